Context: an optimization exercise on an open-source flow, tuned for small area. The choices shown serve that exercise and are no tape-out recipe. In this exercise RTL edits were held to simulation tests only and were not proved equivalent to the original. Order is by start time. A run may have started before the one above it ended, and the first run may already hold edits. Not every run is shown, and edits may drop behaviour that the tests do not exercise. The flow treats the clock pin as an ideal source, which a real chip does not have. Power figures rest on the tool's default switching activity, not on a simulated workload.

`flow/design.v`:
```
`timescale 1ns / 1ps
module Decoder(input Clk,
					 input rst,
					 input High,
					 input Low,
					 output reg [31:0] Out,
					 output reg valid,
					input speed
    );
reg [1:0] High_reg;
reg [1:0] Low_reg;
reg decode_h;
reg decode_l;
reg [8:0] high_cnt;
reg [8:0] low_cnt;
reg [4:0] tmp_high;
reg [4:0] tmp_low;
reg [3:0] flg_h;
reg [3:0] flg_l;
reg [31:0] out_r;
reg dis_reg;
reg [5:0] cnt_v;
reg busy_l;
reg busy_h;
 reg flg;
reg [3:0] cnt_v_h;
reg [3:0] cnt_v_l;
	always@(posedge Clk) 
	begin
	 High_reg[0] <= High;
	 High_reg[1] <= High_reg[0];
	end
	always@(posedge Clk)  
	begin
	 Low_reg[0] <= Low;
	 Low_reg[1] <= Low_reg[0];
	end
	always@(posedge Clk )
	if(rst)
	begin
		valid <= 0;
		decode_h <= 0;
		decode_l <= 0;
		high_cnt <= 0;
		low_cnt <= 0;
		flg_h <= 0;
		flg_l <= 0;
		dis_reg <= 0;
		cnt_v <= 0;
		busy_l <= 0;
		busy_h <= 0;
		flg <= 0;
		cnt_v_h <= 0;
		cnt_v_l <= 0;
	end
	else
	begin
			valid <= 0 ;
		 if(dis_reg == 0)
		 begin
		 if(High_reg == 2'b01) 
		 decode_h <= 1;
		if( Low_reg == 2'b01) 
		 decode_l <= 1;
		 end
			if(speed == 1) 
			begin
				 if(decode_h == 1) 
			begin
			busy_h <= 1;
			dis_reg <= 1;
			high_cnt <= high_cnt + 1;
			if(flg_h == 0)
			begin
				if(high_cnt == 37)
				begin
				tmp_high <= {tmp_high[3:0],High};
				high_cnt <= 0;
				flg_h <= flg_h + 1;
				end
			end
			else
			begin
				if(high_cnt == 38)
				begin
					if(flg_h == 2)
					begin
					flg_h <= flg_h + 1;
					high_cnt <= 0;
					end
					else
					begin
					tmp_high <= {tmp_high[3:0],High};
					high_cnt <= 0;
					flg_h <= flg_h + 1;
					end
				end
			end
			if(flg_h == 6)
				begin
				flg_h <= 0;	
				dis_reg <= 0;
				decode_h <= 0;
				if(tmp_high == 5'b11000)
					begin
					out_r <= {1'b1,out_r[31:1]};
					cnt_v <= cnt_v + 1;
					end
				end
			end
		else busy_h <= 0;
				if(cnt_v == 32)
					begin
					busy_h <=1;
					high_cnt <= high_cnt + 1;
					if(high_cnt == 37)
					begin
					if(flg_h == 2)
						begin
						flg_h <= flg_h + 1;
						end
					else
						begin
						tmp_high <= {tmp_high[3:0],High};
						high_cnt <= 0;
						flg_h <= flg_h + 1;
						end
					end
					if(flg_h == 6)
						begin
						flg_h <= 0;
						decode_h <= 0;
						if(tmp_high == 5'b00000)
						cnt_v_h <= cnt_v_h + 1;
					end
			end	
			end
			if(speed == 1) 
		 begin
			 if(decode_l == 1) 
			begin
			busy_l <= 1;
			dis_reg <= 1;
			low_cnt <= low_cnt + 1;
			if(flg_l == 0)
			begin
				if(low_cnt == 37)
				begin
				tmp_low <= {tmp_low[3:0],Low};
				low_cnt <= 0;
				flg_l <= flg_l + 1;
				end
			end
			else
			begin
				if(low_cnt == 38)
				begin
					if(flg_l == 2)
					begin
					flg_l <= flg_l + 1;
					low_cnt <= 0;
					end
					else
					begin
					tmp_low <= {tmp_low[3:0],Low};
					low_cnt <= 0;
					flg_l <= flg_l + 1;
					end
				end
			end
			if(flg_l == 6)
				begin
				flg_l <= 0;	
				dis_reg <= 0;
				decode_l <= 0;
				if(tmp_low == 5'b11000)
					begin
					out_r <= {1'b0,out_r[31:1]};
					cnt_v <= cnt_v + 1;
					end
				end
			end
		 busy_l <= 0;
				if(cnt_v == 32)
					begin
					busy_l <= 1;
					low_cnt <= low_cnt + 1;
					if(low_cnt == 37)
					begin
					if(flg_l == 2)
						begin
						flg_l <= flg_l + 1;
						end
					else
						begin
						tmp_low <= {tmp_low[3:0],Low};
						low_cnt <= 0;
						flg_l <= flg_l + 1;
						end
					end
					if(flg_l == 6)
						begin
						flg_l <= 0;
						decode_l <= 0;
						if(tmp_low == 5'b00000)
						cnt_v_l <= cnt_v_l + 1;
					end
			end	
	end	
		if(speed == 0) 
			begin
			if(decode_h == 1) 
			begin
			busy_h <= 1;
			dis_reg <= 1;
			high_cnt <= high_cnt + 1;
			if(flg_h == 0)
			begin
				if(high_cnt == 317)
				begin
				tmp_high <= {tmp_high[3:0],High};
				high_cnt <= 0;
				flg_h <= flg_h + 1;
				end
			end
			else
			begin
				if(high_cnt == 317)
				begin
					if(flg_h == 2)
					begin
					flg_h <= flg_h + 1;
					high_cnt <= 0;
					end
					else
					begin
					tmp_high <= {tmp_high[3:0],High};
					high_cnt <= 0;
					flg_h <= flg_h + 1;
					end
				end
			end
			if(flg_h == 6)
				begin
				flg_h <= 0;	
				dis_reg <= 0;
				decode_h <= 0;
				if(tmp_high == 5'b11000)
					begin
					out_r <= {1'b1,out_r[31:1]};
					cnt_v <= cnt_v + 1;
					end
				end
			end
		else busy_h <= 0;
				if(cnt_v == 32)
					begin
					busy_h <=1;
					high_cnt <= high_cnt + 1;
					if(high_cnt == 317)
					begin
					if(flg_h == 2)
						begin
						flg_h <= flg_h + 1;
						end
					else
						begin
						tmp_high <= {tmp_high[3:0],High};
						high_cnt <= 0;
						flg_h <= flg_h + 1;
						end
					end
					if(flg_h == 6)
						begin
						flg_h <= 0;
						decode_h <= 0;
						if(tmp_high == 5'b00000)
						cnt_v_h <= cnt_v_h + 1;
					end
			end	
			end
			if(speed == 0) 
		 begin
			 if(decode_l == 1) 
			begin
			busy_l <= 1;
			dis_reg <= 1;
			low_cnt <= low_cnt + 1;
			if(flg_l == 0)
			begin
				if(low_cnt == 317)
				begin
				tmp_low <= {tmp_low[3:0],Low};
				low_cnt <= 0;
				flg_l <= flg_l + 1;
				end
			end
			else
			begin
				if(low_cnt == 317)
				begin
					if(flg_l == 2)
					begin
					flg_l <= flg_l + 1;
					low_cnt <= 0;
					end
					else
					begin
					tmp_low <= {tmp_low[3:0],Low};
					low_cnt <= 0;
					flg_l <= flg_l + 1;
					end
				end
			end
			if(flg_l == 6)
				begin
				flg_l <= 0;	
				dis_reg <= 0;
				decode_l <= 0;
				if(tmp_low == 5'b11000)
					begin
					out_r <= {1'b0,out_r[31:1]};
					cnt_v <= cnt_v + 1;
					end
				end
			end
		 busy_l <= 0;
				if(cnt_v == 32)
					begin
					busy_l <= 1;
					low_cnt <= low_cnt + 1;
					if(low_cnt == 317)
					begin
					if(flg_l == 2)
						begin
						flg_l <= flg_l + 1;
						end
					else
						begin
						tmp_low <= {tmp_low[3:0],Low};
						low_cnt <= 0;
						flg_l <= flg_l + 1;
						end
					end
					if(flg_l == 6)
						begin
						flg_l <= 0;
						decode_l <= 0;
						if(tmp_low == 5'b00000)
						cnt_v_l <= cnt_v_l + 1;
					end
			end	
	end	
	if(cnt_v_h == 4  && cnt_v_l == 4)
		begin
		flg <= 1;
		cnt_v_l <= 0;
		cnt_v_h <= 0;
		cnt_v <= 0;
		end
		if(flg)
		valid <= 1;
		if(valid)
			begin
			Out <= out_r;
			busy_l <= 0;
			busy_l <= 0;
			flg <= 0;
			end
end
endmodule
```
`flow/run.sh`:
```
#!/bin/bash
# synth_recipe.tcl (not shown) runs the flow's synth.tcl, then flattens the netlist and writes it again
# the make line also repeats each setting of config.mk as NAME=value (left out here)
make -C /OpenROAD-flow-scripts/flow DESIGN_CONFIG=/design/flow/config.mk WORK_HOME=/design/flow/orfs CLKGATE_MAP_FILE= SYNTH_SCRIPT=/design/flow/synth_recipe.tcl finish
```
`flow/constraint.sdc`:
```
create_clock -name core_clock -period 10.0 [get_ports {Clk}]
set_input_delay 2.0000 -clock core_clock [delete_from_list [all_inputs] [get_ports {Clk}]]
set_output_delay 2.0000 -clock core_clock [all_outputs]
set_load 0.01 [all_outputs]
```
`flow/config.mk`:
```
export PLATFORM = sky130hd
export DESIGN_NAME = Decoder
export DESIGN_NICKNAME = Decoder
export VERILOG_FILES = /design/flow/design.v
export SDC_FILE = /design/flow/constraint.sdc
export NUM_CORES = 4
export LEC_CHECK = 0
export CAP_MARGIN = 20
export CORE_MARGIN = 2
export CORE_UTILIZATION = 40
export SLEW_MARGIN = 20
```
==> results.toml, run 1 <==
[job]
cap_viol_max_count = 0

[worst_setup_path]
cp-startpoint = "speed"
critPathKind = "primary input to flop"
critical_path_peak_fanout = 31
cpPeakStageDelay_ns = 0.45
crit_slowest_cell = "clkdlybuf4s50_1"
crit_buf_inv = 2
crit_family = "buffers and inverters"
cp.depth = 5
cp.required_ns = 10.16
regToRegStartpoint = "cnt_v[0]"
regToRegSetupSlack_ns = 7.17
crit_chain = "clkdlybuf4s50_1 -> buf_4 -> and3b_1 -> o21ai_1 -> mux2_2"
reg2regPathDepth = 8
crit_path_end_kind = "flop"
cp-start-kind = "primary input"
cp.arrival_ns = 3.71
critPathCapture = "tmp_low[2]"
rr_endpoint = "cnt_v_l[3]"

[drt]
drc_errors = 0
routedWlPerCell_um = 15.4
ant_nets = 0
vias_per_cell = 5.52
dr.pass1.iters = 6
drtIter0Drc = 443
num_vias = 4783
routed_wl_um = 13400

[final_layout]
fin_cells = 866
area_delta_synth_final_pct = 17.3
n_fill_cell = 1456
antenna_cells = 0
final_util_pct = 47.6
drive_gt1_share_pct = 14.9
top_regs = "Out: 32 flops, out_r: 32 flops"
nets = 661

[synthesis]
netlist_area_sq_um = 6390
synth_ff_type = "edfxtp_1"
synth_top_family_by_area = "simple AND/OR/NAND/NOR gates"
synthAdderAreaFrac_pct = 3.52
ys_seq_area_share_pct = 50.1
ys_async_sr_fraction_pct = 0
syn_area_per_cell_sq_um = 10.5
synth_compound_area_share_pct = 15.0
ys_types = 76
synth_nets = 631
synthTopCellsByArea = "edfxtp_1, dfxtp_1, mux2_2"
syn_inst = 608
synth_top_area_share_pct = 34.7
yosys.area_share.simple_pct = 17.5
synth_area_leader_cell = "edfxtp_1"
synth-seq-cells = 123
synth_xor_xnor_area_share_pct = 1.78
yosysWarnings = 1
synth.area.mux_share_pct = 8.12
synth_edf_count = 74

[cts]
clock_latency_ns = 0.42
cts_tree = "yes"
cts.path.max_buffers = 2
clk_pin_slew_ns = 0.05
cts_hold_buffers = 0
cts_resized = 0
ctsHtreeMaxLevel = 4
root_buffer = "clkbuf_16"
cts_inserted_buffers = 17
cts_setup_buffers = 0
cts.sinks = 123

[place]
io_buffer_count = 37
post-place-cells = 835
place.gp.congestion = 0.857
hpwl_um = 8880

[floorplanning]
ios = 38
die_x_um = 130
core-area_sq_um = 15800
dieArea_sq_um = 17000
start_util_pct = 40.6
placementRows = 46
die_h_um = 130

[global_routing]
grt_max_degree = 49
antenna_found_initial = 0
grt_pass1_wl_um = 21600
grt_use_total_pct = 16.2
gr-total-overflow = 0
grt_pass1_vias = 4389

[run_status]
outcome = "finished clean"

[timing]
fin_skew_ns = 0.0101
finalSetupViolCount = 0
tns_ns = 0
rsz0062_at_grt = "false"
whs_ns = 0.356
period_share_pct = 35.5
fin_crit_ns = 3.55
relSlewSlack_pct = 30.5
hold_viol = 0
slew_viol_final = 0
fmax_mhz = 282
worst_pin_slew_ns = 1.03

[pwr]
pwr_density_cell_nw_per_um2 = 163
peakVddDrop_uv = 115
leakagePower_nw = 2.61

[worst_hold_path]
hold_path_class = "flop to flop"
-- cells in the mapped netlist, types with 4 or more instances --
| cell | count |
|---|---|
| edfxtp_1 | 74 |
| dfxtp_1 | 49 |
| nand2_1 | 48 |
| a21oi_1 | 45 |
| nor2_1 | 45 |
| mux2_2 | 39 |
| o21ai_0 | 33 |
| inv_1 | 23 |
| clkbuf_1 | 20 |
| nand3_1 | 20 |
| ha_1 | 18 |
| nor3_1 | 18 |
| nand4_1 | 12 |
| xor2_1 | 9 |
| a31oi_1 | 8 |
| and2_1 | 8 |
| mux2i_1 | 8 |
| a211oi_1 | 7 |
| and3_1 | 7 |
| buf_2 | 5 |
| buf_6 | 5 |
| nor4_1 | 5 |
| o31ai_1 | 5 |
| a22o_1 | 4 |
| nor2b_1 | 4 |
| o22ai_1 | 4 |
| o32ai_1 | 4 |
| or2_2 | 4 |
| or3_1 | 4 |
| xnor2_1 | 4 |
-- stage by stage --
| step | power, mW | instance area, sq um | setup slack (ns) |
|---|---|---|---|
| finish | 1.22 | 7500 | 6.45 |
| global placement | 0.627 | 6920 | 6.09 |
| global route | 1.26 | 7500 | 6.33 |
| CTS | 1.23 | 7500 | 6.48 |
| floorplan | 0.612 | 6390 | 5.81 |
| detailed placement | 0.628 | 6920 | 6.05 |
-- power breakdown --
group	switching, mW	internal [mW]	leakage (nW)	total (mW)
clock network	0.219	0.387	0.275	0.606
registers	0.0138	0.552	1.09	0.566
logic	0.0312	0.0206	1.24	0.0518
total	0.264	0.960	2.61	1.22
-- worst min path at each step --
| stage | cells after the start | slack, ns | endpoint | startpoint |
|---|---|---|---|---|
| final | 0 | 0.36 | High_reg[1] | High_reg[0] |
| after global routing | 0 | 0.37 | High_reg[1] | High_reg[0] |
| after global placement | 0 | 0.33 | High_reg[1] | High_reg[0] |
| after CTS | 0 | 0.36 | High_reg[1] | High_reg[0] |
| after detailed placement | 0 | 0.35 | High_reg[1] | High_reg[0] |
| after floorplan | 0 | 0.33 | High_reg[1] | High_reg[0] |
-- worst reg2reg max path: stages (launching register included) --
cell and delay, ns:
dfxtp_1 0.32, inv_1 0.10, ha_1 0.18, nor4b_4 0.31
nand2_1 0.41, nor4_1 0.96, nand4_1 0.21, xor2_1 0.18
nor2_1 0.05
-- metal layers --
layer	GRT usage (%)	vias to the layer above	part of all wire (%)
met4	6.26	0	2.1
li1	-	2335	-
met1	20.4	2293	47
met3	3.75	30	4.2
met5	0	-	0
met2	27.0	125	47
-- placed cells by master (no fill, tap or decap), types with 4 or more instances in the layout --
cell type	count
edfxtp_1	74
dfxtp_1	49
nand2_1	48
nor2_1	45
a21oi_1	45
mux2_2	39
clkdlybuf4s50_1	37
o21ai_0	33
inv_1	23
nand3_1	20
nor3_1	18
ha_1	18
clkbuf_16	17
nand4_1	12
xor2_1	9
and2_1	8
a31oi_1	8
mux2i_1	8
a211oi_1	7
and3_1	7
buf_4	6
nor4_1	5
o31ai_1	5
a22o_1	4
o22ai_1	4
or2_2	4
o32ai_1	4
xnor2_1	4
or3_1	4
clkinv_2	4
clkinvlp_4	4
-- logic make-up (layout without fill, tap and decap cells) --
kind of cell    count (synthesis)  in the layout
fa+ha+maj                      18             18
xor+xnor                       13             13
flops                         123            123
compound gates                144            144
simple gates                  207            207
mux                            47             47
buf+inv                        56             98
-- area by class of cell --
cell class	count	area [sq um]	share of cell area [%]
Clock inverter	13	153	2.04
Sequential cell	123	3200	42.7
Multi-Input combinational cell	429	2940	39.2
Inverter	24	90.1	1.20
Tap cell	216	270	3.60
Timing Repair Buffer	43	415	5.54
Clock buffer	18	429	5.72
==> run 2, diff against run 1 <==
==> flow/design.v (replaced) <==
`timescale 1ns / 1ps
module Decoder(input Clk,
               input rst,
               input High,
               input Low,
               output reg [31:0] Out,
               output reg valid,
               input speed
    );
reg [1:0] High_reg;
reg [1:0] Low_reg;
reg decode_h, decode_l;
reg [8:0] high_cnt, low_cnt;
reg [2:0] flg_h, flg_l;
reg m1_h, m0_h, m1_l, m0_l;
reg [31:0] out_r;
reg dis_reg;
reg [5:0] cnt_v;
reg flg;
reg [3:0] cnt_v_h, cnt_v_l;
always @(posedge Clk) begin
  High_reg <= {High_reg[0], High};
  Low_reg  <= {Low_reg[0], Low};
end
wire cv32 = (cnt_v == 6'd32);
wire h_e37 = (high_cnt == 9'd37), h_e38 = (high_cnt == 9'd38), h_e317 = (high_cnt == 9'd317);
wire l_e37 = (low_cnt == 9'd37),  l_e38 = (low_cnt == 9'd38),  l_e317 = (low_cnt == 9'd317);
wire h_f0 = (flg_h == 3'd0), h_f2 = (flg_h == 3'd2), h_f6 = (flg_h == 3'd6);
wire l_f0 = (flg_l == 3'd0), l_f2 = (flg_l == 3'd2), l_f6 = (flg_l == 3'd6);
wire h_hitG = speed ? h_e37 : h_e317;
wire l_hitG = speed ? l_e37 : l_e317;
wire h_hitD = speed ? (h_f0 ? h_e37 : h_e38) : h_e317;
wire l_hitD = speed ? (l_f0 ? l_e37 : l_e38) : l_e317;
wire h_act = decode_h | cv32;
wire l_act = decode_l | cv32;
wire h_inc = (decode_h & h_hitD) | (cv32 & h_hitG);
wire l_inc = (decode_l & l_hitD) | (cv32 & l_hitG);
wire h_clr = cv32 ? (h_hitG & ~h_f2) : (decode_h & h_hitD);
wire l_clr = cv32 ? (l_hitG & ~l_f2) : (decode_l & l_hitD);
wire h_shift = h_inc & ~h_f2;
wire l_shift = l_inc & ~l_f2;
wire h_end = h_act & h_f6;
wire l_end = l_act & l_f6;
wire acc_h = decode_h & h_f6 & m1_h;
wire acc_l = decode_l & l_f6 & m1_l;
wire gap_h = cv32 & h_f6 & m0_h;
wire gap_l = cv32 & l_f6 & m0_l;
wire acc = acc_h | acc_l;
wire both4 = (cnt_v_h == 4'd4) & (cnt_v_l == 4'd4);
always @(posedge Clk) begin
  if (h_shift) begin
    m1_h <= (flg_h[2] | flg_h[1]) ? (m1_h & ~High) : (h_f0 ? High : (m1_h & High));
    m0_h <= ~High & (h_f0 | m0_h);
  end
  if (l_shift) begin
    m1_l <= (flg_l[2] | flg_l[1]) ? (m1_l & ~Low) : (l_f0 ? Low : (m1_l & Low));
    m0_l <= ~Low & (l_f0 | m0_l);
  end
  if (acc & ~rst)
    out_r <= {~acc_l, out_r[31:1]};
  if (valid & ~rst)
    Out <= out_r;
end
always @(posedge Clk) begin
  if (rst) begin
    valid <= 1'b0;
    decode_h <= 1'b0;
    decode_l <= 1'b0;
    high_cnt <= 9'd0;
    low_cnt <= 9'd0;
    flg_h <= 3'd0;
    flg_l <= 3'd0;
    dis_reg <= 1'b0;
    cnt_v <= 6'd0;
    flg <= 1'b0;
    cnt_v_h <= 4'd0;
    cnt_v_l <= 4'd0;
  end else begin
    valid <= flg;
    flg <= ~valid & (flg | both4);
    if (h_end) decode_h <= 1'b0;
    else if (~dis_reg & ~High_reg[1] & High_reg[0]) decode_h <= 1'b1;
    if (l_end) decode_l <= 1'b0;
    else if (~dis_reg & ~Low_reg[1] & Low_reg[0]) decode_l <= 1'b1;
    if (decode_l) dis_reg <= ~l_f6;
    else if (decode_h) dis_reg <= ~h_f6;
    if (h_clr) high_cnt <= 9'd0;
    else if (h_act) high_cnt <= high_cnt + 9'd1;
    if (l_clr) low_cnt <= 9'd0;
    else if (l_act) low_cnt <= low_cnt + 9'd1;
    if (h_end) flg_h <= 3'd0;
    else if (h_inc) flg_h <= flg_h + 3'd1;
    if (l_end) flg_l <= 3'd0;
    else if (l_inc) flg_l <= flg_l + 3'd1;
    if (both4) begin
      cnt_v <= 6'd0;
      cnt_v_h <= 4'd0;
      cnt_v_l <= 4'd0;
    end else begin
      if (acc) cnt_v <= cnt_v + 6'd1;
      if (gap_h) cnt_v_h <= cnt_v_h + 4'd1;
      if (gap_l) cnt_v_l <= cnt_v_l + 4'd1;
    end
  end
end
endmodule
==> run 2 against run 1 <==
Net effect:
- clock power up 1%
- total power down 6.7%
- synthesized cell count down 42%
- clock skew down 0.0034 ns
- core utilization up 4.1 points
- sequential cell count down 8
- first-iteration DRC count down 78%
- sequential share of layout area up 9.9 points
- still clean on timing, DRC and antenna
- combinational power down 53%
- sequential power down 11%
- design area down 24%
==> results.toml, run 2 <==
[worst_setup_path]
cp.arrival_ns = 3.58
critical_path_peak_fanout = 32
crit_chain = "clkdlybuf4s50_1 -> a21oi_4"
crit_slowest_cell = "a21oi_4"
critPathKind = "primary input to flop"
crit_path_end_kind = "flop"
cp-start-kind = "primary input"
cpPeakStageDelay_ns = 0.90
cp.required_ns = 10.03
crit_family = "compound AO/OA/AOI/OAI gates"
crit_buf_inv = 1

[timing]
fin_skew_ns = 0.00671
rsz0062_at_grt = "false"
tns_ns = 0
fin_crit_ns = 3.55
period_share_pct = 35.5
worst_pin_slew_ns = 1.01
fmax_mhz = 282
slew_viol_final = 0
hold_viol = 0
finalSetupViolCount = 0
relSlewSlack_pct = 32.3

[global_routing]
grt_pass1_vias = 2701
grt_use_total_pct = 13.0
gr-total-overflow = 0
antenna_found_initial = 0
grt_max_degree = 33
grt_pass1_wl_um = 12800

[synthesis]
synth_ff_type = "edfxtp_1"
ys_seq_area_share_pct = 65.5
synth_top_area_share_pct = 44.8
synth_commonest_cells = "edfxtp_1, dfxtp_1, nor2_1"
ys_async_sr_fraction_pct = 0
netlist_area_sq_um = 4550
synth-seq-cells = 115
synth_area_leader_cell = "edfxtp_1"
syn_area_per_cell_sq_um = 12.9
syn_inst = 353
synth_edf_count = 68
yosysMostFrequentCell = "edfxtp_1"
yosysWarnings = 1
ys_types = 43
synthTopCellsByArea = "edfxtp_1, dfxtp_1, ha_1"
synth_nets = 376

[cts]
ctsHtreeMaxLevel = 4
cts_inserted_buffers = 17
cts.sinks = 115
cts.path.max_buffers = 2
cts_setup_buffers = 0
clock_latency_ns = 0.41
clk_pin_slew_ns = 0.06
cts_hold_buffers = 0
cts_tree = "yes"
root_buffer = "clkbuf_16"
cts_resized = 0

[place]
dpl_cell_area_sq_um = 5070
place.gp.congestion = 0.762
post-place-cells = 522
hpwl_um = 4930
io_buffer_count = 37

[floorplanning]
placementRows = 38
die_h_um = 111
die_x_um = 111
core-area_sq_um = 11000
ios = 38
start_util_pct = 41.5
dieArea_sq_um = 12300

[drt]
routedWlPerCell_um = 13.5
routed_wl_um = 7490
ant_nets = 0
num_vias = 2700
drtIter0Drc = 99
dr.pass1.iters = 4
drc_errors = 0
vias_per_cell = 4.87

[pwr]
pwr_density_cell_nw_per_um2 = 201
leakagePower_nw = 2.02
peakVddDrop_uv = 81.0

[final_layout]
drive_gt1_share_pct = 10.9
multiInputGateArea_sq_um = 1470
fin_area_sq_um = 5670
mostFrequentLayoutCells = "edfxtp_1, dfxtp_1, nor2_1, clkdlybuf4s50_1, nand2_1"
area_delta_synth_final_pct = 24.6
final_common_cell = "edfxtp_1"
nets = 424
fin_cells = 554
ff_latch_area_sq_um = 2980
n_fill_cell = 989
top_regs = "Out: 32 flops, out_r: 32 flops"
antenna_cells = 0

[run_status]
outcome = "finished clean"

[job]
cap_viol_max_count = 0

[worst_hold_path]
hold_path_class = "flop to flop"
-- run 2: cell types whose count changed after synthesis, moves of 13 or more --
cell and delta:
a21oi_1 -35, nor3_1 -16, xor2_1 +13, nand2_1 -23, mux2_2 -39, o21ai_0 -29
nand3_1 -15, clkbuf_1 -17
-- run 2: cell type report --
class | instances | area share (%)
flip-flops and latches | 115 | 52.6
multi-input cells | 211 | 25.8
inverters | 18 | 1.19
well taps | 140 | 3.09
repair buffers | 38 | 6.66
clock buffers | 17 | 7.50
clock inverters | 15 | 3.18
-- run 2: power by group --
group          total (mW)  switching, mW  internal [mW]  leakage, nW
Sequential          0.506        0.00555          0.500        0.992
Clock               0.612          0.234          0.378        0.296
Combinational      0.0242         0.0142         0.0100        0.729
Total                1.14          0.254          0.888         2.02
-- run 2: per-layer routing --
| metal | routed length (um) | track usage, % | vias up |
|---|---|---|---|
| met5 | 0 | 0 | - |
| met4 | 131 | 6.08 | 0 |
| met3 | 318 | 4.26 | 15 |
| met2 | 3330 | 19.6 | 54 |
| met1 | 3710 | 17.2 | 1268 |
| li1 | - | - | 1363 |
-- run 2: cells by family after synthesis --
kind of cell    Yosys count  synth area share [%]
buf+inv                  27                  2.64
simple gates            124                  14.3
fa+ha+maj                18                  4.95
mux                       9                  1.98
flops                   115                  65.5
xor+xnor                 27                  5.19
compound gates           33                  5.41
-- run 2: through the flow --
step           total power, mW  worst slack [ns]  hold WS, ns  util [%]
6_report                  1.14              6.45        0.360      51.7
5_1_grt                   1.18              6.33        0.369      51.7
4_1_cts                   1.15              6.43        0.359      51.7
2_1_floorplan            0.534              5.78        0.331         -
3_3_place_gp             0.539              6.02        0.338      46.1
3_5_place_dp             0.540              5.98        0.354      46.1
-- run 2: final timing paths --
| check | start | to | slack [ns] | depth (start not counted) |
|---|---|---|---|---|
| setup / recovery | rst | out_r[24] | 6.45 | 2 |
| hold / removal | Low_reg[0] | Low_reg[1] | 0.36 | 0 |
| setup reg to reg | cnt_v[0] | flg_h[0] | 7.67 | 7 |
| hold reg to reg | Low_reg[0] | Low_reg[1] | 0.36 | 0 |
==> run 3, diff against run 2 <==
--- a/flow/design.v
+++ b/flow/design.v
@@ -19,13 +19,28 @@
 reg flg;
 reg [3:0] cnt_v_h, cnt_v_l;
+function [8:0] nx9(input [8:0] s);
+  nx9 = {s[7:0], s[8] ^ s[4] ^ (s[7:0] == 8'd0)};
+endfunction
+function [5:0] nx6(input [5:0] s);
+  nx6 = {s[4:0], s[5] ^ s[4] ^ (s[4:0] == 5'd0)};
+endfunction
+function [3:0] nx4(input [3:0] s);
+  nx4 = {s[2:0], s[3] ^ s[2] ^ (s[2:0] == 3'd0)};
+endfunction
+function [2:0] nx3(input [2:0] s);
+  nx3 = {s[1:0], s[2] ^ s[1] ^ (s[1:0] == 2'd0)};
+endfunction
+localparam [8:0] C37 = 9'b011000011, C38 = 9'b110000110, C317 = 9'b101110101;
+localparam [5:0] C32 = 6'b100100;
+localparam [3:0] C4 = 4'b1001;
 always @(posedge Clk) begin
   High_reg <= {High_reg[0], High};
   Low_reg  <= {Low_reg[0], Low};
 end
-wire cv32 = (cnt_v == 6'd32);
-wire h_e37 = (high_cnt == 9'd37), h_e38 = (high_cnt == 9'd38), h_e317 = (high_cnt == 9'd317);
-wire l_e37 = (low_cnt == 9'd37),  l_e38 = (low_cnt == 9'd38),  l_e317 = (low_cnt == 9'd317);
-wire h_f0 = (flg_h == 3'd0), h_f2 = (flg_h == 3'd2), h_f6 = (flg_h == 3'd6);
-wire l_f0 = (flg_l == 3'd0), l_f2 = (flg_l == 3'd2), l_f6 = (flg_l == 3'd6);
+wire cv32 = (cnt_v == C32);
+wire h_e37 = (high_cnt == C37), h_e38 = (high_cnt == C38), h_e317 = (high_cnt == C317);
+wire l_e37 = (low_cnt == C37),  l_e38 = (low_cnt == C38),  l_e317 = (low_cnt == C317);
+wire h_f0 = (flg_h == 3'b000), h_f2 = (flg_h == 3'b010), h_f6 = (flg_h == 3'b110);
+wire l_f0 = (flg_l == 3'b000), l_f2 = (flg_l == 3'b010), l_f6 = (flg_l == 3'b110);
 wire h_hitG = speed ? h_e37 : h_e317;
 wire l_hitG = speed ? l_e37 : l_e317;
@@ -47,5 +62,5 @@
 wire gap_l = cv32 & l_f6 & m0_l;
 wire acc = acc_h | acc_l;
-wire both4 = (cnt_v_h == 4'd4) & (cnt_v_l == 4'd4);
+wire both4 = (cnt_v_h == C4) & (cnt_v_l == C4);
 always @(posedge Clk) begin
   if (h_shift) begin
@@ -86,11 +101,11 @@
     else if (decode_h) dis_reg <= ~h_f6;
     if (h_clr) high_cnt <= 9'd0;
-    else if (h_act) high_cnt <= high_cnt + 9'd1;
+    else if (h_act) high_cnt <= nx9(high_cnt);
     if (l_clr) low_cnt <= 9'd0;
-    else if (l_act) low_cnt <= low_cnt + 9'd1;
+    else if (l_act) low_cnt <= nx9(low_cnt);
     if (h_end) flg_h <= 3'd0;
-    else if (h_inc) flg_h <= flg_h + 3'd1;
+    else if (h_inc) flg_h <= nx3(flg_h);
     if (l_end) flg_l <= 3'd0;
-    else if (l_inc) flg_l <= flg_l + 3'd1;
+    else if (l_inc) flg_l <= nx3(flg_l);
     if (both4) begin
       cnt_v <= 6'd0;
@@ -98,7 +113,7 @@
       cnt_v_l <= 4'd0;
     end else begin
-      if (acc) cnt_v <= cnt_v + 6'd1;
-      if (gap_h) cnt_v_h <= cnt_v_h + 4'd1;
-      if (gap_l) cnt_v_l <= cnt_v_l + 4'd1;
+      if (acc) cnt_v <= nx6(cnt_v);
+      if (gap_h) cnt_v_h <= nx4(cnt_v_h);
+      if (gap_l) cnt_v_l <= nx4(cnt_v_l);
     end
   end
==> flow/flow/run.sh (new file) <==
#!/bin/bash
# Standard ORFS layout (standard.sh, standard synthesis) with two changes:
# port buffers use the smallest buffer cell, and CTS inserts no dummy loads.
set -euo pipefail
CTS="-sink_clustering_enable -repair_clock_nets -dont_use_dummy_load -buf_list sky130_fd_sc_hd__clkbuf_8 -sink_clustering_size 30 -sink_clustering_max_diameter 80"
bash standard.sh "BUFFER_PORTS_ARGS=-buffer_cell sky130_fd_sc_hd__buf_1" "CTS_ARGS=$CTS" finish > flow.log 2>&1
==> flow/standard.sh (new file) <==
#!/bin/bash
# synth_recipe.tcl (not shown) runs the flow's synth.tcl, then flattens the netlist and writes it again
# the make line also repeats each setting of config.mk as NAME=value (left out here)
make -C /OpenROAD-flow-scripts/flow DESIGN_CONFIG=/design/flow/config.mk WORK_HOME=/design/flow/orfs CLKGATE_MAP_FILE= SYNTH_SCRIPT=/design/flow/synth_recipe.tcl "${@:-finish}"
--- a/flow/config.mk
+++ b/flow/config.mk
@@ -8,4 +8,4 @@
 export CAP_MARGIN = 20
 export CORE_MARGIN = 2
-export CORE_UTILIZATION = 40
+export CORE_UTILIZATION = 65
 export SLEW_MARGIN = 20
removed: flow/run.sh
==> run 3 against run 2 <==
Net effect:
- still clean
- clock power down 52%
- register-to-register slack better by 0.39 ns
- worst hold slack worse by 0.025 ns
- routed wire length down 6.6%
- clock skew up 0.021 ns
- via count up 2.1%
- design area down 13%
- combinational power down 28%
- critical endpoint is now m1_h
- highest routed layer unchanged
==> results.toml, run 3 <==
[global_routing]
grt_pass1_wl_um = 11600
grt_use_total_pct = 19.7
gr-total-overflow = 0
grt_pass1_vias = 2538
grt_max_degree = 33
antenna_found_initial = 0

[timing]
hold_viol = 0
tns_ns = 0
rsz0062_at_grt = "false"
fin_skew_ns = 0.0275
whs_ns = 0.334
fin_ws_ns = 6.70
worst_pin_slew_ns = 0.557
fmax_mhz = 303
finalSetupViolCount = 0
slew_viol_final = 0
relSlewSlack_pct = 62.8
period_share_pct = 33.0
fin_crit_ns = 3.30

[place]
dpl_cell_area_sq_um = 4690
io_buffer_count = 37
place.gp.congestion = 0.852
hpwl_um = 4670
post-place-cells = 452
preCtsSetupSlack_ns = 6.31

[final_layout]
area_delta_synth_final_pct = 9.73
final_util_pct = 72.9
drive_gt1_share_pct = 11.8
top_regs = "Out: 32 flops, out_r: 32 flops"
antenna_cells = 0
fin_cells = 469
final_common_cell = "edfxtp_1"
mostFrequentLayoutCells = "edfxtp_1, dfxtp_1, nor2_1, buf_1, mux2i_1"
nets = 401
fin_area_sq_um = 4930
n_fill_cell = 470

[drt]
num_vias = 2758
ant_nets = 0
drtIter0Drc = 160
routed_wl_um = 7000
drc_errors = 0
routedWlPerCell_um = 14.9
dr.pass1.iters = 4
vias_per_cell = 5.88

[pwr]
seq_power_share_pct = 62.0
p_sw_uw = 158
pwr-share-clk_pct = 35.9
power_frac_comb_pct = 2.1
peakVddDrop_uv = 106
internal_power_uw = 655
switching_share_pct = 19.4
total_power_uw = 813
leakagePower_nw = 1.61
pwr_density_cell_nw_per_um2 = 165

[floorplanning]
ios = 38
dieArea_sq_um = 7590
start_util_pct = 66.4
die_x_um = 87.1
die_h_um = 87.1
core-area_sq_um = 6760
placementRows = 30

[worst_setup_path]
crit_top_cell = "nor2_1"
cpPeakStageDelay_ns = 0.46
crit_buf_inv = 1
cp.required_ns = 10.08
critPathKind = "primary input to flop"
cp.arrival_ns = 3.38
crit_slowest_cell = "nor4b_1"
crit_chain = "buf_1 -> nand4b_1 -> nor4b_1 -> o31a_1 -> nor2_1 -> nor2_1"
crit_path_end_kind = "flop"
cp-start-kind = "primary input"
critical_path_peak_fanout = 6
crit_family = "simple AND/OR/NAND/NOR gates"

[cts]
cts_setup_buffers = 0
cts_hold_buffers = 0
cts_inserted_buffers = 17
ctsHtreeMaxLevel = 4
cts.path.max_buffers = 2
cts_tree = "yes"
clk_pin_slew_ns = 0.05
cts.sinks = 115
cts_resized = 0
root_buffer = "clkbuf_8"
clock_latency_ns = 0.41

[synthesis]
synth_nets = 352
synth_edf_count = 68
yosysWarnings = 1
synth-seq-cells = 115
synth_commonest_cells = "edfxtp_1, dfxtp_1, nor2_1"
syn_inst = 342
synth_ff_type = "edfxtp_1"
synth_area_leader_cell = "edfxtp_1"
ys_async_sr_fraction_pct = 0
netlist_area_sq_um = 4490
synthTopCellsByArea = "edfxtp_1, dfxtp_1, mux2i_1"
synth_top_area_share_pct = 45.5
ys_types = 54
ys_seq_area_share_pct = 66.4
syn_area_per_cell_sq_um = 13.1
yosysMostFrequentCell = "edfxtp_1"

[run_status]
outcome = "finished clean"

[worst_hold_path]
hold_path_class = "flop to flop"

[job]
cap_viol_max_count = 0
run 3: area by class of cell:
class / count / area, sq um / share of cell area (%)
Clock buffer: 17 / 234 / 4.75
Multi-Input combinational cell: 207 / 1410 / 28.7
Timing Repair Buffer: 39 / 154 / 3.12
Sequential cell: 115 / 2980 / 60.6
Inverter: 11 / 41.3 / 0.838
Tap cell: 80 / 100 / 2.03
run 3: cell families after synthesis:
family,Yosys count,share of synthesized area [%]
compound gates,58,9.42
xor+xnor,3,0.585
fa+ha+maj,5,1.39
buf+inv,20,2.20
flops,115,66.4
mux,21,4.68
simple gates,120,15.3
run 3: per-layer routing:
metal | share of wire (%) | up-vias | track usage [%]
li1 | - | 1350 | -
met1 | 48 | 1329 | 27.1
met2 | 47 | 74 | 30.1
met3 | 4.2 | 5 | 6.73
met4 | 0.66 | 0 | 6.01
met5 | 0 | - | 0
run 3: final timing paths:
path         cells past startpoint     endpoint        from  slack, ns
max                              6         m1_h       speed       6.70
min                              0   Low_reg[1]  Low_reg[0]       0.33
max reg2reg                      7  high_cnt[2]    cnt_v[4]       8.06
min reg2reg                      0   Low_reg[1]  Low_reg[0]       0.33
run 3: power groups by stage:
stage	Combinational (mW)	Sequential (mW)	Clock (mW)
after floorplan	0.0147	0.511	0
after global placement	0.0171	0.513	0
after detailed placement	0.0174	0.513	0
after CTS	0.0174	0.503	0.300
after global routing	0.0195	0.504	0.317
final	0.0174	0.504	0.292
==> run 4, diff against run 3 <==
==> flow/flow/run.sh (replaced) <==
#!/bin/bash
# Standard ORFS layout (standard.sh, standard synthesis) with two changes:
# port buffers use the smallest buffer cell, and CTS inserts no dummy loads.
set -euo pipefail
CTS="-sink_clustering_enable -repair_clock_nets -dont_use_dummy_load -buf_list sky130_fd_sc_hd__clkbuf_4 -sink_clustering_size 20 -sink_clustering_max_diameter 60"
bash standard.sh "BUFFER_PORTS_ARGS=-buffer_cell sky130_fd_sc_hd__buf_1" "CTS_ARGS=$CTS" finish > flow.log 2>&1
==> run 4 against run 3 <==
Net effect:
- critical endpoint unchanged
- routed wire length is 1.9% lower
- highest routed layer unchanged
- design area is 2.2% lower
- first-iteration DRC count is 3.1% lower
- synthesized cell count stayed put
- largest power group unchanged
- largest cell class unchanged
- sequential share of layout area is 1.3 points higher
- global-route usage is 0.23 points higher
- clock skew is 0.017 ns higher
- die area stayed put
==> results.toml, run 4 <==
[timing]
slew_viol_final = 0
rsz0062_at_grt = "false"
tns_ns = 0
period_share_pct = 32.4
fmax_mhz = 308
finalSetupViolCount = 0
fin_skew_ns = 0.0444
worst_pin_slew_ns = 0.564
fin_crit_ns = 3.24
relSlewSlack_pct = 62.3
whs_ns = 0.332
hold_viol = 0

[cts]
cts_resized = 0
root_buffer = "clkbuf_4"
ctsHtreeMaxLevel = 4
clk_pin_slew_ns = 0.07
cts_inserted_buffers = 17
cts.sinks = 115
cts_setup_buffers = 0
cts_hold_buffers = 0
clock_latency_ns = 0.49
cts_tree = "yes"
cts.path.max_buffers = 2

[floorplanning]
dieArea_sq_um = 7590
ios = 38
die_x_um = 87.1
core-area_sq_um = 6760
start_util_pct = 66.4
placementRows = 30
die_h_um = 87.1

[synthesis]
yosys.area_share.simple_pct = 15.3
synth_commonest_cells = "edfxtp_1, dfxtp_1, nor2_1"
synth_area_leader_cell = "edfxtp_1"
synthAdderAreaFrac_pct = 1.39
synth-seq-cells = 115
synth_compound_area_share_pct = 9.42
synth_ff_type = "edfxtp_1"
yosysWarnings = 1
synth_top_area_share_pct = 45.5
ys_types = 54
syn_area_per_cell_sq_um = 13.1
netlist_area_sq_um = 4490
ys_async_sr_fraction_pct = 0
ys_seq_area_share_pct = 66.4
synthTopCellsByArea = "edfxtp_1, dfxtp_1, mux2i_1"
synth_top_family_by_area = "simple AND/OR/NAND/NOR gates"
synth_nets = 352
syn_inst = 342
synth_xor_xnor_area_share_pct = 0.585
synth.area.mux_share_pct = 4.68
yosysMostFrequentCell = "edfxtp_1"
synth_edf_count = 68

[final_layout]
area_delta_synth_final_pct = 7.36
drive_gt1_share_pct = 11.8
n_fill_cell = 481
final_common_cell = "edfxtp_1"
antenna_cells = 0
fin_cells = 469
top_regs = "Out: 32 flops, out_r: 32 flops"
nets = 401
mostFrequentLayoutCells = "edfxtp_1, dfxtp_1, nor2_1, buf_1, mux2i_1"

[drt]
num_vias = 2733
drc_errors = 0
vias_per_cell = 5.83
drtIter0Drc = 155
routed_wl_um = 6870
routedWlPerCell_um = 14.6
dr.pass1.iters = 4
ant_nets = 0

[place]
io_buffer_count = 37
place.gp.congestion = 0.852
hpwl_um = 4670
post-place-cells = 452

[worst_setup_path]
cp-start-kind = "primary input"
critPathKind = "primary input to flop"
crit_path_end_kind = "flop"
cp.arrival_ns = 3.39
critical_path_peak_fanout = 6
cp.required_ns = 10.15

[global_routing]
grt_pass1_wl_um = 11500
antenna_found_initial = 0
gr-total-overflow = 0
grt_use_total_pct = 20.0
grt_max_degree = 33
grt_pass1_vias = 2514

[pwr]
peakVddDrop_uv = 57.3
pwr_density_cell_nw_per_um2 = 151
leakagePower_nw = 1.57

[run_status]
outcome = "finished clean"

[job]
cap_viol_max_count = 0

[worst_hold_path]
hold_path_class = "flop to flop"
-- run 4: worst max-delay path, cell delays in order --
cell      delay, ns
buf_1          0.22
nand4b_1       0.20
nor4b_1        0.46
o31a_1         0.23
nor2_1         0.09
nor2_1         0.19
-- run 4: path summary, 6_finish.rpt --
check	start	end	slack [ns]	cells past startpoint
setup / recovery	speed	m1_h	6.76	6
hold / removal	Low_reg[0]	Low_reg[1]	0.33	0
setup reg to reg	cnt_v[4]	high_cnt[2]	8.07	7
hold reg to reg	Low_reg[0]	Low_reg[1]	0.33	0
-- run 4: final cells by class --
class | count | area, sq um | area share, %
flip-flops and latches | 115 | 2980 | 61.9
multi-input cells | 207 | 1410 | 29.3
repair buffers | 39 | 154 | 3.19
clock buffers | 17 | 128 | 2.65
well taps | 80 | 100 | 2.08
inverters | 11 | 41.3 | 0.857
-- run 4: cell families (layout without fill, tap and decap cells) --
group | after synthesis | after routing
and+or+nand+nor | 120 | 120
DFF | 115 | 115
AOI/OAI and AO/OA | 58 | 58
muxes | 21 | 21
buffers and inverters | 20 | 67
adders and majority gates | 5 | 5
xor gates and xnor gates | 3 | 3
-- run 4: stage by stage --
step / util, % / instance area, sq um / worst slack [ns] / power, mW
after floorplan: - / 4490 / 5.86 / 0.526
after global placement: 69.4 / 4690 / 6.42 / 0.530
after detailed placement: 69.4 / 4690 / 6.31 / 0.531
after CTS: 71.3 / 4820 / 6.81 / 0.737
after global routing: 71.3 / 4820 / 6.61 / 0.758
final: 71.3 / 4820 / 6.76 / 0.729
-- run 4: power by group --
group	internal [mW]	switching, mW
registers	0.498	0.00395
clock network	0.0776	0.131
logic	0.00677	0.0106
total	0.583	0.146
-- run 4: metal layers --
metal | track usage [%] | part of all wire [%]
met2 | 29.2 | 46
met5 | 0 | 0
met4 | 8.53 | 0.93
met1 | 27.1 | 49
met3 | 7.30 | 4.0
==> run 5, diff against run 4 <==
==> flow/flow/run.sh (replaced) <==
#!/bin/bash
# Standard ORFS layout (standard.sh, standard synthesis) with two changes:
# port buffers use the smallest buffer cell, and CTS inserts no dummy loads.
set -euo pipefail
CTS="-sink_clustering_enable -repair_clock_nets -dont_use_dummy_load -buf_list sky130_fd_sc_hd__clkbuf_4 -sink_clustering_size 20 -sink_clustering_max_diameter 60"
bash standard.sh "BUFFER_PORTS_ARGS=-buffer_cell sky130_fd_sc_hd__buf_1" "CTS_ARGS=$CTS" RECOVER_POWER=100 finish > flow.log 2>&1
--- a/flow/config.mk
+++ b/flow/config.mk
@@ -8,4 +8,4 @@
 export CAP_MARGIN = 20
 export CORE_MARGIN = 2
-export CORE_UTILIZATION = 65
+export CORE_UTILIZATION = 75
 export SLEW_MARGIN = 20
==> run 5 against run 4 <==
Net effect:
- the layout now fails its checks (max-capacitance violations, max-slew violations)
- critical path depth is the same
- non-clock buffer count is the same
- critical endpoint is now low_cnt[3]
- register-to-register slack lost 0.98 ns
- largest cell class unchanged
==> results.toml, run 5 <==
[synthesis]
yosysMostFrequentCell = "edfxtp_1"
ys_async_sr_fraction_pct = 0
synth_commonest_cells = "edfxtp_1, dfxtp_1, nor2_1"
syn_inst = 342
ys_types = 54
synth-seq-cells = 115
synth_edf_count = 68
synth_area_leader_cell = "edfxtp_1"
ys_seq_area_share_pct = 66.4
synth_ff_type = "edfxtp_1"
yosysWarnings = 1
synth_top_area_share_pct = 45.5
netlist_area_sq_um = 4490
synth_nets = 352
synthTopCellsByArea = "edfxtp_1, dfxtp_1, mux2i_1"
syn_area_per_cell_sq_um = 13.1

[run_status]
outcome = "finished with violations"
so.violations = "max-capacitance violations, max-slew violations"

[final_layout]
final_util_pct = 81.4
nets = 401
area_delta_synth_final_pct = 6.13
mostFrequentLayoutCells = "edfxtp_1, dfxtp_1, nor2_1, buf_1, mux2i_1"
antenna_cells = 0
top_regs = "Out: 32 flops, out_r: 32 flops"
fin_area_sq_um = 4760
final_common_cell = "edfxtp_1"
drive_gt1_share_pct = 10.3

[pwr]
peakVddDrop_uv = 92.3
total_power_uw = 740
leakagePower_nw = 1.55
internal_power_uw = 582
p_sw_uw = 158
power_frac_comb_pct = 2.5
pwr-share-clk_pct = 29.5
seq_power_share_pct = 67.9
pwr_density_cell_nw_per_um2 = 155
switching_share_pct = 21.3

[place]
hpwl_um = 6140
place.gp.congestion = 0.863
io_buffer_count = 37
preCtsSetupSlack_ns = 6.23
dpl_cell_area_sq_um = 4690

[drt]
vias_per_cell = 6.54
routed_wl_um = 9490
drtIter0Drc = 469
num_vias = 3036
drc_errors = 0
wl_met1_um = 3670
ant_nets = 0
wl_met2_um = 4620
dr_wl_met3_um = 927
topRoutingLayerUsed = "met4"
dr.pass1.iters = 5
routedWlPerCell_um = 20.4

[timing]
period_share_pct = 37.5
worst_pin_slew_ns = 1.77
hold_viol = 0
finalSetupViolCount = 0
rsz0062_at_grt = "false"
fin_skew_ns = 0.0364
tns_ns = 0
slew_viol_final = 66
fin_ws_ns = 6.25
relSlewSlack_pct = -17.8
fmax_mhz = 267
fin_crit_ns = 3.75

[worst_setup_path]
cp.required_ns = 10.41
cp-start-kind = "primary input"
critical_path_peak_fanout = 9
critPathKind = "primary input to flop"
cp.arrival_ns = 4.15
crit_path_end_kind = "flop"

[global_routing]
grt_use_total_pct = 31.4
grt_pass1_vias = 2927
gr-total-overflow = 0
grt_pass1_wl_um = 14900
grt_max_degree = 33
antenna_found_initial = 0

[cts]
clock_latency_ns = 0.51
cts_setup_buffers = 0
ctsHtreeMaxLevel = 4
cts_resized = 0
cts_inserted_buffers = 17
root_buffer = "clkbuf_4"
cts_hold_buffers = 0
clk_pin_slew_ns = 0.07
cts_tree = "yes"
cts.path.max_buffers = 2
cts.sinks = 115

[floorplanning]
die_x_um = 81.4
core-area_sq_um = 5850
start_util_pct = 76.7
die_h_um = 81.4
dieArea_sq_um = 6620
ios = 38
placementRows = 28

[worst_hold_path]
hold_path_class = "flop to flop"

[job]
cap_viol_max_count = 2
[run 5: cell types whose count changed in the layout (fill, tap and decap cells not counted), sizes merged]
| cell | delta |
|---|---|
| buf | -4 |
| clkbuf | +4 |
[run 5: metrics by stage]
stage          hold WS (ns)  instances
3_5_place_dp          0.355        447
6_report              0.367        464
5_1_grt               0.379        464
3_3_place_gp          0.335        447
2_1_floorplan         0.331        342
4_1_cts               0.366        464
[run 5: layout make-up]
class	count	area [sq um]
sequential	115	2980
fill	296	1090
multi-input combinational	207	1370
inverter	11	41.3
clock buffer	17	128
tap	75	93.8
timing repair buffer	39	146
[run 5: layer usage]
layer  track usage (%)  up-vias
li1                  -     1347
met1              40.2     1432
met2              49.8      224
met3              10.2       33
met4              12.5        0
met5                 0        -
[run 5: power groups by stage]
| stage | clock network, mW | registers (mW) | logic, mW |
|---|---|---|---|
| floorplan | 0 | 0.511 | 0.0147 |
| global placement | 0 | 0.513 | 0.0170 |
| detailed placement | 0 | 0.513 | 0.0184 |
| CTS | 0.220 | 0.502 | 0.0190 |
| global route | 0.240 | 0.503 | 0.0203 |
| finish | 0.219 | 0.503 | 0.0187 |
[run 5: final timing paths]
kind / from / end / slack, ns / cells past startpoint
min reg2reg: High_reg[0] / High_reg[1] / 0.37 / 0
max reg2reg: decode_l / out_r[3] / 7.09 / 3
max: speed / low_cnt[3] / 6.25 / 6
min: High_reg[0] / High_reg[1] / 0.37 / 0
[run 5: cell families (layout without fill, tap and decap cells)]
family	after synthesis	count (layout)	share of synthesized area, %
and+or+nand+nor	120	120	15.3
buffers and inverters	20	67	2.20
muxes	21	21	4.68
DFF	115	115	66.4
xor gates and xnor gates	3	3	0.585
AOI/OAI and AO/OA	58	58	9.42
adders and majority gates	5	5	1.39
[run 5: critical path, stage by stage]
cell and delay [ns]:
clkbuf_1 0.16, and2_0 0.21, and4bb_2 0.23, a221oi_1 0.68, o221ai_1 0.59, a21oi_1 0.28
==> run 6, diff against run 5 <==
--- a/flow/config.mk
+++ b/flow/config.mk
@@ -8,4 +8,4 @@
 export CAP_MARGIN = 20
 export CORE_MARGIN = 2
-export CORE_UTILIZATION = 75
+export CORE_UTILIZATION = 65
 export SLEW_MARGIN = 20
==> run 6 against run 5 <==
Net effect:
- the layout still fails its checks (max-capacitance violations, max-slew violations)
- sequential cell count is the same
- synthesized cell count is the same
- fmax grew 4.5%
- via count shrank 10%
- design area grew 0.13%
- final cell count grew 1.1%
- combinational power shrank 9%
- worst hold slack lost 0.036 ns
- largest cell class unchanged
- largest power group unchanged
==> results.toml, run 6 <==
[run_status]
outcome = "finished with violations"
so.violations = "max-capacitance violations, max-slew violations"

[cts]
cts_tree = "yes"
cts_setup_buffers = 0
cts_hold_buffers = 0
cts_resized = 0
cts.sinks = 115
cts_inserted_buffers = 17
clock_latency_ns = 0.49
cts.path.max_buffers = 2
ctsHtreeMaxLevel = 4
clk_pin_slew_ns = 0.08
root_buffer = "clkbuf_4"

[timing]
period_share_pct = 35.8
slew_viol_final = 66
tns_ns = 0
relSlewSlack_pct = -9.68
fmax_mhz = 279
worst_pin_slew_ns = 1.65
finalSetupViolCount = 0
fin_skew_ns = 0.0429
rsz0062_at_grt = "false"
hold_viol = 0
fin_crit_ns = 3.58

[place]
io_buffer_count = 37
place.gp.congestion = 0.852
hpwl_um = 4670
dpl_cell_area_sq_um = 4690

[floorplanning]
die_x_um = 87.1
start_util_pct = 66.4
core-area_sq_um = 6760
die_h_um = 87.1
ios = 38
dieArea_sq_um = 7590
placementRows = 30

[global_routing]
grt_pass1_vias = 2514
antenna_found_initial = 0
gr-total-overflow = 0
grt_use_total_pct = 20.0
grt_pass1_wl_um = 11500
grt_max_degree = 33

[drt]
vias_per_cell = 5.83
num_vias = 2732
drtIter0Drc = 145
ant_nets = 0
dr.pass1.iters = 4
routed_wl_um = 6910
drc_errors = 0
routedWlPerCell_um = 14.7

[worst_setup_path]
regToRegSetupSlack_ns = 7.25
crit_slowest_cell = "a221oi_1"
cpPeakStageDelay_ns = 0.61
cp.arrival_ns = 3.97
crit_buf_inv = 1
critPathKind = "primary input to flop"
critical_path_peak_fanout = 9
cp-start-kind = "primary input"
crit_path_end_kind = "flop"
crit_chain = "clkbuf_1 -> and2_0 -> and2_2 -> a221oi_1 -> o221ai_1 -> a21oi_1"
cp.required_ns = 10.39
crit_family = "compound AO/OA/AOI/OAI gates"

[pwr]
power_frac_comb_pct = 2.3
p_sw_uw = 146
internal_power_uw = 582
pwr_density_cell_nw_per_um2 = 153
pwr-share-clk_pct = 28.7
leakagePower_nw = 1.55
peakVddDrop_uv = 57.3
switching_share_pct = 20.1
seq_power_share_pct = 68.9

[synthesis]
synth_nets = 352
synth-seq-cells = 115
syn_inst = 342
yosysMostFrequentCell = "edfxtp_1"
ys_types = 54
synth_edf_count = 68
yosysWarnings = 1
ys_async_sr_fraction_pct = 0
synth_ff_type = "edfxtp_1"
ys_seq_area_share_pct = 66.4
syn_area_per_cell_sq_um = 13.1
synth_top_area_share_pct = 45.5
synth_area_leader_cell = "edfxtp_1"
synth_commonest_cells = "edfxtp_1, dfxtp_1, nor2_1"
synthTopCellsByArea = "edfxtp_1, dfxtp_1, mux2i_1"
netlist_area_sq_um = 4490

[final_layout]
antenna_cells = 0
area_delta_synth_final_pct = 6.27
fin_area_sq_um = 4770
n_fill_cell = 488
nets = 401
top_regs = "Out: 32 flops, out_r: 32 flops"
mostFrequentLayoutCells = "edfxtp_1, dfxtp_1, nor2_1, buf_1, mux2i_1"
drive_gt1_share_pct = 10.3
final_common_cell = "edfxtp_1"

[job]
cap_viol_max_count = 2

[worst_hold_path]
hold_path_class = "flop to flop"
-- run 6: cell counts after synthesis --
No cell type changed its count.
-- run 6: layer usage --
metal  share of wire [%]  global-route usage, %
met1                  48                   27.1
met2                  46                   29.2
met5                   0                      0
met4                 1.0                   8.53
met3                 4.5                   7.30
-- run 6: per-stage QoR --
stage	worst slack (ns)	power [mW]	std cells	hold slack, ns	util (%)
floorplan	5.86	0.526	342	0.331	-
global placement	6.42	0.530	452	0.336	69.4
detailed placement	6.31	0.531	452	0.341	69.4
CTS	6.81	0.737	469	0.334	71.3
global route	6.26	0.758	469	0.342	70.6
finish	6.42	0.729	469	0.330	70.6
-- run 6: cell type report --
cell class	instances	area (sq um)	area share, %
sequential	115	2980	62.5
clock buffer	17	128	2.68
timing repair buffer	39	146	3.07
multi-input combinational	207	1370	28.8
inverter	11	41.3	0.865
tap	80	100	2.10
-- run 6: final timing paths --
check	depth (start not counted)	to	startpoint
hold reg to reg	0	Low_reg[1]	Low_reg[0]
setup / recovery	6	low_cnt[5]	speed
setup reg to reg	3	out_r[7]	decode_l
hold / removal	0	Low_reg[1]	Low_reg[0]
-- run 6: cell families after synthesis --
kind of cell / count (synthesis) / synth area share, %
AND/OR/NAND/NOR: 120 / 15.3
buffers and inverters: 20 / 2.20
adder cells (fa/ha/maj): 5 / 1.39
multiplexers: 21 / 4.68
flip-flops: 115 / 66.4
AO/OA/AOI/OAI: 58 / 9.42
XOR/XNOR: 3 / 0.585
-- run 6: power by group through the flow --
| stage | logic, mW | registers, mW | clock network, mW |
|---|---|---|---|
| after floorplan | 0.0147 | 0.511 | 0 |
| after CTS | 0.0175 | 0.502 | 0.217 |
| after global placement | 0.0171 | 0.513 | 0 |
| final | 0.0170 | 0.502 | 0.209 |
| after global routing | 0.0190 | 0.503 | 0.236 |
| after detailed placement | 0.0174 | 0.513 | 0 |
-- run 6: worst reg2reg max path, delay by kind of cell (launching register included) --
kind | cells | cell delay [ns]
AOI/OAI and AO/OA | 1 | 0.18
buffers and inverters | 1 | 1.20
DFF | 1 | 0.69
and+or+nand+nor | 1 | 0.27
==> run 7, diff against run 6 <==
==> flow/flow/run.sh (replaced) <==
#!/bin/bash
# Layout flow: standard.sh (standard synthesis, standard ORFS steps) with these changes:
#  - after the standard synthesis, the combinational logic is re-mapped for area with ABC
#    (flip-flop instances, their names and cell types are kept exactly as synthesised);
#  - port buffers use the smallest buffer cell;
#  - CTS inserts no dummy loads and uses clkbuf_4 buffers.
# Each tool's output goes to a log file in the work folder.
set -euo pipefail
W=$(pwd)
CTS="-sink_clustering_enable -repair_clock_nets -dont_use_dummy_load -buf_list sky130_fd_sc_hd__clkbuf_4 -sink_clustering_size 20 -sink_clustering_max_diameter 60"
ARGS=("BUFFER_PORTS_ARGS=-buffer_cell sky130_fd_sc_hd__buf_1" "CTS_ARGS=$CTS")
bash standard.sh "${ARGS[@]}" synth > synth.log 2>&1
R=$W/orfs/results/${FLOW_PLATFORM}/Decoder/base
cp $R/1_2_yosys.v $W/standard_netlist.v
REMAP_LIB=$FLOW_HOME/platforms/sky130hd/lib/sky130_fd_sc_hd__tt_025C_1v80.lib \
REMAP_IN=$W/standard_netlist.v REMAP_OUT=$W/remapped.v REMAP_SCRIPT=$W/flow/area.abc \
REMAP_TOP=$FLOW_TOP REMAP_DONT_USE="sky130_fd_sc_hd__lpflow_* sky130_fd_sc_hd__probe*" \
REMAP_STAT=$W/remap_stat.txt yosys -c $W/flow/remap.tcl > remap.log 2>&1
cp $W/remapped.v $R/1_2_yosys.v
rm -f $R/1_synth.odb
bash standard.sh "${ARGS[@]}" finish > flow.log 2>&1
==> flow/flow/area.abc (new file) <==
strash
dch -f
amap
topo
==> flow/flow/remap.tcl (new file) <==
# Re-map the combinational logic of the standard synthesis netlist for area.
# Registers (flip-flop cell instances) are kept as they are, with their names.
yosys -import
set lib $::env(REMAP_LIB)
set in $::env(REMAP_IN)
set out $::env(REMAP_OUT)
set script $::env(REMAP_SCRIPT)
read_liberty -ignore_miss_func $lib
read_verilog $in
hierarchy -top $::env(REMAP_TOP)
set ffs {}
foreach m [split [string trim [exec grep -o {sky130_fd_sc_hd__[a-z0-9_]*} $in | sort -u]] "\n"] {
  if {[regexp {__(e?df|sdf|dl|sedf|dfb|dfr|dfs)} $m]} { lappend ffs $m }
}
puts "keeping: $ffs"
foreach m $ffs { setattr -mod -set keep_hierarchy 1 $m }
flatten
opt_clean -purge
set du {}
foreach c $::env(REMAP_DONT_USE) { lappend du -dont_use $c }
abc -liberty $lib -script $script {*}$du
opt_clean -purge
setundef -zero
splitnets
opt_clean -purge
hilomap -singleton -hicell sky130_fd_sc_hd__conb_1 HI -locell sky130_fd_sc_hd__conb_1 LO
insbuf -buf sky130_fd_sc_hd__buf_4 A X
foreach m $ffs { blackbox $m }
tee -o $::env(REMAP_STAT) stat -liberty $lib
write_verilog -noattr -nohex -nodec -selected $out
==> run 7 against run 6 <==
Net effect:
- now clean on timing, DRC and antenna
- synthesized area is 8.3% lower
- clock-buffer cell count stayed put
- design area is 5.6% lower
- final cell count is 1.3% lower
- sequential share of layout area is 3.7 points higher
- first-iteration DRC count is 19% higher
- worst setup slack better by 0.24 ns
- via count is 2.2% lower
- critical path type unchanged
- largest power group unchanged
==> results.toml, run 7 <==
[worst_setup_path]
crit_family = "simple AND/OR/NAND/NOR gates"
cp.depth = 10
critical_path_peak_fanout = 18
critPathKind = "primary input to flop"
regToRegStartpoint = "flg_h[1]"
critPathCapture = "low_cnt[5]"
crit_chain = "buf_1 -> clkinv_1 -> nor3_1 -> nand3_1 -> nor4_1 -> nand2_1 -> a31oi_1 -> a211oi_1 -> buf_4 -> a32o_1"
crit_path_end_kind = "flop"
cp-startpoint = "speed"
reg2regPathDepth = 8
crit_buf_inv = 3
cpPeakStageDelay_ns = 0.33
rr_endpoint = "out_r[16]"
crit_slowest_cell = "nor4_1"
cp-start-kind = "primary input"
regToRegSetupSlack_ns = 7.17
cp.required_ns = 10.35
cp.arrival_ns = 3.69

[timing]
fin_skew_ns = 0.0540
relSlewSlack_pct = 32.9
tns_ns = 0
whs_ns = 0.354
fin_crit_ns = 3.35
slew_viol_final = 0
worst_pin_slew_ns = 1.00
rsz0062_at_grt = "false"
hold_viol = 0
finalSetupViolCount = 0
period_share_pct = 33.5
fmax_mhz = 299

[cts]
cts_tree = "yes"
cts.sinks = 115
cts_resized = 0
cts_inserted_buffers = 17
cts_setup_buffers = 0
ctsHtreeMaxLevel = 4
cts.path.max_buffers = 2
root_buffer = "clkbuf_4"
cts_hold_buffers = 0
clock_latency_ns = 0.50
clk_pin_slew_ns = 0.06

[run_status]
outcome = "finished clean"

[place]
place.gp.congestion = 0.876
hpwl_um = 4480
io_buffer_count = 37

[drt]
ant_nets = 0
drtIter0Drc = 173
routedWlPerCell_um = 14.1
drc_errors = 0
num_vias = 2673
dr.pass1.iters = 5
vias_per_cell = 5.77
routed_wl_um = 6520

[synthesis]
yosysWarnings = 1
synth_nets = 336
syn_area_per_cell_sq_um = 12.4
netlist_area_sq_um = 4120
syn_inst = 331

[floorplanning]
ios = 38
die_h_um = 83.6
die_x_um = 83.6
placementRows = 28
core-area_sq_um = 6030
start_util_pct = 68.3
dieArea_sq_um = 6990

[final_layout]
antenna_cells = 0
drive_gt1_share_pct = 5.67
top_regs = "Out: 32 flops, out_r: 32 flops"
nets = 395
area_delta_synth_final_pct = 9.42
n_fill_cell = 396
mostFrequentLayoutCells = "edfxtp_1, nor2_1, dfxtp_1, buf_1, clkinv_1"
final_common_cell = "edfxtp_1"

[global_routing]
grt_use_total_pct = 19.5
grt_max_degree = 33
grt_pass1_vias = 2403
antenna_found_initial = 0
gr-total-overflow = 0
grt_pass1_wl_um = 10700

[pwr]
pwr_density_cell_nw_per_um2 = 163
leakagePower_nw = 1.44
peakVddDrop_uv = 94.8

[worst_hold_path]
hold_path_class = "flop to flop"

[job]
cap_viol_max_count = 0
## run 7: cell count changes in the layout (fill, tap and decap cells not counted), sizes merged, moves of 9 or more
cell	delta
clkinv	+31
mux2i	-21
nor2	+21
o221a	+12
inv	-11
a21oi	-9
a32o	+9
## run 7: cell type report
class,count,area [sq um],share of cell area [%]
clock buffer,17,128,2.83
inverter,31,116,2.58
timing repair buffer,40,161,3.58
sequential,115,2980,66.2
tap,75,93.8,2.08
multi-input combinational,185,1020,22.7
## run 7: per-stage QoR
stage / util (%) / power (mW) / instances / setup slack (ns) / area [sq um]
2_1_floorplan: - / 0.532 / 331 / 6.12 / 4120
3_3_place_gp: 72.7 / 0.538 / 446 / 6.29 / 4380
3_5_place_dp: 72.7 / 0.539 / 446 / 6.22 / 4380
4_1_cts: 74.8 / 0.740 / 463 / 6.68 / 4510
5_1_grt: 74.8 / 0.764 / 463 / 6.45 / 4510
6_report: 74.8 / 0.735 / 463 / 6.65 / 4510
## run 7: worst min-delay path by stage
stage,startpoint,end,depth (start not counted),slack (ns)
6_report,High_reg[0],High_reg[1],0,0.35
5_1_grt,Low_reg[0],Low_reg[1],0,0.36
4_1_cts,High_reg[0],High_reg[1],0,0.35
3_5_place_dp,Low_reg[0],Low_reg[1],0,0.34
3_3_place_gp,Low_reg[0],Low_reg[1],0,0.34
2_1_floorplan,High_reg[0],High_reg[1],0,0.33
## run 7: report_power, final
group | switching, mW | internal (mW)
clock | 0.130 | 0.0775
combinational | 0.0134 | 0.00833
sequential | 0.00546 | 0.501
## run 7: layer usage
layer  global-route usage [%]  routed length, um
met3                     6.23                394
met5                        0                  0
met2                     29.4               2910
met1                     25.5               3050
met4                     10.6                165
==> run 8, diff against run 7 <==
==> flow/design.v: back to that of run 2 <==
--- a/flow/flow/run.sh
+++ b/flow/flow/run.sh
@@ -14,5 +14,5 @@
 cp $R/1_2_yosys.v $W/standard_netlist.v
 REMAP_LIB=$FLOW_HOME/platforms/sky130hd/lib/sky130_fd_sc_hd__tt_025C_1v80.lib \
-REMAP_IN=$W/standard_netlist.v REMAP_OUT=$W/remapped.v REMAP_SCRIPT=$W/flow/area.abc \
+REMAP_IN=$W/standard_netlist.v REMAP_OUT=$W/remapped.v REMAP_SCRIPTS="$W/flow/a1.abc $W/flow/a2.abc $W/flow/a3.abc" \
 REMAP_TOP=$FLOW_TOP REMAP_DONT_USE="sky130_fd_sc_hd__lpflow_* sky130_fd_sc_hd__probe*" \
 REMAP_STAT=$W/remap_stat.txt yosys -c $W/flow/remap.tcl > remap.log 2>&1
==> flow/flow/a1.abc (new file) <==
strash
dch -f
amap
topo
==> flow/flow/a2.abc (new file) <==
strash
&get -n
&deepsyn -T 90
&put
dch -f
amap
topo
==> flow/flow/a3.abc (new file) <==
strash
resub -K 8
rewrite -l
refactor -l
resub -K 10 -N 2
dch -f
amap
topo
--- a/flow/flow/remap.tcl
+++ b/flow/flow/remap.tcl
@@ -1,9 +1,9 @@
 # Re-map the combinational logic of the standard synthesis netlist for area.
-# Registers (flip-flop cell instances) are kept as they are, with their names.
+# Registers (flip-flop cell instances) are kept as they are, with their names and cell types.
+# Several ABC scripts are tried; the smallest result is written.
 yosys -import
 set lib $::env(REMAP_LIB)
 set in $::env(REMAP_IN)
 set out $::env(REMAP_OUT)
-set script $::env(REMAP_SCRIPT)
 read_liberty -ignore_miss_func $lib
 read_verilog $in
@@ -17,8 +17,22 @@
 flatten
 opt_clean -purge
+design -save base
 set du {}
 foreach c $::env(REMAP_DONT_USE) { lappend du -dont_use $c }
-abc -liberty $lib -script $script {*}$du
-opt_clean -purge
+set best ""
+set bestarea 1e30
+foreach script $::env(REMAP_SCRIPTS) {
+  design -load base
+  if {[catch {abc -liberty $lib -script $script {*}$du} err]} { puts "script $script failed: $err"; continue }
+  opt_clean -purge
+  tee -q -o $out.stat.tmp stat -liberty $lib
+  set fh [open $out.stat.tmp r]; set txt [read $fh]; close $fh
+  if {[regexp {Chip area for module '\\\S+': ([0-9.]+)} $txt -> area]} {
+    puts "script $script: area $area"
+    if {$area < $bestarea} { set bestarea $area; set best $script; design -save bestdes }
+  }
+}
+puts "best script: $best area $bestarea"
+design -load bestdes
 setundef -zero
 splitnets
removed: flow/flow/area.abc
==> run 8 against run 7 <==
Net effect:
- highest routed layer unchanged
- total power is 1.6% lower
- worst setup slack gained 0.024 ns
- final cell count grew 0.43%
- sequential power fell by 1%
- critical endpoint is now high_cnt[1]
- core utilization shrank 0.38 points
- design area is 1.7% lower
- sequential cell count is the same
- synthesized area shrank 1.9%
- clock power is essentially flat
- non-clock buffer count is the same
- clock skew is 0.017 ns lower
==> results.toml, run 8 <==
[floorplanning]
placementRows = 28
core-area_sq_um = 5960
dieArea_sq_um = 6860
ios = 38
start_util_pct = 67.9
die_h_um = 82.9
die_x_um = 82.9

[final_layout]
area_delta_synth_final_pct = 9.63
top_regs = "Out: 32 flops, out_r: 32 flops"
final_common_cell = "nor2_1"
ff_latch_area_sq_um = 2980
multiInputGateArea_sq_um = 963
antenna_cells = 0
drive_gt1_share_pct = 5.64
mostFrequentLayoutCells = "nor2_1, edfxtp_1, dfxtp_1, buf_1, clkinv_1"
n_fill_cell = 442
nets = 397

[global_routing]
grt_pass1_wl_um = 10500
grt_use_total_pct = 19.5
antenna_found_initial = 0
grt_pass1_vias = 2478
gr-total-overflow = 0
grt_max_degree = 33

[worst_setup_path]
critPathKind = "primary input to flop"
crit_chain = "buf_1 -> clkinv_1 -> nor4_1 -> and3_1 -> o21ai_0 -> o21ai_1 -> nor3_1"
crit_family = "simple AND/OR/NAND/NOR gates"
cp.arrival_ns = 3.66
crit_buf_inv = 2
cpPeakStageDelay_ns = 0.57
crit_slowest_cell = "o21ai_1"
cp.required_ns = 10.33
cp-start-kind = "primary input"
crit_path_end_kind = "flop"
cp-startpoint = "speed"
critical_path_peak_fanout = 9
regToRegStartpoint = "cnt_v[3]"

[pwr]
pwr_density_cell_nw_per_um2 = 163
switching_share_pct = 19.7
pwr-share-clk_pct = 28.8
peakVddDrop_uv = 80.4
p_sw_uw = 143
internal_power_uw = 581
leakagePower_nw = 1.40
power_frac_comb_pct = 2.0
seq_power_share_pct = 69.2

[drt]
ant_nets = 0
dr.pass1.iters = 4
routed_wl_um = 6150
num_vias = 2544
routedWlPerCell_um = 13.2
vias_per_cell = 5.47
drc_errors = 0
drtIter0Drc = 151

[synthesis]
syn_area_per_cell_sq_um = 12.1
syn_inst = 333
yosysWarnings = 1
netlist_area_sq_um = 4040
synth_nets = 338

[cts]
cts_hold_buffers = 0
cts.path.max_buffers = 2
cts_resized = 0
cts.sinks = 115
cts_inserted_buffers = 17
clock_latency_ns = 0.50
clk_pin_slew_ns = 0.08
root_buffer = "clkbuf_4"
cts_setup_buffers = 0
cts_tree = "yes"
ctsHtreeMaxLevel = 4

[timing]
whs_ns = 0.341
fin_crit_ns = 3.32
hold_viol = 0
fmax_mhz = 301
slew_viol_final = 0
relSlewSlack_pct = 49.8
tns_ns = 0
finalSetupViolCount = 0
period_share_pct = 33.2
fin_skew_ns = 0.0367
rsz0062_at_grt = "false"
worst_pin_slew_ns = 0.754

[place]
hpwl_um = 4310
place.gp.congestion = 0.791
io_buffer_count = 37

[job]
cap_viol_max_count = 0

[run_status]
outcome = "finished clean"

[worst_hold_path]
hold_path_class = "flop to flop"
hp-start = "High_reg[0]"
==> run 8: through the flow <==
| step | total power [mW] | cell area (sq um) | worst slack (ns) | std cells | utilization, % |
|---|---|---|---|---|---|
| after floorplan | 0.521 | 4040 | 5.98 | 333 | - |
| after CTS | 0.731 | 4430 | 6.41 | 465 | 74.4 |
| final | 0.724 | 4430 | 6.68 | 465 | 74.4 |
| after detailed placement | 0.526 | 4300 | 5.89 | 448 | 72.2 |
| after global routing | 0.751 | 4430 | 6.48 | 465 | 74.4 |
| after global placement | 0.526 | 4300 | 6.02 | 448 | 72.2 |
==> run 8: path summary, 6_finish.rpt <==
check	to	slack [ns]	cells past startpoint
setup / recovery	high_cnt[1]	6.68	7
hold / removal	High_reg[1]	0.34	0
setup reg to reg	high_cnt[8]	7.49	14
hold reg to reg	High_reg[1]	0.34	0
==> run 8: worst reg2reg max path: stages, from the launching register on <==
cell	delay (ns)
dfxtp_1	0.32
nor2_1	0.09
nand2_1	0.06
nor4_1	0.22
buf_4	0.20
nor2_1	0.10
nor3_1	0.28
nand2_1	0.15
nor2_1	0.18
nand2_1	0.11
nor2_1	0.16
nand2_1	0.11
nor2_1	0.18
nor2_1	0.06
a211oi_1	0.19
==> run 8: power by group through the flow <==
| stage | Sequential [mW] | Clock [mW] | Combinational, mW |
|---|---|---|---|
| 2_1_floorplan | 0.511 | 0 | 0.0102 |
| 3_3_place_gp | 0.512 | 0 | 0.0139 |
| 3_5_place_dp | 0.512 | 0 | 0.0143 |
| 4_1_cts | 0.501 | 0.216 | 0.0143 |
| 5_1_grt | 0.502 | 0.234 | 0.0161 |
| 6_report | 0.501 | 0.208 | 0.0142 |
==> run 8: layer usage <==
metal  wire length (um)  GRT usage (%)  vias up  part of all wire (%)
li1                   -              -     1299                     -
met1               2710           22.2     1166                    44
met2               3010           32.9       67                    49
met3                320           6.66       12                   5.2
met4                100           9.69        0                   1.6
met5                  0              0        -                     0
==> run 8: area by class of cell <==
type | count | area share [%]
clock buffers | 17 | 2.88
inverters | 27 | 2.29
multi-input cells | 191 | 21.7
flip-flops and latches | 115 | 67.3
well taps | 75 | 2.12
repair buffers | 40 | 3.64
==> run 9, diff against run 8 <==
--- a/flow/flow/run.sh
+++ b/flow/flow/run.sh
@@ -14,5 +14,5 @@
 cp $R/1_2_yosys.v $W/standard_netlist.v
 REMAP_LIB=$FLOW_HOME/platforms/sky130hd/lib/sky130_fd_sc_hd__tt_025C_1v80.lib \
-REMAP_IN=$W/standard_netlist.v REMAP_OUT=$W/remapped.v REMAP_SCRIPTS="$W/flow/a1.abc $W/flow/a2.abc $W/flow/a3.abc" \
+REMAP_IN=$W/standard_netlist.v REMAP_OUT=$W/remapped.v REMAP_SCRIPTS="$W/flow/a1.abc $W/flow/a2.abc $W/flow/a3.abc $W/flow/a4.abc" \
 REMAP_TOP=$FLOW_TOP REMAP_DONT_USE="sky130_fd_sc_hd__lpflow_* sky130_fd_sc_hd__probe*" \
 REMAP_STAT=$W/remap_stat.txt yosys -c $W/flow/remap.tcl > remap.log 2>&1
==> flow/flow/a4.abc (new file) <==
strash
&get -n
&deepsyn -T 90
&put
dc2
dch -f
amap
topo
--- a/flow/flow/remap.tcl
+++ b/flow/flow/remap.tcl
@@ -28,5 +28,6 @@
   tee -q -o $out.stat.tmp stat -liberty $lib
   set fh [open $out.stat.tmp r]; set txt [read $fh]; close $fh
-  if {[regexp {Chip area for module '\\\S+': ([0-9.]+)} $txt -> area]} {
+  set top $::env(REMAP_TOP)
+  if {[regexp "Chip area for module '\\\\$top': (\[0-9.\]+)" $txt -> area]} {
     puts "script $script: area $area"
     if {$area < $bestarea} { set bestarea $area; set best $script; design -save bestdes }
==> run 9 against run 8 <==
Net effect:
- combinational power shrank 9%
- non-clock buffer count is the same
- core utilization shrank 0.70 points
- critical path type unchanged
- highest routed layer unchanged
==> results.toml, run 9 <==
[place]
preCtsSetupSlack_ns = 6.14
hpwl_um = 4150
io_buffer_count = 37
post-place-cells = 429
dpl_cell_area_sq_um = 4230
place.gp.congestion = 0.828

[cts]
clk_pin_slew_ns = 0.08
clock_latency_ns = 0.49
cts_resized = 0
ctsHtreeMaxLevel = 4
cts_tree = "yes"
cts_hold_buffers = 0
root_buffer = "clkbuf_4"
cts_inserted_buffers = 17
cts.sinks = 115
cts_setup_buffers = 0
cts.path.max_buffers = 2

[timing]
rsz0062_at_grt = "false"
fin_skew_ns = 0.0442
finalSetupViolCount = 0
relSlewSlack_pct = 33.3
slew_viol_final = 0
whs_ns = 0.355
hold_viol = 0
worst_pin_slew_ns = 0.990
tns_ns = 0
fmax_mhz = 298
fin_ws_ns = 6.65
fin_crit_ns = 3.35
period_share_pct = 33.5

[synthesis]
netlist_area_sq_um = 3980
syn_area_per_cell_sq_um = 12.6
syn_inst = 315
synth_nets = 320
yosysWarnings = 1

[run_status]
outcome = "finished clean"

[final_layout]
final_common_cell = "edfxtp_1"
antenna_cells = 0
mostFrequentLayoutCells = "edfxtp_1, nor2_1, dfxtp_1, buf_1, nor3_1"
fin_area_sq_um = 4360
area_delta_synth_final_pct = 9.69
drive_gt1_share_pct = 5.91
top_regs = "Out: 32 flops, out_r: 32 flops"
nets = 379
fin_cells = 447
n_fill_cell = 386

[floorplanning]
dieArea_sq_um = 6760
die_h_um = 82.2
die_x_um = 82.2
ios = 38
start_util_pct = 67.2
core-area_sq_um = 5920
placementRows = 28

[pwr]
leakagePower_nw = 1.37
pwr_density_cell_nw_per_um2 = 165
peakVddDrop_uv = 92.7

[drt]
wl_met1_um = 2800
routedWlPerCell_um = 13.5
vias_per_cell = 5.47
topRoutingLayerUsed = "met4"
dr.pass1.iters = 4
drc_errors = 0
wl_met2_um = 2720
drtIter0Drc = 170
num_vias = 2446
routed_wl_um = 6020
dr_wl_met3_um = 356
ant_nets = 0

[worst_setup_path]
crit_path_end_kind = "flop"
crit_slowest_cell = "o21ai_0"
critical_path_peak_fanout = 9
cpPeakStageDelay_ns = 0.79
cp.required_ns = 10.32
crit_family = "compound AO/OA/AOI/OAI gates"
cp-start-kind = "primary input"
regToRegSetupSlack_ns = 7.60
critPathKind = "primary input to flop"
cp.arrival_ns = 3.67
reg2regPathDepth = 13
regToRegStartpoint = "cnt_v[3]"
crit_chain = "buf_1 -> clkinv_1 -> nor3_1 -> nand2_1 -> nor2_1 -> o21ai_0 -> o21ai_0 -> nor3_1"
rr_endpoint = "low_cnt[8]"
crit_buf_inv = 2

[worst_hold_path]
hold_end = "Low_reg[1]"
hold_path_class = "flop to flop"
hold_path_depth = 0
hp-start = "Low_reg[0]"

[global_routing]
grt_pass1_vias = 2249
grt_use_total_pct = 20.3
grt_max_degree = 33
grt_pass1_wl_um = 9960
gr-total-overflow = 0
antenna_found_initial = 0

[job]
cap_viol_max_count = 0
-- run 9: how the worst max path moves through the flow --
stage / start / endpoint / cells after the start
6_report: speed / high_cnt[0] / 8
4_1_cts: speed / high_cnt[0] / 8
2_1_floorplan: rst / Out[0] / 1
3_3_place_gp: speed / high_cnt[0] / 8
5_1_grt: speed / high_cnt[0] / 8
3_5_place_dp: speed / high_cnt[0] / 8
-- run 9: layout make-up --
cell class                      count  area, sq um  share of cell area, %
Timing Repair Buffer               40          159                   3.64
Multi-Input combinational cell    177          913                   20.9
Tap cell                           75         93.8                   2.15
Inverter                           23         86.3                   1.98
Sequential cell                   115         2980                   68.4
Clock buffer                       17          128                   2.93
-- run 9: power breakdown --
group,internal [mW],switching (mW)
Sequential,0.499,0.00227
Combinational,0.00454,0.00833
Clock,0.0775,0.130
-- run 9: metal layers --
layer | vias to the layer above | GRT usage, %
li1 | 1250 | -
met1 | 1099 | 26.4
met2 | 79 | 30.2
met3 | 18 | 7.17
met4 | 0 | 9.83
met5 | - | 0
-- run 9: through the flow --
stage | utilization (%) | power (mW)
floorplan | - | 0.520
global placement | 71.4 | 0.524
detailed placement | 71.4 | 0.525
CTS | 73.6 | 0.727
global route | 73.7 | 0.748
finish | 73.7 | 0.721
==> run 10, diff against run 9 <==
--- a/flow/design.v
+++ b/flow/design.v
@@ -26,6 +26,6 @@
 wire h_e37 = (high_cnt == 9'd37), h_e38 = (high_cnt == 9'd38), h_e317 = (high_cnt == 9'd317);
 wire l_e37 = (low_cnt == 9'd37),  l_e38 = (low_cnt == 9'd38),  l_e317 = (low_cnt == 9'd317);
-wire h_f0 = (flg_h == 3'd0), h_f2 = (flg_h == 3'd2), h_f6 = (flg_h == 3'd6);
-wire l_f0 = (flg_l == 3'd0), l_f2 = (flg_l == 3'd2), l_f6 = (flg_l == 3'd6);
+wire h_f0 = (flg_h == 3'd0), h_f2 = (flg_h == 3'd2), h_f6 = flg_h[2] & flg_h[1];
+wire l_f0 = (flg_l == 3'd0), l_f2 = (flg_l == 3'd2), l_f6 = flg_l[2] & flg_l[1];
 wire h_hitG = speed ? h_e37 : h_e317;
 wire l_hitG = speed ? l_e37 : l_e317;
==> flow/flow/run.sh (replaced) <==
#!/bin/bash
# Layout flow: standard.sh (standard synthesis, standard ORFS steps) with these changes:
#  - after the standard synthesis, the combinational logic is re-mapped for area with ABC
#    (flip-flop instances, their names and cell types are kept exactly as synthesised);
#  - port buffers use the smallest buffer cell;
#  - CTS inserts no dummy loads and uses clkbuf_4 buffers; afterwards, leaf clock buffers
#    whose flip-flop clock pins keep a low slew are swapped to clkbuf_2 (flow/post_cts.tcl).
# Each tool's output goes to a log file in the work folder.
set -euo pipefail
W=$(pwd)
CTS="-sink_clustering_enable -repair_clock_nets -dont_use_dummy_load -buf_list sky130_fd_sc_hd__clkbuf_4 -sink_clustering_size 20 -sink_clustering_max_diameter 60"
ARGS=("BUFFER_PORTS_ARGS=-buffer_cell sky130_fd_sc_hd__buf_1" "CTS_ARGS=$CTS" "POST_CTS_TCL=$W/flow/post_cts.tcl")
bash standard.sh "${ARGS[@]}" synth > synth.log 2>&1
R=$W/orfs/results/${FLOW_PLATFORM}/Decoder/base
cp $R/1_2_yosys.v $W/standard_netlist.v
REMAP_LIB=$FLOW_HOME/platforms/sky130hd/lib/sky130_fd_sc_hd__tt_025C_1v80.lib \
REMAP_IN=$W/standard_netlist.v REMAP_OUT=$W/remapped.v REMAP_SCRIPTS="$W/flow/a1.abc $W/flow/a2.abc $W/flow/a3.abc $W/flow/a4.abc $W/flow/a5.abc" \
REMAP_TOP=$FLOW_TOP REMAP_DONT_USE="sky130_fd_sc_hd__lpflow_* sky130_fd_sc_hd__probe*" \
REMAP_STAT=$W/remap_stat.txt yosys -c $W/flow/remap.tcl > remap.log 2>&1
cp $W/remapped.v $R/1_2_yosys.v
rm -f $R/1_synth.odb
bash standard.sh "${ARGS[@]}" finish > flow.log 2>&1
==> flow/flow/a5.abc (new file) <==
strash
&get -n
&deepsyn -T 60 -S 2
&put
dch -f
amap
topo
==> flow/flow/downsize.tcl (new file) <==
# Downsize clock-tree leaf buffers to a smaller clock buffer where the flip-flop
# clock pins they drive keep a slew below a threshold (estimated parasitics).
proc clk_sink_slew {inst} {
  set w 0
  set net [[$inst findITerm X] getNet]
  foreach it [$net getITerms] {
    if {[$it isInputSignal]} {
      set p [get_pins [[$it getInst] getName]/[[$it getMTerm] getName]]
      set s [get_property $p slew_max]
      if {$s > $w} { set w $s }
    }
  }
  return $w
}
proc downsize_clock_leaves {small thr} {
  set db [ord::get_db]
  set sm [$db findMaster $small]
  set n 0
  foreach inst [[ord::get_db_block] getInsts] {
    set m [$inst getMaster]
    if {![string match "sky130_fd_sc_hd__clkbuf_*" [$m getName]]} continue
    if {[$m getName] eq $small} continue
    set net [[$inst findITerm X] getNet]
    if {$net eq "NULL"} continue
    set leaf 1
    foreach it [$net getITerms] {
      if {[$it isInputSignal] && [string match "*clkbuf*" [[[$it getInst] getMaster] getName]]} { set leaf 0 }
    }
    if {!$leaf} continue
    $inst swapMaster $sm
    estimate_parasitics -placement
    set s [clk_sink_slew $inst]
    if {$s > $thr} {
      $inst swapMaster $m
      estimate_parasitics -placement
    } else { incr n }
  }
  puts "downsized $n clock leaf buffers to $small"
}
==> flow/flow/post_cts.tcl (new file) <==
# ORFS POST_CTS_TCL hook: use clkbuf_2 for clock-tree leaf buffers whose
# flip-flop clock pins stay below 105 ps slew (placement parasitics).
source [file join [file dirname [info script]] downsize.tcl]
estimate_parasitics -placement
downsize_clock_leaves sky130_fd_sc_hd__clkbuf_2 0.105
detailed_placement
check_placement -verbose
--- a/flow/config.mk
+++ b/flow/config.mk
@@ -8,4 +8,4 @@
 export CAP_MARGIN = 20
 export CORE_MARGIN = 2
-export CORE_UTILIZATION = 65
+export CORE_UTILIZATION = 75
 export SLEW_MARGIN = 20
==> run 10 against run 9 <==
Net effect:
- die area is 13% lower
- final cell count down 2.0%
- synthesized area is 0.94% lower
- critical path type is now flop to flop
- largest power group unchanged
==> results.toml, run 10 <==
[floorplanning]
start_util_pct = 77.6
dieArea_sq_um = 5850
ios = 38
core-area_sq_um = 5070
die_h_um = 76.5
die_x_um = 76.5
placementRows = 26

[global_routing]
grt_pass1_wl_um = 10600
grt_pass1_vias = 2278
antenna_found_initial = 0
gr-total-overflow = 0
grt_use_total_pct = 24.1
grt_max_degree = 33

[pwr]
leakagePower_nw = 1.15
switching_share_pct = 19.8
pwr-share-clk_pct = 27.8
peakVddDrop_uv = 101
pwr_density_cell_nw_per_um2 = 165
p_sw_uw = 141
seq_power_share_pct = 70.4
power_frac_comb_pct = 1.9
internal_power_uw = 571

[job]
cap_viol_max_count = 0

[drt]
drc_errors = 0
dr.pass1.iters = 5
vias_per_cell = 5.72
routed_wl_um = 6430
routedWlPerCell_um = 14.7
num_vias = 2504
ant_nets = 0
drtIter0Drc = 217

[final_layout]
nets = 375
antenna_cells = 0
drive_gt1_share_pct = 5.71
ff_latch_area_sq_um = 2980
mostFrequentLayoutCells = "edfxtp_1, nor2_1, dfxtp_1, buf_1, clkinv_1"
area_delta_synth_final_pct = 9.18
n_fill_cell = 274
fin_area_sq_um = 4300
final_common_cell = "edfxtp_1"
multiInputGateArea_sq_um = 857
top_regs = "Out: 32 flops, out_r: 32 flops"

[worst_setup_path]
crit_buf_inv = 2
crit_chain = "clkinv_1 -> or4_1 -> nor3_1 -> clkinv_1 -> nand2_1 -> nand2_1 -> a311oi_1 -> a31oi_1 -> nor4_1 -> o31a_1 -> a221o_1 -> nor3_1"
crit_family = "simple AND/OR/NAND/NOR gates"
cp.required_ns = 10.32
crit_slowest_cell = "or4_1"
crit_path_end_kind = "flop"
critical_path_peak_fanout = 9
cp.arrival_ns = 4.04
cp-start-kind = "flop"
cpPeakStageDelay_ns = 0.52
critPathKind = "flop to flop"

[timing]
slew_viol_final = 0
worst_pin_slew_ns = 0.739
fin_crit_ns = 3.72
fmax_mhz = 269
fin_ws_ns = 6.28
fin_skew_ns = 0.0449
relSlewSlack_pct = 50.8
rsz0062_at_grt = "false"
hold_viol = 0
finalSetupViolCount = 0
period_share_pct = 37.2
tns_ns = 0

[cts]
clk_pin_slew_ns = 0.10
cts.sinks = 115
clock_latency_ns = 0.48
cts_tree = "yes"

[synthesis]
syn_inst = 312
synth_nets = 317
netlist_area_sq_um = 3940
yosysWarnings = 1
syn_area_per_cell_sq_um = 12.6

[run_status]
outcome = "finished clean"

[place]
preCtsSetupSlack_ns = 6.24
place.gp.congestion = 0.841
dpl_cell_area_sq_um = 4190
hpwl_um = 4460
io_buffer_count = 37

[worst_hold_path]
hold_path_class = "flop to flop"
==> run 10: power groups by stage <==
stage               logic (mW)  clock network [mW]  registers [mW]
global placement        0.0124                   0           0.511
global route            0.0151               0.219           0.501
detailed placement      0.0132                   0           0.511
floorplan              0.00915                   0           0.511
finish                  0.0135               0.198           0.501
==> run 10: per-layer routing <==
| layer | GRT usage [%] | routed length, um | vias up | share of wire (%) |
|---|---|---|---|---|
| met3 | 7.23 | 390 | 11 | 6.1 |
| met2 | 36.5 | 3060 | 113 | 48 |
| met4 | 12.2 | 76 | 0 | 1.2 |
| met1 | 32.1 | 2900 | 1156 | 45 |
| met5 | 0 | 0 | - | 0 |
| li1 | - | - | 1224 | - |
==> run 10: metrics by stage <==
step | utilization [%] | instances | hold slack, ns | power (mW)
after global routing | 84.8 | 438 | 0.356 | 0.735
after floorplan | - | 312 | 0.331 | 0.520
after global placement | 82.5 | 421 | 0.335 | 0.524
final | 84.8 | 438 | 0.347 | 0.712
after detailed placement | 82.5 | 421 | 0.336 | 0.525
==> run 10: layout make-up <==
class / instances / share of cell area [%]
inverter: 28 / 2.44
clock buffer: 17 / 2.68
timing repair buffer: 39 / 3.58
tap: 70 / 2.04
multi-input combinational: 169 / 19.9
sequential: 115 / 69.3
==> run 10: path summary, 6_finish.rpt <==
kind	end	depth (start not counted)	slack, ns	start
max reg2reg	low_cnt[2]	12	6.28	cnt_v[5]
min reg2reg	High_reg[1]	0	0.35	High_reg[0]
min	High_reg[1]	0	0.35	High_reg[0]
max	low_cnt[2]	12	6.28	cnt_v[5]
==> run 10: worst reg2reg max path, stage by stage, from the launching register on <==
cell      delay (ns)
dfxtp_1         0.35
clkinv_1        0.08
or4_1           0.52
nor3_1          0.46
clkinv_1        0.31
nand2_1         0.15
nand2_1         0.11
a311oi_1        0.26
a31oi_1         0.07
nor4_1          0.51
o31a_1          0.30
a221o_1         0.35
nor3_1          0.10
==> run 11, diff against run 10 <==
--- a/flow/config.mk
+++ b/flow/config.mk
@@ -8,4 +8,4 @@
 export CAP_MARGIN = 20
 export CORE_MARGIN = 2
-export CORE_UTILIZATION = 75
+export CORE_UTILIZATION = 65
 export SLEW_MARGIN = 20
==> run 11 against run 10 <==
Net effect:
- die area rose by 15%
- critical path depth stayed put
- sequential share of layout area fell by 0.10 points
- clock power hardly changed
- worst hold slack better by 0.0045 ns
- global-route usage shrank 3.2 points
- combinational power is 4% lower
- register-to-register slack better by 0.16 ns
- critical endpoint is now low_cnt[7]
- largest cell class unchanged
==> results.toml, run 11 <==
[final_layout]
antenna_cells = 0
fin_cells = 443
ff_latch_area_sq_um = 2980
mostFrequentLayoutCells = "edfxtp_1, nor2_1, dfxtp_1, buf_1, clkinv_1"
nets = 375
final_util_pct = 73.2
drive_gt1_share_pct = 5.71
multiInputGateArea_sq_um = 857
n_fill_cell = 405
area_delta_synth_final_pct = 9.34
final_common_cell = "edfxtp_1"
top_regs = "Out: 32 flops, out_r: 32 flops"

[pwr]
seq_power_share_pct = 70.4
leakagePower_nw = 1.15
pwr-share-clk_pct = 27.8
total_power_uw = 711
peakVddDrop_uv = 90.1
power_frac_comb_pct = 1.8
internal_power_uw = 571
p_sw_uw = 140
switching_share_pct = 19.7
pwr_density_cell_nw_per_um2 = 165

[global_routing]
gr-total-overflow = 0
grt_pass1_vias = 2152
use_met3_pct = 8.57
grt.busiest_layer = "met2"
grt_pass1_wl_um = 9980
antenna_found_initial = 0
grt_use_total_pct = 20.9
globalRouteMet2Util_pct = 31.0
grtUsageMet1_pct = 27.5
grt_max_degree = 33

[floorplanning]
dieArea_sq_um = 6700
start_util_pct = 66.9
die_x_um = 81.9
die_h_um = 81.9
placementRows = 28
core-area_sq_um = 5890
ios = 38

[timing]
fmax_mhz = 281
slew_viol_final = 0
fin_skew_ns = 0.0395
rsz0062_at_grt = "false"
period_share_pct = 35.6
finalSetupViolCount = 0
tns_ns = 0
worst_pin_slew_ns = 0.760
hold_viol = 0
fin_crit_ns = 3.56
relSlewSlack_pct = 49.3

[worst_setup_path]
critPathKind = "flop to flop"
crit_slowest_cell = "or4_1"
cp.required_ns = 10.32
critical_path_peak_fanout = 9
cp-start-kind = "flop"
crit_chain = "clkinv_1 -> or4_1 -> nor3_1 -> clkinv_1 -> nand2_1 -> nand2_1 -> a311oi_1 -> a31oi_1 -> nor4_1 -> o31a_1 -> a221o_1 -> nor3_1"
reg2regPathDepth = 12
cpPeakStageDelay_ns = 0.52
cp.arrival_ns = 3.89
crit_path_end_kind = "flop"

[synthesis]
yosysWarnings = 1
netlist_area_sq_um = 3940
synth_nets = 317
syn_area_per_cell_sq_um = 12.6
syn_inst = 312

[worst_hold_path]
hold_path_class = "flop to flop"
hold_path_depth = 0

[run_status]
outcome = "finished clean"

[drt]
num_vias = 2413
drtIter0Drc = 181
drc_errors = 0
routed_wl_um = 6200
ant_nets = 0
routedWlPerCell_um = 14.0
dr.pass1.iters = 4
vias_per_cell = 5.45

[place]
io_buffer_count = 37
hpwl_um = 4370
place.gp.congestion = 0.813
post-place-cells = 426

[cts]
clk_pin_slew_ns = 0.10
cts_tree = "yes"
cts.sinks = 115
clock_latency_ns = 0.48

[job]
cap_viol_max_count = 0
run 11: power by group through the flow:
stage	registers (mW)	logic [mW]	clock network [mW]
final	0.500	0.0129	0.198
after global routing	0.501	0.0147	0.224
after floorplan	0.511	0.00915	0
after global placement	0.511	0.0126	0
after detailed placement	0.511	0.0128	0
run 11: per-stage QoR:
step	setup slack (ns)	hold WS [ns]	cell area (sq um)
2_1_floorplan	6.12	0.331	3940
3_3_place_gp	6.33	0.337	4190
3_5_place_dp	6.28	0.345	4190
5_1_grt	5.89	0.367	4310
6_report	6.44	0.351	4310
run 11: path summary, 6_finish.rpt:
path | start | end | slack [ns]
max | cnt_v[5] | low_cnt[7] | 6.44
min | Low_reg[0] | Low_reg[1] | 0.35
max reg2reg | cnt_v[5] | low_cnt[7] | 6.44
min reg2reg | Low_reg[0] | Low_reg[1] | 0.35
run 11: metal layers:
metal | up-vias | wire length (um) | part of all wire [%]
met3 | 11 | 406 | 6.5
met1 | 1117 | 2800 | 45
met4 | 0 | 76 | 1.2
met5 | - | 0 | 0
met2 | 60 | 2920 | 47
li1 | 1225 | - | -
run 11: layout make-up:
cell class,instances,share of cell area (%)
Sequential cell,115,69.2
Multi-Input combinational cell,169,19.9
Timing Repair Buffer,39,3.57
Clock buffer,17,2.67
Inverter,28,2.44
Tap cell,75,2.18
run 11: critical path, delay by kind of cell, from the launching register on:
kind	cells	cell delay, ns
compound gates	4	0.93
buf+inv	2	0.37
flops	1	0.35
simple gates	6	1.78
==> run 12, diff against run 11 <==
--- a/flow/flow/run.sh
+++ b/flow/flow/run.sh
@@ -15,5 +15,5 @@
 cp $R/1_2_yosys.v $W/standard_netlist.v
 REMAP_LIB=$FLOW_HOME/platforms/sky130hd/lib/sky130_fd_sc_hd__tt_025C_1v80.lib \
-REMAP_IN=$W/standard_netlist.v REMAP_OUT=$W/remapped.v REMAP_SCRIPTS="$W/flow/a1.abc $W/flow/a2.abc $W/flow/a3.abc $W/flow/a4.abc $W/flow/a5.abc" \
+REMAP_IN=$W/standard_netlist.v REMAP_OUT=$W/remapped.v REMAP_SCRIPTS="$W/flow/a1.abc $W/flow/a2.abc $W/flow/a3.abc $W/flow/a4.abc $W/flow/a5.abc $W/flow/a6.abc $W/flow/a7.abc $W/flow/a8.abc" \
 REMAP_TOP=$FLOW_TOP REMAP_DONT_USE="sky130_fd_sc_hd__lpflow_* sky130_fd_sc_hd__probe*" \
 REMAP_STAT=$W/remap_stat.txt yosys -c $W/flow/remap.tcl > remap.log 2>&1
==> flow/flow/a6.abc (new file) <==
strash
&get -n
&deepsyn -T 60 -S 3
&put
dch -f
amap
topo
==> flow/flow/a7.abc (new file) <==
strash
&get -n
&deepsyn -T 60 -S 4
&put
dch -f
amap
topo
==> flow/flow/a8.abc (new file) <==
strash
&get -n
&deepsyn -T 60 -S 5
&put
dch -f
amap
topo
--- a/flow/config.mk
+++ b/flow/config.mk
@@ -8,4 +8,4 @@
 export CAP_MARGIN = 20
 export CORE_MARGIN = 2
-export CORE_UTILIZATION = 65
+export CORE_UTILIZATION = 75
 export SLEW_MARGIN = 20
==> run 12 against run 11 <==
Net effect:
- still clean
- register-to-register slack better by 0.77 ns
- routed wire length rose by 0.77%
- sequential power is essentially flat
- sequential share of layout area is 0.32 points higher
- critical path type is now primary input to flop
- critical endpoint is now high_cnt[3]
- largest cell class unchanged
==> results.toml, run 12 <==
[timing]
worst_pin_slew_ns = 0.851
fmax_mhz = 248
period_share_pct = 40.4
finalSetupViolCount = 0
rsz0062_at_grt = "false"
fin_crit_ns = 4.04
relSlewSlack_pct = 43.3
slew_viol_final = 0
tns_ns = 0
hold_viol = 0
fin_skew_ns = 0.0510

[worst_setup_path]
crit_chain = "buf_1 -> clkinv_1 -> nor4_1 -> a41oi_1 -> nor4b_1 -> a31oi_1 -> a311o_1 -> o221ai_1 -> nor3_1"
crit_slowest_cell = "o221ai_1"
cp.arrival_ns = 4.36
cpPeakStageDelay_ns = 0.67
regToRegSetupSlack_ns = 7.21
cp-start-kind = "primary input"
crit_path_end_kind = "flop"
critPathKind = "primary input to flop"
critical_path_peak_fanout = 9
cp.required_ns = 10.32

[drt]
vias_per_cell = 5.73
routedWlPerCell_um = 14.6
drtIter0Drc = 158
routed_wl_um = 6250
ant_nets = 0
drc_errors = 0
dr.pass1.iters = 4
num_vias = 2447

[final_layout]
n_fill_cell = 285
area_delta_synth_final_pct = 9.42
mostFrequentLayoutCells = "edfxtp_1, nor2_1, dfxtp_1, buf_1, clkinv_1"
nets = 364
drive_gt1_share_pct = 6.16
final_common_cell = "edfxtp_1"
antenna_cells = 0
top_regs = "Out: 32 flops, out_r: 32 flops"

[synthesis]
syn_area_per_cell_sq_um = 13.1
netlist_area_sq_um = 3920
syn_inst = 300
synth_nets = 305
yosysWarnings = 1

[pwr]
total_power_uw = 710
leakagePower_nw = 1.15
pwr_density_cell_nw_per_um2 = 166
peakVddDrop_uv = 136

[run_status]
outcome = "finished clean"

[floorplanning]
start_util_pct = 77.2
placementRows = 26
dieArea_sq_um = 5820
core-area_sq_um = 5070
die_x_um = 76.3
die_h_um = 76.3
ios = 38

[worst_hold_path]
hold_path_class = "flop to flop"

[global_routing]
grt_pass1_wl_um = 10600
grt_max_degree = 33
antenna_found_initial = 0
gr-total-overflow = 0
grt_use_total_pct = 24.0
grt_pass1_vias = 2311

[cts]
cts.sinks = 115
cts_tree = "yes"
clk_pin_slew_ns = 0.10
clock_latency_ns = 0.50

[job]
cap_viol_max_count = 0

[place]
place.gp.congestion = 0.793
hpwl_um = 4300
io_buffer_count = 37
## run 12: cell types whose count changed in the layout (fill, tap and decap cells not counted), sizes merged, moves of 2 or more
| cell | change |
|---|---|
| nor2 | -4 |
| clkinv | -6 |
| o21ai | -2 |
| nand2 | -7 |
| a211oi | +2 |
| nor3 | -2 |
| and3 | +2 |
| nand4 | +2 |
| nor4 | +3 |
| nand3 | +3 |
| a31oi | -2 |
## run 12: worst paths after layout
path                    start          end  depth (start not counted)
hold reg to reg   High_reg[0]  High_reg[1]                          0
setup reg to reg     cnt_v[5]   low_cnt[8]                         14
hold / removal    High_reg[0]  High_reg[1]                          0
setup / recovery        speed  high_cnt[3]                          9
## run 12: stage by stage
step           utilization (%)  cell area, sq um  hold slack (ns)  setup WS, ns  cells
6_report                  84.5              4290            0.329          5.96    427
5_1_grt                   84.5              4290            0.330          5.78    427
2_1_floorplan                -              3920            0.331          6.12    300
3_5_place_dp              82.2              4170            0.348          5.55    410
3_3_place_gp              82.2              4170            0.334          5.90    410
## run 12: worst max-delay path: cells and delay by family
family / cells / cell delay [ns]
AO/OA/AOI/OAI: 4 / 1.19
buffers and inverters: 2 / 0.24
AND/OR/NAND/NOR: 3 / 0.92
## run 12: layout make-up
class,instances,area (sq um),share of cell area [%]
Sequential cell,115,2980,69.6
Multi-Input combinational cell,163,858,20.0
Timing Repair Buffer,40,161,3.76
Clock buffer,17,115,2.68
Tap cell,70,87.6,2.04
Inverter,22,82.6,1.93
## run 12: power by group
part           switching [mW]  internal, mW  total, mW
registers             0.00193         0.498      0.500
logic                 0.00783       0.00380     0.0116
clock network           0.131        0.0679      0.198
## run 12: routing by layer
layer  global-route usage, %  vias up  part of all wire (%)
li1                        -     1218                     -
met1                    31.0     1154                    44
met2                    37.1       65                    49
met3                    8.77       10                   4.9
met4                    10.2        0                   1.7
met5                       0        -                     0
==> run 13, diff against run 12 <==
--- a/flow/design.v
+++ b/flow/design.v
@@ -19,9 +19,12 @@
 reg flg;
 reg [3:0] cnt_v_h, cnt_v_l;
+function [5:0] nx6(input [5:0] s);
+  nx6 = {s[4:0], s[5] ^ s[4] ^ (s[4:0] == 5'd0)};
+endfunction
 always @(posedge Clk) begin
   High_reg <= {High_reg[0], High};
   Low_reg  <= {Low_reg[0], Low};
 end
-wire cv32 = (cnt_v == 6'd32);
+wire cv32 = (cnt_v == 6'b100100);
 wire h_e37 = (high_cnt == 9'd37), h_e38 = (high_cnt == 9'd38), h_e317 = (high_cnt == 9'd317);
 wire l_e37 = (low_cnt == 9'd37),  l_e38 = (low_cnt == 9'd38),  l_e317 = (low_cnt == 9'd317);
@@ -98,5 +101,5 @@
       cnt_v_l <= 4'd0;
     end else begin
-      if (acc) cnt_v <= cnt_v + 6'd1;
+      if (acc) cnt_v <= nx6(cnt_v);
       if (gap_h) cnt_v_h <= cnt_v_h + 4'd1;
       if (gap_l) cnt_v_l <= cnt_v_l + 4'd1;
--- a/flow/config.mk
+++ b/flow/config.mk
@@ -8,4 +8,4 @@
 export CAP_MARGIN = 20
 export CORE_MARGIN = 2
-export CORE_UTILIZATION = 75
+export CORE_UTILIZATION = 65
 export SLEW_MARGIN = 20
==> run 13 against run 12 <==
Net effect:
- sequential power hardly changed
- combinational power is 9% higher
- highest routed layer unchanged
- total power is 0.41% higher
- fmax is 17% higher
==> results.toml, run 13 <==
[drt]
vias_per_cell = 5.43
routed_wl_um = 6230
drc_errors = 0
dr.pass1.iters = 4
ant_nets = 0
routedWlPerCell_um = 14.2
drtIter0Drc = 149
num_vias = 2390

[pwr]
leakagePower_nw = 1.39
pwr_density_cell_nw_per_um2 = 166
total_power_uw = 713
peakVddDrop_uv = 98.6

[final_layout]
top_regs = "Out: 32 flops, out_r: 32 flops"
antenna_cells = 0
ff_latch_area_sq_um = 2980
area_delta_synth_final_pct = 9.43
drive_gt1_share_pct = 5.75
mostFrequentLayoutCells = "edfxtp_1, nor2_1, dfxtp_1, buf_1, clkinv_1"
fin_area_sq_um = 4300
multiInputGateArea_sq_um = 838
final_common_cell = "edfxtp_1"
n_fill_cell = 404
final_util_pct = 73.0
nets = 372

[worst_setup_path]
cp.arrival_ns = 3.82
crit_path_end_kind = "flop"
cp-start-kind = "flop"
regToRegSetupSlack_ns = 6.54
critical_path_peak_fanout = 9
regToRegStartpoint = "cnt_v[0]"
critPathKind = "flop to flop"
cp-startpoint = "cnt_v[0]"
rr_endpoint = "high_cnt[3]"
cp.required_ns = 10.36
reg2regPathDepth = 14

[timing]
slew_viol_final = 0
fin_skew_ns = 0.0502
whs_ns = 0.361
worst_pin_slew_ns = 0.772
hold_viol = 0
fin_crit_ns = 3.46
finalSetupViolCount = 0
relSlewSlack_pct = 48.2
fmax_mhz = 289
period_share_pct = 34.6
tns_ns = 0
rsz0062_at_grt = "false"

[synthesis]
syn_area_per_cell_sq_um = 12.7
synth_nets = 314
syn_inst = 309
netlist_area_sq_um = 3930
yosysWarnings = 1

[place]
dpl_cell_area_sq_um = 4180
place.gp.congestion = 0.842
hpwl_um = 4420
io_buffer_count = 37

[floorplanning]
placementRows = 28
die_h_um = 81.7
start_util_pct = 66.8
core-area_sq_um = 5890
die_x_um = 81.7
ios = 38
dieArea_sq_um = 6680

[cts]
cts.sinks = 115
clock_latency_ns = 0.49
cts_tree = "yes"
clk_pin_slew_ns = 0.09

[global_routing]
grt_pass1_vias = 2128
gr-total-overflow = 0
grt_pass1_wl_um = 10200
grt_use_total_pct = 21.6
antenna_found_initial = 0
grt_max_degree = 27

[worst_hold_path]
hold_end = "High_reg[1]"
hold_path_class = "flop to flop"
hp-start = "High_reg[0]"
hold_path_depth = 0

[job]
cap_viol_max_count = 0

[run_status]
outcome = "finished clean"
## run 13: changes by cell type in the layout (fill, tap and decap cells not counted), moves of 3 or more
cell,change
a211oi_1,-5
clkinv_1,+8
nand2_1,-4
nor2_1,+4
nor3_1,-5
nor4_1,-3
o21ai_0,+8
o22ai_1,+6
## run 13: layer usage
metal	track usage [%]	vias to the layer above	part of all wire, %
li1	-	1224	-
met1	28.5	1095	45
met2	31.5	62	48
met3	8.24	9	5.2
met4	10.3	0	1.5
met5	0	-	0
## run 13: critical path, cell delays in order (launching register included)
cell and delay (ns):
dfxtp_1 0.33, clkinv_1 0.11, nand3_1 0.12, o21ai_0 0.13
nor3_1 0.66, nor2_1 0.17, nor2_1 0.18, clkinv_1 0.13
a211oi_1 0.20, a41oi_1 0.07, nor3_1 0.25, clkinv_1 0.18
a31oi_1 0.30, a221o_1 0.40, a211oi_1 0.10
## run 13: worst max path at each step
stage | to | slack (ns)
floorplan | Out[0] | 6.12
global placement | high_cnt[7] | 6.18
detailed placement | high_cnt[3] | 6.05
global route | high_cnt[4] | 6.18
finish | high_cnt[3] | 6.54
## run 13: layout make-up
class | count | area share (%)
clock buffer | 17 | 2.74
timing repair buffer | 39 | 3.58
inverter | 30 | 2.62
multi-input combinational | 164 | 19.5
sequential | 115 | 69.4
tap | 75 | 2.18
## run 13: per-stage QoR
step / setup slack (ns) / instances
after floorplan: 6.12 / 309
after global placement: 6.18 / 423
after detailed placement: 6.05 / 423
after global routing: 6.18 / 440
final: 6.54 / 440
## run 13: power by group
part | internal [mW] | leakage, nW | switching [mW]
combinational | 0.00425 | 0.321 | 0.00838
clock | 0.0698 | 0.0764 | 0.130
sequential | 0.499 | 0.992 | 0.00234
==> run 14, diff against run 13 <==
--- a/flow/design.v
+++ b/flow/design.v
@@ -19,12 +19,9 @@
 reg flg;
 reg [3:0] cnt_v_h, cnt_v_l;
-function [5:0] nx6(input [5:0] s);
-  nx6 = {s[4:0], s[5] ^ s[4] ^ (s[4:0] == 5'd0)};
-endfunction
 always @(posedge Clk) begin
   High_reg <= {High_reg[0], High};
   Low_reg  <= {Low_reg[0], Low};
 end
-wire cv32 = (cnt_v == 6'b100100);
+wire cv32 = (cnt_v == 6'd32);
 wire h_e37 = (high_cnt == 9'd37), h_e38 = (high_cnt == 9'd38), h_e317 = (high_cnt == 9'd317);
 wire l_e37 = (low_cnt == 9'd37),  l_e38 = (low_cnt == 9'd38),  l_e317 = (low_cnt == 9'd317);
@@ -101,5 +98,5 @@
       cnt_v_l <= 4'd0;
     end else begin
-      if (acc) cnt_v <= nx6(cnt_v);
+      if (acc) cnt_v <= cnt_v + 6'd1;
       if (gap_h) cnt_v_h <= cnt_v_h + 4'd1;
       if (gap_l) cnt_v_l <= cnt_v_l + 4'd1;
--- a/flow/config.mk
+++ b/flow/config.mk
@@ -6,6 +6,6 @@
 export NUM_CORES = 4
 export LEC_CHECK = 0
-export CAP_MARGIN = 20
+export CAP_MARGIN = 0
 export CORE_MARGIN = 2
 export CORE_UTILIZATION = 65
-export SLEW_MARGIN = 20
+export SLEW_MARGIN = 0
==> run 14 against run 13 <==
Net effect:
- synthesized cell count fell by 2.9%
- largest power group unchanged
- worst setup slack worse by 0.46 ns
- largest cell class unchanged
- total power is essentially flat
- fmax decreased by 12%
- still clean
- clock skew down 0.00060 ns
==> results.toml, run 14 <==
[drt]
dr.pass1.iters = 4
vias_per_cell = 5.59
num_vias = 2413
routedWlPerCell_um = 14.6
drc_errors = 0
drtIter0Drc = 160
routed_wl_um = 6310
ant_nets = 0

[timing]
relSlewSlack_pct = 51.3
rsz0062_at_grt = "false"
fin_skew_ns = 0.0496
tns_ns = 0
worst_pin_slew_ns = 0.730
fmax_mhz = 255
hold_viol = 0
whs_ns = 0.345
finalSetupViolCount = 0
period_share_pct = 39.2
fin_crit_ns = 3.92
slew_viol_final = 0

[pwr]
peakVddDrop_uv = 89.5
pwr_density_cell_nw_per_um2 = 166
leakagePower_nw = 1.15

[global_routing]
grtUsageMet1_pct = 28.6
grt_max_degree = 33
use_met3_pct = 7.03
gr-total-overflow = 0
grt.busiest_layer = "met2"
globalRouteMet2Util_pct = 32.3
antenna_found_initial = 0
grt_pass1_vias = 2199
grt_pass1_wl_um = 10300
grt_use_total_pct = 21.7

[worst_hold_path]
hold_path_class = "flop to flop"

[final_layout]
n_fill_cell = 398
antenna_cells = 0
mostFrequentLayoutCells = "edfxtp_1, nor2_1, dfxtp_1, buf_1, clkinv_1"
drive_gt1_share_pct = 6.16
top_regs = "Out: 32 flops, out_r: 32 flops"
fin_cells = 432
final_common_cell = "edfxtp_1"
area_delta_synth_final_pct = 9.58
nets = 364

[worst_setup_path]
critPathKind = "primary input to flop"
cp.arrival_ns = 4.22
critical_path_peak_fanout = 9
cp.required_ns = 10.30
crit_path_end_kind = "flop"
cp-start-kind = "primary input"

[place]
io_buffer_count = 37
hpwl_um = 4390
place.gp.congestion = 0.818
post-place-cells = 415

[synthesis]
yosysWarnings = 1
synth_nets = 305
syn_area_per_cell_sq_um = 13.1
syn_inst = 300
netlist_area_sq_um = 3920

[cts]
clock_latency_ns = 0.49
cts.sinks = 115
cts_tree = "yes"
clk_pin_slew_ns = 0.09

[floorplanning]
core-area_sq_um = 5890
start_util_pct = 66.6
die_h_um = 81.6
placementRows = 28
die_x_um = 81.6
ios = 38
dieArea_sq_um = 6670

[job]
cap_viol_max_count = 0

[run_status]
outcome = "finished clean"
[run 14: stage by stage]
stage	total power, mW	utilization, %	worst slack (ns)	instance area [sq um]
finish	0.713	73.0	6.08	4290
global placement	0.522	71.0	5.88	4180
global route	0.735	73.0	5.89	4290
floorplan	0.519	-	6.12	3920
detailed placement	0.523	71.0	5.64	4180
[run 14: critical path, stage by stage]
cell	delay (ns)
buf_1	0.12
clkinv_1	0.13
nor4_1	0.30
a41oi_1	0.08
nor4b_1	0.44
a31oi_1	0.09
a311o_1	0.33
o221ai_1	0.57
nor3_1	0.16
[run 14: path summary, 6_finish.rpt]
kind	from	endpoint	slack, ns	cells after the start
setup / recovery	speed	high_cnt[1]	6.08	9
hold / removal	Low_reg[0]	Low_reg[1]	0.34	0
setup reg to reg	cnt_v[5]	high_cnt[8]	7.16	14
hold reg to reg	Low_reg[0]	Low_reg[1]	0.34	0
[run 14: cell type report]
cell class / count / area [sq um] / share of cell area (%)
sequential: 115 / 2980 / 69.5
multi-input combinational: 163 / 858 / 20.0
timing repair buffer: 40 / 161 / 3.76
clock buffer: 17 / 115 / 2.68
tap: 75 / 93.8 / 2.19
inverter: 22 / 82.6 / 1.92
[run 14: power breakdown]
group          internal, mW  leakage, nW  total (mW)  switching [mW]
Sequential            0.498        0.773       0.500         0.00211
Combinational       0.00380        0.304      0.0113         0.00746
Clock                0.0680       0.0760       0.201           0.133
Total                 0.570         1.15       0.713           0.143
[run 14: per-layer routing]
metal	routed length [um]	vias to the layer above
li1	-	1215
met1	2880	1104
met2	2890	77
met3	405	17
met4	136	0
met5	0	-
==> run 15, diff against run 14 <==
--- a/flow/config.mk
+++ b/flow/config.mk
@@ -9,3 +9,4 @@
 export CORE_MARGIN = 2
 export CORE_UTILIZATION = 65
+export GPL_TIMING_DRIVEN = 0
 export SLEW_MARGIN = 0
==> run 15 against run 14 <==
Net effect:
- die area unchanged
- clock-buffer cell count unchanged
- fmax increased by 0.89%
- critical path type unchanged
==> results.toml, run 15 <==
[final_layout]
final_util_pct = 72.8
area_delta_synth_final_pct = 9.39
antenna_cells = 0
fin_area_sq_um = 4290
mostFrequentLayoutCells = "edfxtp_1, nor2_1, dfxtp_1, buf_1, clkinv_1"
final_common_cell = "edfxtp_1"
n_fill_cell = 409
fin_cells = 429
nets = 361
top_regs = "Out: 32 flops, out_r: 32 flops"
drive_gt1_share_pct = 5.37

[synthesis]
syn_area_per_cell_sq_um = 13.1
netlist_area_sq_um = 3920
synth_nets = 305
syn_inst = 300
yosysWarnings = 1

[pwr]
peakVddDrop_uv = 101
pwr_density_cell_nw_per_um2 = 166
leakagePower_nw = 1.14

[cts]
cts_tree = "yes"
cts.sinks = 115
clock_latency_ns = 0.48
clk_pin_slew_ns = 0.07

[floorplanning]
die_x_um = 81.6
core-area_sq_um = 5890
ios = 38
dieArea_sq_um = 6670
placementRows = 28
die_h_um = 81.6
start_util_pct = 66.6

[worst_setup_path]
crit_buf_inv = 2
regToRegStartpoint = "cnt_v[5]"
crit_path_end_kind = "flop"
crit_slowest_cell = "o221ai_1"
critical_path_peak_fanout = 9
crit_chain = "buf_1 -> clkinv_1 -> nor4_1 -> a41oi_1 -> nor4b_1 -> a31oi_1 -> a311o_1 -> o221ai_1 -> nor3_1"
cp.arrival_ns = 4.21
cp-start-kind = "primary input"
reg2regPathDepth = 13
rr_endpoint = "high_cnt[8]"
cp.required_ns = 10.32
regToRegSetupSlack_ns = 6.60
cpPeakStageDelay_ns = 0.61
critPathKind = "primary input to flop"
crit_family = "compound AO/OA/AOI/OAI gates"

[timing]
finalSetupViolCount = 0
slew_viol_final = 0
fmax_mhz = 257
relSlewSlack_pct = 27.0
tns_ns = 0
rsz0062_at_grt = "false"
fin_crit_ns = 3.89
hold_viol = 0
fin_skew_ns = 0.0439
period_share_pct = 38.9
whs_ns = 0.348
worst_pin_slew_ns = 1.09

[global_routing]
grt_use_total_pct = 20.7
grt_max_degree = 33
antenna_found_initial = 0
grt_pass1_wl_um = 10000
grt_pass1_vias = 2230
gr-total-overflow = 0

[drt]
num_vias = 2381
drtIter0Drc = 113
routed_wl_um = 5990
ant_nets = 0
vias_per_cell = 5.55
drc_errors = 0
dr.pass1.iters = 4
routedWlPerCell_um = 14.0

[place]
post-place-cells = 412
hpwl_um = 4100
place.gp.congestion = 0.776
io_buffer_count = 37
dpl_cell_area_sq_um = 4170

[job]
cap_viol_max_count = 0

[worst_hold_path]
hold_end = "Low_reg[1]"
hold_path_depth = 0
hold_path_class = "flop to flop"
hp-start = "Low_reg[0]"

[run_status]
outcome = "finished clean"
[run 15: how the worst max path moves through the flow]
stage	startpoint	endpoint	slack, ns	cells after the start
floorplan	rst	Out[0]	6.12	1
global placement	rst	out_r[0]	5.38	2
detailed placement	speed	high_cnt[3]	5.69	9
global route	speed	high_cnt[7]	5.91	9
finish	speed	high_cnt[7]	6.11	9
[run 15: metrics by stage]
| step | setup WS (ns) | power, mW |
|---|---|---|
| after floorplan | 6.12 | 0.519 |
| after global routing | 5.91 | 0.740 |
| after detailed placement | 5.69 | 0.523 |
| after global placement | 5.38 | 0.522 |
| final | 6.11 | 0.713 |
[run 15: layout make-up]
cell class | instances | area, sq um | share of cell area, %
Sequential cell | 115 | 2980 | 69.6
Clock buffer | 17 | 120 | 2.80
Timing Repair Buffer | 37 | 139 | 3.24
Inverter | 22 | 82.6 | 1.93
Multi-Input combinational cell | 163 | 868 | 20.3
Tap cell | 75 | 93.8 | 2.19
[run 15: metal layers]
metal | vias up | GRT usage, % | part of all wire, % | wire length, um
met2 | 63 | 30.5 | 45 | 2710
met3 | 12 | 7.69 | 6.2 | 369
met1 | 1091 | 27.4 | 47 | 2820
li1 | 1215 | - | - | -
met4 | 0 | 9.67 | 1.7 | 99
met5 | - | 0 | 0 | 0
[run 15: report_power, final]
part	internal (mW)	switching (mW)
Combinational	0.00380	0.00752
Sequential	0.498	0.00191
Clock	0.0718	0.130
==> run 16, diff against run 15 <==
==> flow/flow/post_cts.tcl (replaced) <==
# ORFS POST_CTS_TCL hook: use clkbuf_2 for clock-tree leaf buffers whose
# flip-flop clock pins stay below 112 ps slew (placement parasitics).
source [file join [file dirname [info script]] downsize.tcl]
estimate_parasitics -placement
downsize_clock_leaves sky130_fd_sc_hd__clkbuf_2 0.112
detailed_placement
check_placement -verbose
==> run 16 against run 15 <==
Net effect:
- global-route usage unchanged
- design area is 0.12% lower
- non-clock buffer count did not move
- sequential cell count did not move
- routed wire length about the same
- highest routed layer unchanged
- synthesized cell count stayed put
- fmax about the same
- final cell count is the same
- clock power barely moved
==> results.toml, run 16 <==
[run_status]
outcome = "finished clean"

[worst_setup_path]
crit_buf_inv = 2
regToRegSetupSlack_ns = 6.60
critical_path_peak_fanout = 9
crit_slowest_cell = "o221ai_1"
critPathKind = "primary input to flop"
crit_family = "compound AO/OA/AOI/OAI gates"
regToRegStartpoint = "cnt_v[5]"
cpPeakStageDelay_ns = 0.61
rr_endpoint = "high_cnt[8]"
cp-start-kind = "primary input"
cp.depth = 9
reg2regPathDepth = 13
crit_chain = "buf_1 -> clkinv_1 -> nor4_1 -> a41oi_1 -> nor4b_1 -> a31oi_1 -> a311o_1 -> o221ai_1 -> a211oi_1"
crit_path_end_kind = "flop"
cp-startpoint = "speed"
cp.arrival_ns = 4.19
critPathCapture = "high_cnt[0]"
cp.required_ns = 10.30

[timing]
tns_ns = 0
period_share_pct = 38.9
fin_crit_ns = 3.89
whs_ns = 0.350
relSlewSlack_pct = 27.0
slew_viol_final = 0
fmax_mhz = 257
rsz0062_at_grt = "false"
hold_viol = 0
fin_ws_ns = 6.11
finalSetupViolCount = 0
worst_pin_slew_ns = 1.09
fin_skew_ns = 0.0439

[cts]
cts.sinks = 115
clk_pin_slew_ns = 0.10
cts_tree = "yes"
clock_latency_ns = 0.48

[global_routing]
gr-total-overflow = 0
antenna_found_initial = 0
globalRouteMet2Util_pct = 30.5
grtUsageMet1_pct = 27.4
grt.busiest_layer = "met2"
grt_use_total_pct = 20.7
grt_max_degree = 33
grt_pass1_wl_um = 10000
use_met3_pct = 7.69
grt_pass1_vias = 2230

[place]
hpwl_um = 4100
io_buffer_count = 37
place.gp.congestion = 0.776
preCtsSetupSlack_ns = 5.69

[floorplanning]
ios = 38
die_x_um = 81.6
dieArea_sq_um = 6670
start_util_pct = 66.6
core-area_sq_um = 5890
die_h_um = 81.6
placementRows = 28

[drt]
routed_wl_um = 5990
drc_errors = 0
dr.pass1.iters = 4
drtIter0Drc = 113
routedWlPerCell_um = 14.0
ant_nets = 0
vias_per_cell = 5.55
num_vias = 2381

[pwr]
pwr-share-clk_pct = 27.9
total_power_uw = 709
power_frac_comb_pct = 1.6
internal_power_uw = 570
switching_share_pct = 19.6
p_sw_uw = 139
leakagePower_nw = 1.14
peakVddDrop_uv = 101
seq_power_share_pct = 70.5
pwr_density_cell_nw_per_um2 = 166

[synthesis]
netlist_area_sq_um = 3920
yosysWarnings = 1
syn_inst = 300
synth_nets = 305
syn_area_per_cell_sq_um = 13.1

[final_layout]
nets = 361
antenna_cells = 0
mostFrequentLayoutCells = "edfxtp_1, nor2_1, dfxtp_1, buf_1, clkinv_1"
area_delta_synth_final_pct = 9.26
drive_gt1_share_pct = 5.37
top_regs = "Out: 32 flops, out_r: 32 flops"
final_common_cell = "edfxtp_1"
n_fill_cell = 411

[worst_hold_path]
hold_path_class = "flop to flop"

[job]
cap_viol_max_count = 0
==> run 16: stage by stage <==
stage | cells | utilization [%] | area (sq um)
floorplan | 300 | - | 3920
global placement | 412 | 70.5 | 4150
detailed placement | 412 | 70.8 | 4170
global route | 429 | 72.7 | 4280
finish | 429 | 72.7 | 4280
==> run 16: final cells by class <==
type	instances	area [sq um]	share of cell area (%)
flip-flops and latches	115	2980	69.7
multi-input cells	163	868	20.3
repair buffers	37	139	3.24
clock buffers	17	115	2.69
well taps	75	93.8	2.19
inverters	22	82.6	1.93
==> run 16: power by group through the flow <==
stage               clock [mW]  combinational [mW]  sequential [mW]
floorplan                    0             0.00786            0.511
global placement             0              0.0107            0.511
detailed placement           0              0.0114            0.511
global route             0.222              0.0130            0.501
finish                   0.198              0.0113            0.500
==> run 16: worst min path at each step <==
stage / depth (start not counted) / slack [ns] / end / startpoint
floorplan: 0 / 0.33 / High_reg[1] / High_reg[0]
global placement: 0 / 0.34 / Low_reg[1] / Low_reg[0]
detailed placement: 0 / 0.34 / High_reg[1] / High_reg[0]
global route: 0 / 0.37 / Low_reg[1] / Low_reg[0]
finish: 0 / 0.35 / Low_reg[1] / Low_reg[0]
==> run 16: routing by layer <==
metal | up-vias | part of all wire, %
met5 | - | 0
met1 | 1091 | 47
li1 | 1215 | -
met3 | 12 | 6.2
met2 | 63 | 45
met4 | 0 | 1.7

==> afterwards: timing with drivers on the ports <==
Ports are ideal in the flow. The routed layouts listed here were re-timed in OpenROAD.
Step 1, drivers: a clkbuf_16 drives Clk and a buf_2 each remaining input, both assumed.
Step 2 times the ports against the registers' clock, not the clock port: input delays grow and output delays shrink by t, the midpoint of the rising clock arrivals with the driver on.
Slacks: ideal ports / drivers / drivers and shift; pairs: ideal ports / drivers.
| run | shift t [ns] | setup WS [ns] | worst register clock-pin slew, ns | worst data-port slew with drivers (ns) | cell pins on the clock port's net |
|---|---|---|---|---|---|
| run 1 | 0.451 | 6.453 / 6.467 / 6.016 | 0.06 / 0.06 | 0.03 | 1 |
| run 2 | 0.443 | 6.448 / 6.459 / 6.016 | 0.06 / 0.06 | 0.06 | 1 |
| run 3 | 0.422 | 6.698 / 6.702 / 6.279 | 0.07 / 0.07 | 0.04 | 1 |
| run 4 | 0.492 | 6.758 / 6.763 / 6.270 | 0.11 / 0.11 | 0.04 | 1 |
| run 5 | 0.522 | 6.254 / 6.262 / 5.739 | 0.11 / 0.11 | 0.03 | 1 |
| run 6 | 0.497 | 6.415 / 6.422 / 5.925 | 0.11 / 0.11 | 0.04 | 1 |
| run 7 | 0.504 | 6.653 / 6.658 / 6.154 | 0.12 / 0.12 | 0.04 | 1 |
| run 8 | 0.504 | 6.677 / 6.681 / 6.177 | 0.10 / 0.10 | 0.03 | 1 |
| run 9 | 0.493 | 6.648 / 6.655 / 6.162 | 0.10 / 0.10 | 0.03 | 1 |
| run 10 | 0.479 | 6.276 / 6.276 / 6.226 | 0.11 / 0.11 | 0.04 | 1 |
| run 11 | 0.492 | 6.435 / 6.435 / 6.235 | 0.10 / 0.10 | 0.03 | 1 |
| run 12 | 0.498 | 5.964 / 5.964 / 5.465 | 0.10 / 0.11 | 0.03 | 1 |
| run 13 | 0.495 | 6.544 / 6.544 / 6.060 | 0.10 / 0.10 | 0.04 | 1 |
| run 14 | 0.496 | 6.080 / 6.083 / 5.587 | 0.11 / 0.11 | 0.03 | 1 |
| run 15 | 0.490 | 6.114 / 6.120 / 5.630 | 0.11 / 0.11 | 0.04 | 1 |
| run 16 | 0.491 | 6.112 / 6.118 / 5.627 | 0.11 / 0.11 | 0.04 | 1 |
The setup slack of run 5, which loses most, moves by +0.008 ns with the drivers and by -0.515 ns with both steps.
